This design comes from an exercise in tuning for a short achievable clock period and few clock cycles on the open sky130 flow, not from production work.
Function was checked by simulation only, so behaviour that the tests miss may differ from the original.
Order is by start time. A run may have started before the one above it ended, and the first run may already hold edits.
Not every run is shown, and edits may drop behaviour that the tests do not exercise.
Power and IR drop assume default switching activity.

File: design/flow/run.sh
#!/bin/bash
# synth_recipe.tcl (not shown) runs the flow's synth.tcl, then flattens the netlist and writes it again
# the make line also repeats each setting of config.mk as NAME=value (left out here)
make -C /OpenROAD-flow-scripts/flow DESIGN_CONFIG=/design/flow/config.mk WORK_HOME=/design/flow/orfs CLKGATE_MAP_FILE= SYNTH_SCRIPT=/design/flow/synth_recipe.tcl finish
File: design/flow/config.mk
export PLATFORM = sky130hd
export DESIGN_NAME = SNAIL
export DESIGN_NICKNAME = SNAIL
export VERILOG_FILES = /design/flow/design.v
export SDC_FILE = /design/flow/constraint.sdc
export NUM_CORES = 4
export LEC_CHECK = 0
export CAP_MARGIN = 20
export CORE_MARGIN = 2
export CORE_UTILIZATION = 40
export SLEW_MARGIN = 20
File: design/flow/constraint.sdc
create_clock -name core_clock -period 10.0 [get_ports {clk}]
set_input_delay 2.0000 -clock core_clock [delete_from_list [all_inputs] [get_ports {clk}]]
set_output_delay 2.0000 -clock core_clock [all_outputs]
set_load 0.01 [all_outputs]
File: design/flow/design.v
module ALU (
    input wire [7:0] A,
    input wire [7:0] B,
    input wire [1:0] op,
    output reg [7:0] E
);
    always @(*) begin
        case (op)
            2'd0: E = A + B;
            2'd1: E = A - B;
            2'd2: E = A & B;
            default: E = A ^ B;
        endcase
    end
endmodule
module REGFILE (
    input wire [2:0] srcA,
    input wire [2:0] srcB,
    output wire [7:0] A,
    output wire [7:0] B,
    output wire [7:0] R7,
    input wire weE,
    input wire [2:0] dstE,
    input wire [7:0] E,
    input wire weP,
    input wire [2:0] dstP,
    input wire [7:0] P,
    input wire weM,
    input wire [2:0] dstM,
    input wire [7:0] M,
    input wire clk
);
    wire [7:0] rv [0:7];
    assign rv[0] = 8'h00;
    assign A = rv[srcA];
    assign B = rv[srcB];
    assign R7 = rv[7];
    genvar i;
    generate
        for (i = 1; i < 8; i = i + 1) begin : g_r
            reg [7:0] q;
            assign rv[i] = q;
            always @(posedge clk) begin
                if (weE && dstE == i)
                    q <= E;
                else if (weP && dstP == i)
                    q <= P;
                else if (weM && dstM == i)
                    q <= M;
            end
        end
    endgenerate
endmodule
module SNAIL (
    output wire [7:0] ram_addr,
    output wire [7:0] ram_wdat,
    input wire [7:0] ram_rdat,
    output wire ram_rd_, ram_wr_,
    output wire [7:0] rom_addr,
    input wire [23:0] rom_data,
    input wire clk, rst_
);
    reg [7:0] pc;            
    reg [7:0] ra_pred;       
    reg dv;                  
    reg [23:0] ir;           
    reg [7:0] dpc;           
    reg [7:0] m_addr, m_wdat;
    reg m_wr_n, m_rd_n;
    reg m_rdop;              
    reg m_ldw;               
    reg [2:0] m_dst;
    assign rom_addr = pc;
    assign ram_addr = m_addr;
    assign ram_wdat = m_wdat;
    assign ram_wr_ = m_wr_n;
    assign ram_rd_ = m_rd_n;
    wire [3:0] ins = ir[23:20];
    wire [3:0] fn = ir[19:16];
    wire [7:0] b1 = ir[15:8];
    wire [7:0] b2 = ir[7:0];
    wire is_ld = ins == 4'h1;
    wire is_st = ins == 4'h2;
    wire is_opr = ins == 4'h3;
    wire is_opi = ins == 4'h4;
    wire is_jxx = ins == 4'h5;
    wire is_push = ins == 4'h6;
    wire is_pop = ins == 4'h7;
    wire is_call = ins == 4'h8;
    wire is_ret = ins == 4'h9;
    wire is_cbr = is_jxx && (fn == 4'h1 || fn == 4'h2 || fn == 4'h3 || fn == 4'h4);
    wire stk = is_ret || is_call || is_push || is_pop;
    wire [2:0] srcA = is_ret ? 3'h7 : b1[6:4];
    wire [2:0] srcB = stk ? 3'h7 : b1[2:0];
    wire useA = is_ld || is_st || is_opr || is_opi || is_push || is_ret || is_cbr;
    wire useB = is_st || is_opr || stk || is_cbr;
    wire [7:0] valA, valB, r7;
    wire [7:0] aluA = (is_call || is_push) ? 8'hff : (is_ret || is_pop) ? 8'h01 : valA;
    wire [7:0] aluB = (is_ld || is_st || is_opi) ? b2 : valB;
    wire [7:0] valE;
    ALU alu(.A(aluA), .B(aluB), .op(fn[1:0]), .E(valE));
    wire eq = valA == valB;
    wire gt = valA > valB;
    wire taken = fn == 4'h1 && eq || fn == 4'h2 && !eq ||
                 fn == 4'h3 && !eq && !gt || fn == 4'h4 && gt;
    wire m_st = !m_wr_n;
    wire fwd = m_st && m_addr == r7;         
    wire ld_use = m_ldw && (useA && srcA == m_dst || useB && srcB == m_dst);
    wire stk_wait = (is_pop || is_ret) && (m_rdop || m_st && !fwd);
    wire stall = dv && (ld_use || stk_wait);
    wire commit = dv && !stall;
    wire [7:0] memval = m_st ? m_wdat : ram_rdat;    
    wire [2:0] dstE = stk ? 3'h7 : is_opr ? b2[6:4] : is_opi ? b1[2:0] : 3'h0;
    wire pop7 = is_pop && b1[6:4] == 3'h7;
    wire weE = commit && dstE != 3'h0 && !pop7;
    wire weP = commit && is_pop;
    REGFILE regfile(
        .srcA(srcA), .srcB(srcB), .A(valA), .B(valB), .R7(r7),
        .weE(weE), .dstE(dstE), .E(valE),
        .weP(weP), .dstP(b1[6:4]), .P(memval),
        .weM(m_ldw), .dstM(m_dst), .M(ram_rdat),
        .clk(clk)
    );
    wire [7:0] r7_next = (weE && dstE == 3'h7) ? valE :
                         (weP && pop7) ? memval :
                         (m_ldw && m_dst == 3'h7) ? ram_rdat : r7;
    wire [7:0] dpc2 = dpc + 8'd2;
    wire [7:0] dpc3 = dpc + 8'd3;
    wire mem_op = commit && (is_ld || is_st || is_push || is_call);
    wire st_op = is_st || is_push || is_call;
    always @(posedge clk or negedge rst_) begin
        if (!rst_) begin
            m_wr_n <= 1'b1;
            m_rd_n <= 1'b1;
            m_rdop <= 1'b0;
            m_ldw <= 1'b0;
        end else begin
            m_wr_n <= !(mem_op && st_op);
            m_rd_n <= mem_op && st_op;
            m_rdop <= mem_op && is_ld;
            m_ldw <= mem_op && is_ld && b1[2:0] != 3'h0;
        end
    end
    always @(posedge clk) begin
        m_addr <= mem_op ? valE : r7_next;
        m_wdat <= is_st ? valB : is_push ? valA : dpc2;
        m_dst <= b1[2:0];
    end
    wire [3:0] fins = rom_data[23:20];
    wire [3:0] ffn = rom_data[19:16];
    wire f_jmp = fins == 4'h5 && ffn == 4'h0;
    wire f_cbr = fins == 4'h5 && (ffn == 4'h1 || ffn == 4'h2 || ffn == 4'h3 || ffn == 4'h4);
    wire f_call = fins == 4'h8;
    wire f_ret = fins == 4'h9;
    wire f_hlt = fins == 4'hF;
    wire f_len1 = fins == 4'h0 || f_ret;
    wire f_len2 = f_jmp || fins == 4'h6 || fins == 4'h7 || f_call;
    wire [7:0] pc1 = pc + 8'd1;
    wire [7:0] pc2 = pc + 8'd2;
    wire [7:0] pc3 = pc + 8'd3;
    wire [7:0] fpred = (f_jmp || f_call) ? rom_data[15:8] :
                       f_cbr ? rom_data[7:0] :
                       f_ret ? ra_pred :
                       f_hlt ? pc :
                       f_len1 ? pc1 :
                       f_len2 ? pc2 : pc3;
    wire redir_br = commit && is_cbr && !taken;
    wire redir_ret = commit && is_ret && memval != pc;
    wire redir = redir_br || redir_ret;
    always @(posedge clk or negedge rst_) begin
        if (!rst_) begin
            pc <= 8'h00;
            dv <= 1'b0;
            ra_pred <= 8'h00;
        end else begin
            pc <= redir_ret ? memval : redir_br ? dpc3 : stall ? pc : fpred;
            dv <= redir ? 1'b0 : stall ? dv : 1'b1;
            if (f_call && !stall && !redir)
                ra_pred <= pc2;
        end
    end
    always @(posedge clk) begin
        if (!stall) begin
            ir <= rom_data;
            dpc <= pc;
        end
    end
endmodule
==> metrics.md, run 1 <==
| Metric | Value |
|---|---|
| Status | `finished clean` |
| Final hold vios | `0` |
| Power per Cell Area | `235 nW/um^2` |
| Post-synth design cell area | `9390 um^2` |
| Synth cell types | `78` |
| Setup CP Type | `reg -> reg` |
| Die H | `157 um` |
| Post-synthesis mux area share | `20.9%` |
| Slowest cell delay on critical path | `760 ps` |
| Setup Buffers After CTS | `0` |
| Setup TNS | `0 ps` |
| Largest net degree at the start of global routing | `34` |
| Fmax | `0.179 GHz` |
| Total wire length | `31.1 mm` |
| Commonest non-fill, non-tap cell in the layout | `mux2i_1` |
| Crit path cell chain | `nand4bb_1, nand2_1, nor3_1, a221oi_1, nand2_1, ha_1, o21a_1, o211ai_1, a31oi_1, a211oi_1, mux2_2, o2111a_1, and4b_1, mux2_1` |
| Compound-Gate Fraction of Synth Area | `14.8%` |
| Post-synth EDFFs | `78` |
| Synth top area share | `24.9%` |
| CTS tree | `built` |
| CTS root buf | `clkbuf_16` |
| Initial antenna violation count | `0` |
| Placed cell count | `1281` |
| CP Buf/Inv Count | `0` |
| CTS max path bufs | `2` |
| Avg Cell Area, Syn | `9.70 um^2` |
| Largest family of logic cells by synthesized area | `multiplexers` |
| Routed Antenna Nets | `0` |
| Nets | `1048` |
| Syn nets | `1034` |
| Final period util | `55.9%` |
| Adder-Cell Fraction of Synth Area | `4.34%` |
| Clock skew | `12.5 ps` |
| DRC Markers | `0` |
| Die Wd | `157 um` |
| CP Launch Type | `flop` |
| Clock-pin slew on the worst setup and hold paths | `70 ps` |
| Max-slew headroom | `23.6%` |
| Share of cells above drive strength 1 | `7.94%` |
| RePlAce Congestion | `0.944` |
| Starting Density | `40.4%` |
| Flops & latches, synth | `126` |
| Std-Cell Rows | `56` |
| Register area | `3410 um^2` |
| DR vias | `7884` |
| Most frequent cells in the layout | `mux2i_1 (162), nand2_1 (79), edfxtp_1 (78)` |
| Die Area | `24700 um^2` |
| Ant diodes | `0` |
| Post-DP HPWL | `23.4 mm` |
| # fillers | `2284` |
| 1st-pass router iterations | `5` |
| Post-synth top area cell | `edfxtp_1` |
| Via density | `6.00` |
| Min Tclk post-route | `5590 ps` |
| TritonCTS Sinks | `126` |
| Hold Crit Class | `reg -> reg` |
| Pwr Total | `2.53 mW` |
| Static Leak | `4.72 nW` |
| H-tree depth | `4` |
| Clock Latency Late Sink | `430 ps` |
| Max Slew Vio Count | `0` |
| Synth area leaders | `edfxtp_1 (25%), mux2i_1 (17%), dfxtp_1 (5.8%)` |
| First-pass GRT wire length | `47.0 mm` |
| I/O Buffers | `59` |
| Drt initial violations | `1019` |
| Area Overhead vs Synth | `14.4%` |
| RSZ-0062 raised after global routing | `no` |
| Ys flop type | `edfxtp_1` |
| Req. time, crit path | `10320 ps` |
| Area of the multi-input gates | `5570 um^2` |
| Vias in the first global route | `7547` |
| Post_cts resized | `0` |
| CTS Buf Count | `17` |
| Total GRT Usage | `25.6%` |
| Gate Count Post-Synth | `968` |
| Critical Path Most Common Cell | `nand2_1` |
| Tightest Pin Transition | `1140 ps` |
| Top Ports | `60` |
| Critical path peak fanout | `21` |
| Routed wire per std cell | `23.7 um` |
| Core ar. | `23300 um^2` |
| Worst path arrival time | `5900 ps` |
| Sequential area share after synthesis | `36.3%` |
| Post-Synth XOR/XNOR Area | `4.72%` |
| Synth warn | `3` |
| Worst path top cell family by delay | `simple AND/OR/NAND/NOR gates` |
| GRT overflow | `0` |
| Cts hold-fix bufs | `0` |
| Final std cells w/o fill | `1314` |
| Max stage delay cell, worst path | `edfxtp_1` |
| Final number of setup-violating endpoints | `0` |
| Area share of and/or/nand/nor cells after synthesis | `14.3%` |
| Worst ir drop on vdd | `0.154 mV` |
| CP endpoint kind | `flop` |
| Asr flop ratio synth | `16.7%` |
| MaxCap Viol Count | `0` |
## path summary, 6_finish.rpt
kind | slack, ps | from | cells past startpoint | endpoint
min in group asynchronous | 1550 | rst_ | 1 | ra_pred[6]$_DFFE_PN0P_
hold reg to reg | 500 | ra_pred[6]$_DFFE_PN0P_ | 1 | ra_pred[6]$_DFFE_PN0P_
setup reg to reg | 4410 | ir[22]$_DFFE_PN_ | 14 | ra_pred[0]$_DFFE_PN0P_
setup / recovery | 4410 | ir[22]$_DFFE_PN_ | 14 | ra_pred[0]$_DFFE_PN0P_
max in group asynchronous | 8060 | rst_ | 1 | pc[3]$_DFFE_PN0P_
hold / removal | 500 | ra_pred[6]$_DFFE_PN0P_ | 1 | ra_pred[6]$_DFFE_PN0P_
## metrics by stage
stage | setup WS [ps] | util, % | area [um^2] | hold slack (ps)
6_report | 4410 | 46.2 | 10700 | 502
5_1_grt | 4000 | 46.2 | 10700 | 523
4_1_cts | 4520 | 46.1 | 10700 | 499
3_5_place_dp | 4540 | 43.6 | 10100 | 483
3_3_place_gp | 4550 | 43.6 | 10100 | 471
2_1_floorplan | 5780 | - | 9390 | 343
## layer usage
layer	part of all wire (%)	vias to the layer above	GRT usage (%)
li1	-	3659	-
met1	47	3864	38.2
met2	44	331	37.8
met3	7.7	30	5.07
met4	1.6	0	6.54
met5	0	-	0
## where the power goes
group	leakage [nW]	internal, mW	total, mW	switching [mW]
sequential	1.23	0.684	0.889	0.204
combinational	3.19	0.452	1.01	0.558
clock	0.299	0.381	0.626	0.246
## sequential cells by signal, indices dropped and copies added, names as in the netlist, 3 cells and up
register and cells:
dpc 8, m_wdat 8, regfile.g_r.q 56, m_dst 3, m_addr 8, ir 22, pc 8, ra_pred 8
## cells by family (layout without fill, tap and decap cells)
logic type / Yosys count / in the layout
flip-flops: 126 / 126
adder cells (fa/ha/maj): 32 / 32
XOR/XNOR: 49 / 49
multiplexers: 192 / 192
AO/OA/AOI/OAI: 201 / 201
AND/OR/NAND/NOR: 264 / 264
buffers and inverters: 104 / 131
## Yosys cell counts (13+ instances only)
cell type / n
dfxtp_1: 27
dfrtp_1: 19
edfxtp_1: 78
xnor2_1: 26
nor2_1: 55
buf_2: 20
nor3_1: 17
nor2b_1: 13
mux2_2: 24
a21oi_1: 44
ha_1: 31
inv_1: 30
nand3_1: 23
mux2i_1: 162
nand2_1: 79
nand4_1: 15
o21ai_0: 41
xor2_1: 22
clkbuf_1: 44
## final cells by class
type | instances | area share, %
clock buffers | 19 | 4.22
well taps | 319 | 3.72
multi-input cells | 738 | 51.8
clock inverters | 13 | 1.23
repair buffers | 69 | 6.22
flip-flops and latches | 126 | 31.8
inverters | 30 | 1.05
Testbench counts, summed over its fixed seeds: cycles 12,124.
==> inputs of run 2 (changes only) <==
==> design/flow/design.v (replaced) <==
module ALU (
    input wire [7:0] A,
    input wire [7:0] B,
    input wire [3:0] op,     
    output wire [7:0] E
);
    wire [7:0] sum = A + (B ^ {8{op[1]}}) + {7'd0, op[1]};
    assign E = ({8{op[0] | op[1]}} & sum) |
               ({8{op[2]}} & (A & B)) |
               ({8{op[3]}} & (A ^ B));
endmodule
module REGFILE (
    input wire [7:1] selA,
    input wire [7:1] selB,
    input wire [7:1] selS,
    output wire [7:0] A,
    output wire [7:0] B,
    output wire [7:0] S,
    output wire [7:0] R7,
    input wire [7:1] weE,
    input wire [7:0] E,
    input wire [7:1] weP,
    input wire [7:0] P,
    input wire [7:1] weM,
    input wire [7:0] M,
    input wire clk
);
    wire [7:0] q [1:7];
    wire [7:0] ra [0:7];
    wire [7:0] rb [0:7];
    wire [7:0] rs [0:7];
    assign ra[0] = 8'h00;
    assign rb[0] = 8'h00;
    assign rs[0] = 8'h00;
    genvar i;
    generate
        for (i = 1; i < 8; i = i + 1) begin : g_r
            reg [7:0] r;
            assign q[i] = r;
            always @(posedge clk) begin
                if (weE[i])
                    r <= E;
                else if (weP[i])
                    r <= P;
                else if (weM[i])
                    r <= M;
            end
            assign ra[i] = ra[i-1] | ({8{selA[i]}} & r);
            assign rb[i] = rb[i-1] | ({8{selB[i]}} & r);
            assign rs[i] = rs[i-1] | ({8{selS[i]}} & r);
        end
    endgenerate
    assign A = ra[7];
    assign B = rb[7];
    assign S = rs[7];
    assign R7 = q[7];
endmodule
module SNAIL (
    output wire [7:0] ram_addr,
    output wire [7:0] ram_wdat,
    input wire [7:0] ram_rdat,
    output wire ram_rd_, ram_wr_,
    output wire [7:0] rom_addr,
    input wire [23:0] rom_data,
    input wire clk, rst_
);
    function [7:1] onehot(input [2:0] r);
        integer k;
        for (k = 1; k < 8; k = k + 1)
            onehot[k] = r == k;
    endfunction
    reg [7:0] pc;            
    reg [7:0] ra_pred;       
    reg dv;                  
    reg [7:0] e_b2;          
    reg [7:0] e_pc2, e_pc3;  
    reg [7:1] e_selA;        
    reg [7:1] e_selB;        
    reg [7:1] e_selS;        
    reg [7:1] e_read;        
    reg [7:1] e_weE;         
    reg [7:1] e_weP;         
    reg [2:0] e_ldd;         
    reg e_kFF, e_k01, e_kB2, e_kcall;
    reg [3:0] e_op;          
    reg [3:0] e_cc;          
    reg e_ld, e_st, e_popret, e_ret;
    reg [7:0] m_addr, m_wdat;
    reg m_wr_n, m_rd_n;
    reg m_rdop;              
    reg [7:1] m_ldh;         
    assign rom_addr = pc;
    assign ram_addr = m_addr;
    assign ram_wdat = m_wdat;
    assign ram_wr_ = m_wr_n;
    assign ram_rd_ = m_rd_n;
    wire [7:0] valA, valB, valS, r7;
    wire [7:0] aluA = valA | {8{e_kFF}} | {7'd0, e_k01};
    wire [7:0] aluB = valB | ({8{e_kB2}} & e_b2);
    wire [7:0] valE;
    ALU alu(.A(aluA), .B(aluB), .op(e_op), .E(valE));
    wire eq = aluA == aluB;
    wire gt = aluA > aluB;
    wire taken = e_cc[0] & eq | e_cc[1] & !eq | e_cc[2] & !eq & !gt | e_cc[3] & gt;
    wire m_st = !m_wr_n;
    wire fwd = m_st && m_addr == r7;         
    wire ld_use = |(e_read & m_ldh);
    wire stk_wait = e_popret && (m_rdop || m_st && !fwd);
    wire stall = dv && (ld_use || stk_wait);
    wire commit = dv && !stall;
    wire [7:0] memval = m_st ? m_wdat : ram_rdat;    
    wire [7:1] weE = {7{commit}} & e_weE;
    wire [7:1] weP = {7{commit}} & e_weP;
    REGFILE regfile(
        .selA(e_selA), .selB(e_selB), .selS(e_selS),
        .A(valA), .B(valB), .S(valS), .R7(r7),
        .weE(weE), .E(valE),
        .weP(weP), .P(memval),
        .weM(m_ldh), .M(ram_rdat),
        .clk(clk)
    );
    wire mem_op = commit && (e_ld || e_st);
    wire addr_e = mem_op || weE[7];
    always @(posedge clk or negedge rst_) begin
        if (!rst_) begin
            m_wr_n <= 1'b1;
            m_rd_n <= 1'b1;
            m_rdop <= 1'b0;
            m_ldh <= 7'd0;
        end else begin
            m_wr_n <= !(commit && e_st);
            m_rd_n <= commit && e_st;
            m_rdop <= commit && e_ld;
            m_ldh <= (commit && e_ld) ? onehot(e_ldd) : 7'd0;
        end
    end
    always @(posedge clk) begin
        m_addr <= addr_e ? valE : weP[7] ? memval : m_ldh[7] ? ram_rdat : r7;
        m_wdat <= e_kcall ? e_pc2 : valS;
    end
    wire [3:0] fins = rom_data[23:20];
    wire [3:0] ffn = rom_data[19:16];
    wire [2:0] fa = rom_data[14:12];
    wire [2:0] fb = rom_data[10:8];
    wire [2:0] fc = rom_data[6:4];
    wire f_ld = fins == 4'h1;
    wire f_st = fins == 4'h2;
    wire f_opr = fins == 4'h3;
    wire f_opi = fins == 4'h4;
    wire f_jxx = fins == 4'h5;
    wire f_push = fins == 4'h6;
    wire f_pop = fins == 4'h7;
    wire f_call = fins == 4'h8;
    wire f_ret = fins == 4'h9;
    wire f_hlt = fins == 4'hF;
    wire f_jmp = f_jxx && ffn == 4'h0;
    wire f_cbr = f_jxx && (ffn == 4'h1 || ffn == 4'h2 || ffn == 4'h3 || ffn == 4'h4);
    wire f_stk = f_push || f_pop || f_call || f_ret;
    wire f_len1 = fins == 4'h0 || f_ret;
    wire f_len2 = f_jmp || f_push || f_pop || f_call;
    wire [7:0] pc1 = pc + 8'd1;
    wire [7:0] pc2 = pc + 8'd2;
    wire [7:0] pc3 = pc + 8'd3;
    wire [7:0] fpred = (f_jmp || f_call) ? rom_data[15:8] :
                       f_cbr ? rom_data[7:0] :
                       f_ret ? ra_pred :
                       f_hlt ? pc :
                       f_len1 ? pc1 :
                       f_len2 ? pc2 : pc3;
    wire redir_br = commit && e_cc != 4'd0 && !taken;
    wire redir_ret = commit && e_ret && memval != pc;
    wire redir = redir_br || redir_ret;
    always @(posedge clk or negedge rst_) begin
        if (!rst_) begin
            pc <= 8'h00;
            dv <= 1'b0;
            ra_pred <= 8'h00;
        end else begin
            pc <= redir_ret ? memval : redir_br ? e_pc3 : stall ? pc : fpred;
            dv <= !redir;
            if (f_call)
                ra_pred <= pc2;
        end
    end
    wire f_usea = f_ld || f_st || f_opr || f_opi || f_cbr;
    always @(posedge clk) begin
        if (!stall) begin
            e_b2 <= rom_data[7:0];
            e_pc2 <= pc2;
            e_pc3 <= pc3;
            e_selA <= f_usea ? onehot(fa) : 7'd0;
            e_selB <= (f_opr || f_cbr) ? onehot(fb) : f_stk ? 7'b1000000 : 7'd0;
            e_selS <= f_st ? onehot(fb) : f_push ? onehot(fa) : 7'd0;
            e_read <= (f_usea ? onehot(fa) : 7'd0) |
                      ((f_opr || f_cbr || f_st) ? onehot(fb) : 7'd0) |
                      (f_push ? onehot(fa) : 7'd0) |
                      (f_stk ? 7'b1000000 : 7'd0);
            e_weE <= f_opr ? onehot(fc) : f_opi ? onehot(fb) :
                     (f_push || f_call || f_ret || f_pop && fa != 3'h7) ? 7'b1000000 : 7'd0;
            e_weP <= f_pop ? onehot(fa) : 7'd0;
            e_ldd <= fb;
            e_kFF <= f_push || f_call;
            e_k01 <= f_pop || f_ret;
            e_kB2 <= f_ld || f_st || f_opi;
            e_kcall <= f_call;
            e_op <= {ffn[1:0] == 2'd3, ffn[1:0] == 2'd2, ffn[1:0] == 2'd1, ffn[1:0] == 2'd0};
            e_cc <= f_jxx ? {ffn == 4'h4, ffn == 4'h3, ffn == 4'h2, ffn == 4'h1} : 4'd0;
            e_ld <= f_ld;
            e_st <= f_st || f_push || f_call;
            e_popret <= f_pop || f_ret;
            e_ret <= f_ret;
        end
    end
endmodule
==> run 2 against run 1 <==
Final cell count grew 6.6%. Non-clock buffer count is the same. Worst setup slack gained 740 ps. Total power grew 41%. Clock skew grew 4.3 ps. Cell area grew 12%. First-iteration DRC count grew 25%. Worst hold slack lost 61 ps. Critical endpoint is now e_read[7]$_DFFE_PN_. Largest power group unchanged. Highest routed layer unchanged.
==> metrics.md, run 2 <==
| Metric | Value |
|---|---|
| Cell with the most instances after synthesis | `edfxtp_1` |
| Area share of and/or/nand/nor cells after synthesis | `13.5%` |
| Power per Cell Area | `297 nW/um^2` |
| Max stage delay cell, worst path | `clkdlybuf4s50_1` |
| Total wire length | `37.0 mm` |
| Cts hold-fix bufs | `0` |
| Most frequent cells in the layout | `edfxtp_1 (132), a22oi_1 (98), nor2_1 (89)` |
| Min Tclk post-route | `4850 ps` |
| Largest family of logic cells by synthesized area | `compound AO/OA/AOI/OAI gates` |
| Post-synth top area cell | `edfxtp_1` |
| Gate power share | `43.5%` |
| CP Launch Type | `input pin` |
| Final period util | `48.5%` |
| Post_cts resized | `0` |
| Std-Cell Rows | `59` |
| Avg Cell Area, Syn | `10.2 um^2` |
| RSZ-0062 raised after global routing | `no` |
| Synth area leaders | `edfxtp_1 (37%), a22oi_1 (6.9%), dfrtp_1 (5.9%)` |
| Max reg flops | `56` |
| Nets | `1113` |
| 1st-pass router iterations | `6` |
| CTS root buf | `clkbuf_16` |
| Core ar. | `26100 um^2` |
| GRT overflow | `0` |
| Final setup margin | `5150 ps` |
| First-pass GRT wire length | `55.4 mm` |
| Setup TNS | `0 ps` |
| Most frequent cells after synthesis | `edfxtp_1 (132), a22oi_1 (98), nor2_1 (90)` |
| Compound-Gate Fraction of Synth Area | `22.6%` |
| Top reg by flops | `regfile.g_r.r` |
| Vias in the first global route | `8408` |
| Starting Density | `40.8%` |
| Pre-CTS WS | `4740 ps` |
| Asr flop ratio synth | `14.8%` |
| Final number of setup-violating endpoints | `0` |
| M1 WL | `15.5 mm` |
| CTS max path bufs | `2` |
| Total GRT Usage | `26.6%` |
| Die Area | `27900 um^2` |
| Cell-internal power | `2.04 mW` |
| Post-synthesis mux area share | `4.29%` |
| Hold WS | `441 ps` |
| I/O Buffers | `59` |
| DR vias | `8951` |
| Slowest cell delay on critical path | `790 ps` |
| Clock Latency Late Sink | `440 ps` |
| Commonest non-fill, non-tap cell in the layout | `edfxtp_1` |
| Static Leak | `4.47 nW` |
| Max-slew headroom | `38.8%` |
| Area Overhead vs Synth | `13.0%` |
| Clock-pin slew on the worst setup and hold paths | `70 ps` |
| Sw Share | `42.5%` |
| Synth top area share | `37.3%` |
| DRC Markers | `0` |
| Setup Buffers After CTS | `0` |
| TritonCTS Sinks | `183` |
| Synth warn | `2` |
| CTS tree | `built` |
| Status | `finished clean` |
| Req. time, crit path | `10190 ps` |
| Post-Synth XOR/XNOR Area | `3.96%` |
| Ys flop type | `edfxtp_1` |
| Top Ports | `60` |
| Syn nets | `1099` |
| Routed wire per std cell | `26.4 um` |
| Wire length on met2 | `17.0 mm` |
| Max Slew Vio Count | `0` |
| Crit path cell chain | `clkdlybuf4s50_1, nand2b_1, nor3_1, and2_1, a31oi_1, nor2b_1, nor2_1, or3_1` |
| Drt initial violations | `1277` |
| H-tree depth | `4` |
| Die H | `167 um` |
| Via density | `6.39` |
| Post-synth design cell area | `10600 um^2` |
| Adder-Cell Fraction of Synth Area | `3.25%` |
| Share of total power in sequential cells | `37.8%` |
| Share of cells above drive strength 1 | `8.73%` |
| Top routing layer used | `met4` |
| Critical path peak fanout | `18` |
| Flops & latches, synth | `183` |
| CP endpoint kind | `flop` |
| Fmax | `0.206 GHz` |
| Setup CP Type | `in -> reg` |
| Hold Crit Class | `reg -> reg` |
| Largest net degree at the start of global routing | `54` |
| Psw | `1.51 mW` |
| RePlAce Congestion | `0.923` |
| Synth cell types | `79` |
| Sequential area share after synthesis | `48.2%` |
| Met3 routed WL | `3.10 mm` |
| Tightest Pin Transition | `910 ps` |
| Gate Count Post-Synth | `1038` |
| CTS Buf Count | `17` |
| Worst ir drop on vdd | `0.152 mV` |
| Final hold vios | `0` |
| Clock power share | `18.7%` |
| Post-DP HPWL | `28.9 mm` |
| Post-synth EDFFs | `132` |
| Die Wd | `167 um` |
| MaxCap Viol Count | `0` |
| Worst path arrival time | `5040 ps` |
| Clock skew | `16.8 ps` |
| Routed Antenna Nets | `0` |
| # fillers | `2468` |
| Initial antenna violation count | `1` |
[run 2: per-stage QoR]
step / cell area, um^2 / utilization (%) / cells / power (mW)
2_1_floorplan: 10600 / - / 1038 / 2.27
3_5_place_dp: 11400 / 43.8 / 1368 / 2.87
5_1_grt: 12000 / 46.0 / 1400 / 3.76
3_3_place_gp: 11400 / 43.8 / 1367 / 2.86
4_1_cts: 12000 / 46.0 / 1400 / 3.54
6_report: 12000 / 46.0 / 1401 / 3.56
[run 2: cell families after synthesis]
kind of cell               after synthesis
AOI/OAI and AO/OA                      334
xor gates and xnor gates                48
adders and majority gates               27
buffers and inverters                  110
DFF                                    183
muxes                                   42
and+or+nand+nor                        294
[run 2: area by class of cell]
cell class | count | area, um^2 | share of cell area [%]
Sequential cell | 183 | 5120 | 42.7
Multi-Input combinational cell | 745 | 5080 | 42.3
Timing Repair Buffer | 69 | 663 | 5.53
Clock buffer | 19 | 443 | 3.69
Tap cell | 335 | 419 | 3.49
Inverter | 36 | 136 | 1.14
Clock inverter | 13 | 135 | 1.13
Antenna cell | 1 | 2.50 | 0.0209
[run 2: worst paths after layout]
check                                     from                  end  cells past startpoint  slack [ps]
max in group asynchronous                 rst_     m_rd_n$_DFF_PN1_                      2        7730
setup / recovery                  rom_data[21]  e_read[7]$_DFFE_PN_                      8        5150
hold reg to reg                 e_st$_DFFE_PN_     m_wr_n$_DFF_PN1_                      1         440
setup reg to reg           e_selA[1]$_DFFE_PN_    pc[7]$_DFFE_PN0P_                     11        5550
min in group asynchronous                 rst_   m_ldh[2]$_DFF_PN0_                      2        1950
hold / removal                  e_st$_DFFE_PN_     m_wr_n$_DFF_PN1_                      1         440
[run 2: worst max-delay path: cells and delay by family]
kind | cells | cell delay (ps)
AND/OR/NAND/NOR | 6 | 1680
buffers and inverters | 1 | 790
AO/OA/AOI/OAI | 1 | 560
[run 2: metal layers]
layer | GRT usage [%] | vias up
li1 | - | 3999
met1 | 36.3 | 4273
met2 | 42.5 | 572
met3 | 4.40 | 107
met4 | 9.90 | 0
met5 | 0 | -
[run 2: power groups by stage]
stage               Clock, mW  Sequential [mW]  Combinational [mW]
global route            0.707             1.36                1.69
global placement            0             1.35                1.51
CTS                     0.675             1.33                1.53
floorplan                   0             1.20                1.07
finish                  0.666             1.34                1.55
detailed placement          0             1.35                1.52
Testbench counts for the RTL of run 2, summed over its fixed seeds: cycles 12,124.
==> inputs of run 3 (changes only) <==
==> design/flow/flow/run.sh (new file) <==
#!/bin/bash
set -euo pipefail
bash standard.sh SETUP_SLACK_MARGIN=7 TNS_END_PERCENT=100 ABC_CLOCK_PERIOD_IN_PS=2500 synth > log_synth.txt 2>&1
bash standard.sh SETUP_SLACK_MARGIN=7 TNS_END_PERCENT=100 ABC_CLOCK_PERIOD_IN_PS=2500 floorplan > log_floorplan.txt 2>&1
bash standard.sh SETUP_SLACK_MARGIN=7 TNS_END_PERCENT=100 ABC_CLOCK_PERIOD_IN_PS=2500 place > log_place.txt 2>&1
bash standard.sh SETUP_SLACK_MARGIN=7 TNS_END_PERCENT=100 ABC_CLOCK_PERIOD_IN_PS=2500 cts > log_cts.txt 2>&1
bash standard.sh SETUP_SLACK_MARGIN=7 TNS_END_PERCENT=100 ABC_CLOCK_PERIOD_IN_PS=2500 route > log_route.txt 2>&1
bash standard.sh SETUP_SLACK_MARGIN=7 TNS_END_PERCENT=100 ABC_CLOCK_PERIOD_IN_PS=2500 finish > log_finish.txt 2>&1
==> design/flow/standard.sh (new file) <==
#!/bin/bash
# synth_recipe.tcl (not shown) runs the flow's synth.tcl, then flattens the netlist and writes it again
# the make line also repeats each setting of config.mk as NAME=value (left out here)
make -C /OpenROAD-flow-scripts/flow DESIGN_CONFIG=/design/flow/config.mk WORK_HOME=/design/flow/orfs CLKGATE_MAP_FILE= SYNTH_SCRIPT=/design/flow/synth_recipe.tcl "${@:-finish}"
removed: design/flow/run.sh
==> run 3 against run 2 <==
Critical endpoint is now pc[3]$_DFFE_PN0P_. Final cell count up 7.9%. Global-route usage is 1.7 points higher. Via count is 6.7% higher. Clock power up 3%. Total power is 23% higher. Critical path type unchanged. Sequential share of layout area shrank 6.2 points.
==> metrics.md, run 3 <==
| Metric | Value |
|---|---|
| First-pass GRT wire length | `58.7 mm` |
| Gate power share | `54.8%` |
| Largest net degree at the start of global routing | `51` |
| CP Launch Type | `input pin` |
| Clock-pin slew on the worst setup and hold paths | `70 ps` |
| Met1 usage | `37.8%` |
| Cell-internal power | `2.52 mW` |
| RePlAce Congestion | `0.969` |
| Hold Crit Class | `reg -> reg` |
| Tightest Pin Transition | `939 ps` |
| Met3 Use GR | `5.73%` |
| Syn nets | `1099` |
| CTS tree | `built` |
| DRC Markers | `0` |
| Psw | `1.85 mW` |
| Die Area | `27900 um^2` |
| Synth top area share | `37.3%` |
| Post-DP HPWL | `28.9 mm` |
| Synth area leaders | `edfxtp_1 (37%), a22oi_1 (6.9%), dfrtp_1 (5.9%)` |
| Clock power share | `15.7%` |
| Cell with the most instances after synthesis | `edfxtp_1` |
| Asr flop ratio synth | `14.8%` |
| Top reg by flops | `regfile.g_r.r` |
| Vias in the first global route | `9008` |
| # fillers | `2234` |
| Final hold vios | `0` |
| Drt initial violations | `1245` |
| Flops & latches, synth | `183` |
| Max Slew Vio Count | `0` |
| Worst path top cell family by delay | `simple AND/OR/NAND/NOR gates` |
| MaxCap Viol Count | `0` |
| Min Tclk post-route | `3580 ps` |
| 1st-pass router iterations | `6` |
| Avg Cell Area, Syn | `10.2 um^2` |
| CTS max path bufs | `2` |
| TritonCTS Sinks | `183` |
| Post-synth design cell area | `10600 um^2` |
| Die Wd | `167 um` |
| Routed wire per std cell | `26.4 um` |
| Std-Cell Rows | `59` |
| Status | `finished clean` |
| Clock Latency Late Sink | `430 ps` |
| Slowest cell delay on critical path | `580 ps` |
| Fmax | `0.279 GHz` |
| Routed Antenna Nets | `0` |
| Gate Count Post-Synth | `1038` |
| Critical path peak fanout | `11` |
| Commonest non-fill, non-tap cell in the layout | `edfxtp_1` |
| H-tree depth | `4` |
| Initial antenna violation count | `2` |
| Final number of setup-violating endpoints | `0` |
| Total GRT Usage | `28.3%` |
| Setup TNS | `0 ps` |
| Crit path cell chain | `buf_12, inv_6, or4_4, buf_6, and2_4, o22a_1, o21ai_0, a211oi_2, a2bb2oi_2, mux2_4` |
| Die H | `167 um` |
| CTS Buf Count | `17` |
| Req. time, crit path | `10300 ps` |
| RSZ-0062 raised after global routing | `yes` |
| Top Ports | `60` |
| CP Buf/Inv Count | `3` |
| Util after Layout | `54.2%` |
| Ys flop type | `edfxtp_1` |
| Max reg flops | `56` |
| Setup CP Type | `in -> reg` |
| Worst ir drop on vdd | `0.504 mV` |
| CP endpoint kind | `flop` |
| Clock skew | `15.4 ps` |
| Starting Density | `40.8%` |
| Final period util | `35.8%` |
| Global route hottest layer | `met2` |
| M2 GR Usage | `45.6%` |
| I/O Buffers | `59` |
| Static Leak | `5.41 nW` |
| Most frequent cells after synthesis | `edfxtp_1 (132), a22oi_1 (98), nor2_1 (90)` |
| Final std cells w/o fill | `1512` |
| Power per Cell Area | `310 nW/um^2` |
| Share of cells above drive strength 1 | `36.1%` |
| Area Overhead vs Synth | `32.9%` |
| DR vias | `9552` |
| Sw Share | `42.4%` |
| Synth warn | `2` |
| Synth cell types | `79` |
| Post-synth EDFFs | `132` |
| Worst path arrival time | `3880 ps` |
| Share of total power in sequential cells | `29.5%` |
| Nets | `1223` |
| Sequential area share after synthesis | `48.2%` |
| Core ar. | `26100 um^2` |
| Max-slew headroom | `37.2%` |
| Max stage delay cell, worst path | `or4_4` |
| Via density | `6.32` |
| Pwr Total | `4.37 mW` |
| Post-synth top area cell | `edfxtp_1` |
| Hold WS | `471 ps` |
| Total wire length | `39.9 mm` |
| Most frequent cells in the layout | `edfxtp_1 (132), nand2_1 (76), buf_4 (73)` |
| GRT overflow | `0` |
| CTS root buf | `clkbuf_16` |
| Placed cell count | `1367` |
[run 3: path summary, 6_finish.rpt]
check / startpoint / endpoint / slack, ps / cells past startpoint
min: e_pc2[1]$_DFFE_PN_ / m_wdat[1]$_DFF_P_ / 470 / 1
min in group asynchronous: rst_ / ra_pred[1]$_DFFE_PN0P_ / 1960 / 2
max in group asynchronous: rst_ / pc[1]$_DFFE_PN0P_ / 7680 / 2
max: rom_data[23] / pc[3]$_DFFE_PN0P_ / 6420 / 10
min reg2reg: e_pc2[1]$_DFFE_PN_ / m_wdat[1]$_DFF_P_ / 470 / 1
max reg2reg: e_selA[1]$_DFFE_PN_ / pc[3]$_DFFE_PN0P_ / 6450 / 13
[run 3: kinds of logic (layout without fill, tap and decap cells)]
logic type / after synthesis / after routing / synth area share [%]
buffers and inverters: 110 / 246 / 4.26
xor gates and xnor gates: 48 / 48 / 3.96
adders and majority gates: 27 / 27 / 3.25
and+or+nand+nor: 294 / 295 / 13.5
muxes: 42 / 42 / 4.29
DFF: 183 / 183 / 48.2
AOI/OAI and AO/OA: 334 / 334 / 22.6
other: 0 / 2 / 0
[run 3: final cells by class]
class	count	area [um^2]	share of cell area (%)
Antenna cell	2	5.00	0.0354
Clock buffer	17	425	3.01
Clock inverter	15	171	1.21
Inverter	36	155	1.10
Multi-Input combinational cell	746	6100	43.2
Sequential cell	183	5160	36.5
Tap cell	335	419	2.97
Timing Repair Buffer	178	1690	12.0
[run 3: repair_timing]
action | 4_1_cts | 5_1_grt
endpoints found under the setup margin | 256 | 148
hold buffers | 0 | 0
gates cloned | 1 | 0
resized for setup | 373 | 105
buffers inserted | 97 | 13
pin swaps | 80 | 71
[run 3: worst reg2reg max path, cell delays in order (launching register included)]
cell and delay, ps:
edfxtp_1 380, buf_6 160, a22o_1 240, a221oi_2 170, nand4_1 210, ha_1 390, nor2_2 50, o21ai_2 180
a21boi_4 120, o41a_1 420, a2111o_1 450, and3_4 230, buf_6 120, mux2_4 290
[run 3: stage by stage]
step	setup slack, ps	cell area [um^2]
floorplan	6260	10900
global placement	4930	11600
detailed placement	4880	11600
CTS	6490	13700
global route	6310	14100
finish	6420	14100
[run 3: per-layer routing]
metal  part of all wire, %  routed length (um)
met1                    41               16300
met2                    46               18500
met3                   9.0                3590
met4                   4.0                1580
met5                     0                   0
[run 3: power groups by stage]
stage | registers, mW | clock network, mW | logic (mW)
4_1_cts | 1.28 | 0.691 | 2.10
3_5_place_dp | 1.36 | 0 | 1.56
6_report | 1.29 | 0.685 | 2.40
5_1_grt | 1.30 | 0.724 | 2.54
2_1_floorplan | 1.20 | 0 | 1.12
3_3_place_gp | 1.36 | 0 | 1.56
==> inputs of run 4 (changes only) <==
--- a/design/flow/design.v
+++ b/design/flow/design.v
@@ -13,9 +13,11 @@
     input wire [7:1] selA,
     input wire [7:1] selB,
     input wire [7:1] selS,
+    input wire [2:0] srcF,
     output wire [7:0] A,
     output wire [7:0] B,
     output wire [7:0] S,
+    output wire [7:0] F,
     output wire [7:0] R7,
     input wire [7:1] weE,
     input wire [7:0] E,
@@ -25,7 +27,7 @@
     input wire [7:0] M,
     input wire clk
 );
-    wire [7:0] q [1:7];
+    wire [7:0] q [0:7];
     wire [7:0] ra [0:7];
     wire [7:0] rb [0:7];
     wire [7:0] rs [0:7];
@@ -50,6 +52,8 @@
             assign rs[i] = rs[i-1] | ({8{selS[i]}} & r);
         end
     endgenerate
+    assign q[0] = 8'h00;
+    assign F = q[srcF];
     assign A = ra[7];
     assign B = rb[7];
     assign S = rs[7];
@@ -64,16 +68,31 @@
     input wire [23:0] rom_data,
     input wire clk, rst_
 );
+    integer k;
     function [7:1] onehot(input [2:0] r);
         integer k;
         for (k = 1; k < 8; k = k + 1)
             onehot[k] = r == k;
     endfunction
     reg [7:0] pc;            
+    reg [7:0] pc_out;        
     reg [7:0] ra_pred;       
     reg dv;                  
+    reg bad;                 
+    reg [7:0] bad_tgt;       
+    reg [7:1] z;             
+    reg [3:0] jt_v;
+    reg [23:0] jt_tag;       
+    reg [27:0] jt_oh;        
+    reg [3:0] jt_tz, jt_tnz; 
     reg [7:0] e_b2;          
     reg [7:0] e_pc2, e_pc3;  
+    reg [7:0] e_pc;          
+    reg e_pt;                
+    reg e_zv;                
+    reg [7:1] e_zoh;         
+    reg e_tz, e_tnz;         
+    reg e_zk, e_zf;          
     reg [7:1] e_selA;        
     reg [7:1] e_selB;        
     reg [7:1] e_selS;        
@@ -89,12 +108,13 @@
     reg m_wr_n, m_rd_n;
     reg m_rdop;              
     reg [7:1] m_ldh;         
-    assign rom_addr = pc;
+    assign rom_addr = pc_out;
     assign ram_addr = m_addr;
     assign ram_wdat = m_wdat;
     assign ram_wr_ = m_wr_n;
     assign ram_rd_ = m_rd_n;
-    wire [7:0] valA, valB, valS, r7;
+    wire [7:0] valA, valB, valS, valF, r7;
+    wire [2:0] fa = rom_data[14:12];
     wire [7:0] aluA = valA | {8{e_kFF}} | {7'd0, e_k01};
     wire [7:0] aluB = valB | ({8{e_kB2}} & e_b2);
     wire [7:0] valE;
@@ -102,18 +122,21 @@
     wire eq = aluA == aluB;
     wire gt = aluA > aluB;
     wire taken = e_cc[0] & eq | e_cc[1] & !eq | e_cc[2] & !eq & !gt | e_cc[3] & gt;
+    wire zadd = (aluA ^ aluB) == {aluA[6:0] | aluB[6:0], 1'b0};
+    wire zE = e_op[0] ? zadd : e_op[2] ? (aluA & aluB) == 8'd0 : eq;
     wire m_st = !m_wr_n;
     wire fwd = m_st && m_addr == r7;         
     wire ld_use = |(e_read & m_ldh);
     wire stk_wait = e_popret && (m_rdop || m_st && !fwd);
-    wire stall = dv && (ld_use || stk_wait);
-    wire commit = dv && !stall;
+    wire ev = dv && !bad;
+    wire stall = ev && (ld_use || stk_wait);
+    wire commit = ev && !stall;
     wire [7:0] memval = m_st ? m_wdat : ram_rdat;    
     wire [7:1] weE = {7{commit}} & e_weE;
     wire [7:1] weP = {7{commit}} & e_weP;
     REGFILE regfile(
-        .selA(e_selA), .selB(e_selB), .selS(e_selS),
-        .A(valA), .B(valB), .S(valS), .R7(r7),
+        .selA(e_selA), .selB(e_selB), .selS(e_selS), .srcF(fa),
+        .A(valA), .B(valB), .S(valS), .F(valF), .R7(r7),
         .weE(weE), .E(valE),
         .weP(weP), .P(memval),
         .weM(m_ldh), .M(ram_rdat),
@@ -123,24 +146,21 @@
     wire addr_e = mem_op || weE[7];
     always @(posedge clk or negedge rst_) begin
         if (!rst_) begin
-            m_wr_n <= 1'b1;
-            m_rd_n <= 1'b1;
             m_rdop <= 1'b0;
             m_ldh <= 7'd0;
         end else begin
-            m_wr_n <= !(commit && e_st);
-            m_rd_n <= commit && e_st;
             m_rdop <= commit && e_ld;
             m_ldh <= (commit && e_ld) ? onehot(e_ldd) : 7'd0;
         end
     end
     always @(posedge clk) begin
+        m_wr_n <= !(commit && e_st);
+        m_rd_n <= commit && e_st;
         m_addr <= addr_e ? valE : weP[7] ? memval : m_ldh[7] ? ram_rdat : r7;
         m_wdat <= e_kcall ? e_pc2 : valS;
     end
     wire [3:0] fins = rom_data[23:20];
     wire [3:0] ffn = rom_data[19:16];
-    wire [2:0] fa = rom_data[14:12];
     wire [2:0] fb = rom_data[10:8];
     wire [2:0] fc = rom_data[6:4];
     wire f_ld = fins == 4'h1;
@@ -161,33 +181,81 @@
     wire [7:0] pc1 = pc + 8'd1;
     wire [7:0] pc2 = pc + 8'd2;
     wire [7:0] pc3 = pc + 8'd3;
+    wire [7:1] eweE = {7{ev}} & e_weE;
+    wire [7:1] zunk = eweE & {7{!e_zk}} | {7{ev}} & e_weP | m_ldh;
+    wire [7:1] zval = eweE & {7{e_zf}} | ~eweE & z;
+    reg [3:0] jpt;
+    always @(*) begin
+        for (k = 0; k < 4; k = k + 1)
+            jpt[k] = !jt_v[k] || jt_tag[k*6 +: 6] != pc[7:2] || |(jt_oh[k*7 +: 7] & zunk) ||
+                     (jt_oh[k*7 +: 7] == 7'd0 || |(jt_oh[k*7 +: 7] & zval) ? jt_tz[k] : jt_tnz[k]);
+    end
+    wire pt = jpt[pc[1:0]];
     wire [7:0] fpred = (f_jmp || f_call) ? rom_data[15:8] :
-                       f_cbr ? rom_data[7:0] :
+                       (f_cbr && pt) ? rom_data[7:0] :
                        f_ret ? ra_pred :
                        f_hlt ? pc :
                        f_len1 ? pc1 :
                        f_len2 ? pc2 : pc3;
-    wire redir_br = commit && e_cc != 4'd0 && !taken;
-    wire redir_ret = commit && e_ret && memval != pc;
-    wire redir = redir_br || redir_ret;
+    wire mis_br = e_cc != 4'd0 && taken != e_pt;
+    wire mis_ret = e_ret && memval != pc;
     always @(posedge clk or negedge rst_) begin
         if (!rst_) begin
             pc <= 8'h00;
             dv <= 1'b0;
             ra_pred <= 8'h00;
+            bad <= 1'b0;
+            z <= 7'd0;
+            jt_v <= 4'd0;
+            jt_tz <= 4'd0;
+            jt_tnz <= 4'd0;
+            jt_tag <= 24'd0;
+            jt_oh <= 28'd0;
         end else begin
-            pc <= redir_ret ? memval : redir_br ? e_pc3 : stall ? pc : fpred;
-            dv <= !redir;
+            pc <= bad ? bad_tgt : stall ? pc : fpred;
+            dv <= !bad;
             if (f_call)
                 ra_pred <= pc2;
-        end
-    end
+            bad <= commit && (mis_br || mis_ret);
+            for (k = 1; k < 8; k = k + 1)
+                if (weE[k])
+                    z[k] <= zE;
+                else if (weP[k])
+                    z[k] <= memval == 8'd0;
+                else if (m_ldh[k])
+                    z[k] <= ram_rdat == 8'd0;
+            if (commit && e_zv) begin
+                jt_v[e_pc[1:0]] <= 1'b1;
+                jt_tag[e_pc[1:0]*6 +: 6] <= e_pc[7:2];
+                jt_oh[e_pc[1:0]*7 +: 7] <= e_zoh;
+                jt_tz[e_pc[1:0]] <= e_tz;
+                jt_tnz[e_pc[1:0]] <= e_tnz;
+            end
+        end
+    end
+    always @(posedge clk) begin
+        pc_out <= !rst_ ? 8'h00 : bad ? bad_tgt : stall ? pc : fpred;
+        bad_tgt <= e_ret ? memval : taken ? e_b2 : e_pc3;
+    end
+    wire [7:0] fb2 = rom_data[7:0];
+    wire f_zk = f_opi && ffn[0] && !(|(onehot(fa) & (weE | weP | m_ldh)));
+    wire f_zf = valF == fb2;
+    wire f_zv = f_cbr && (fa == 3'h0 || fb == 3'h0);
+    wire f_zside = fb == 3'h0;    
     wire f_usea = f_ld || f_st || f_opr || f_opi || f_cbr;
     always @(posedge clk) begin
         if (!stall) begin
             e_b2 <= rom_data[7:0];
             e_pc2 <= pc2;
             e_pc3 <= pc3;
+            e_pc <= pc;
+            e_pt <= pt;
+            e_zv <= f_zv;
+            e_zoh <= onehot(f_zside ? fa : fb);
+            e_tz <= ffn == 4'h1;
+            e_tnz <= ffn == 4'h2 || (f_zside ? ffn == 4'h4 : ffn == 4'h3);
+            e_zk <= f_zk;
+            e_zf <= f_zf;
             e_selA <= f_usea ? onehot(fa) : 7'd0;
             e_selB <= (f_opr || f_cbr) ? onehot(fb) : f_stk ? 7'b1000000 : 7'd0;
             e_selS <= f_st ? onehot(fb) : f_push ? onehot(fa) : 7'd0;
==> run 4 against run 3 <==
Register-to-register slack barely moved. Largest power group unchanged. Worst hold slack better by 1.4 ps. Final cell count increased by 63%. Worst setup slack worse by 27 ps. Via count up 70%. Global-route usage increased by 3.7 points. First-iteration DRC count rose by 82%. Die area rose by 59%. Clock skew is 10 ps higher. Non-clock buffer count increased by 52. Total power up 53%. Cell area is 57% higher. Critical path type unchanged.
==> metrics.md, run 4 <==
| Metric | Value |
|---|---|
| Status | `finished clean` |
| Tightest Pin Transition | `1070 ps` |
| Worst ir drop on vdd | `0.180 mV` |
| TritonCTS Sinks | `291` |
| Largest registers | `regfile.g_r.r x56, jt_oh x28, jt_tag x24` |
| Area of the multi-input gates | `9990 um^2` |
| Post-synth EDFFs | `152` |
| Total GRT Usage | `32.0%` |
| Max Slew Vio Count | `0` |
| Syn nets | `1833` |
| Asr flop ratio synth | `33.3%` |
| Commonest non-fill, non-tap cell in the layout | `nand2_1` |
| Wire length on met2 | `32.1 mm` |
| Clock-pin slew on the worst setup and hold paths | `60 ps` |
| First-pass GRT wire length | `104 mm` |
| Total wire length | `71.8 mm` |
| Register area | `7890 um^2` |
| Top Ports | `60` |
| Die Wd | `211 um` |
| Final number of setup-violating endpoints | `0` |
| RePlAce Congestion | `0.954` |
| Setup TNS | `0 ps` |
| Ys flop type | `edfxtp_1` |
| Core ar. | `42000 um^2` |
| Synth top area share | `26.7%` |
| Post-DP HPWL | `49.0 mm` |
| Vias in the first global route | `15400` |
| 1st-pass router iterations | `6` |
| DRC Markers | `0` |
| RSZ-0062 raised after global routing | `yes` |
| Largest net degree at the start of global routing | `75` |
| Most frequent cells after synthesis | `nand2_1 (191), edfxtp_1 (152), o21ai_0 (122)` |
| Synth warn | `2` |
| Clock skew | `25.6 ps` |
| Final period util | `36.1%` |
| Area Overhead vs Synth | `29.6%` |
| MaxCap Viol Count | `0` |
| Top reg by flops | `regfile.g_r.r` |
| Gate Count Post-Synth | `1760` |
| CTS root buf | `clkbuf_16` |
| Setup CP Type | `in -> reg` |
| Max-slew headroom | `28.6%` |
| Routed wire per std cell | `29.1 um` |
| Hold Crit Class | `reg -> reg` |
| Avg Cell Area, Syn | `9.72 um^2` |
| Critical path peak fanout | `4` |
| Synth area leaders | `edfxtp_1 (27%), dfrtp_1 (14%), dfxtp_1 (4.9%)` |
| Pre-CTS WS | `4830 ps` |
| Initial antenna violation count | `2` |
| M1 WL | `28.0 mm` |
| CTS tree | `built` |
| Power per Cell Area | `301 nW/um^2` |
| I/O Buffers | `59` |
| Met3 routed WL | `7.24 mm` |
| Cell with the most instances after synthesis | `nand2_1` |
| Die Area | `44400 um^2` |
| Final hold vios | `0` |
| Max reg flops | `56` |
| Via density | `6.58` |
| Fmax | `0.277 GHz` |
| Max stage delay cell, worst path | `or4_4` |
| Crit path cell chain | `buf_8, or2_4, or4_4, o21ai_4, nand2_2, a221oi_4, or2_4, mux2_4, a21oi_2` |
| Worst path arrival time | `4080 ps` |
| CP endpoint kind | `flop` |
| Routed Antenna Nets | `0` |
| Req. time, crit path | `10480 ps` |
| GRT overflow | `0` |
| Nets | `1980` |
| Final setup margin | `6390 ps` |
| Post-synth design cell area | `17100 um^2` |
| H-tree depth | `2` |
| Starting Density | `40.7%` |
| Cts hold-fix bufs | `0` |
| Die H | `211 um` |
| Most frequent cells in the layout | `nand2_1 (181), edfxtp_1 (152), buf_4 (125)` |
| CTS Buf Count | `34` |
| Min Tclk post-route | `3610 ps` |
| Post-synth top area cell | `edfxtp_1` |
| Drt initial violations | `2269` |
| Flops & latches, synth | `291` |
| Static Leak | `8.72 nW` |
| Sequential area share after synthesis | `45.8%` |
| Synth cell types | `83` |
| DR vias | `16300` |
| Top routing layer used | `met5` |
| CP Launch Type | `input pin` |
| Share of cells above drive strength 1 | `28.8%` |
| Std-Cell Rows | `75` |
| CTS max path bufs | `3` |
| Slowest cell delay on critical path | `560 ps` |
| Critical Path Most Common Cell | `or2_4` |
| Clock Latency Late Sink | `560 ps` |
| # fillers | `3808` |
[run 4: changes by cell type after synthesis, sizes merged, moves of 19 or more]
cell    before  now
clkbuf      43  101
a22o        16   60
dfrtp       25   97
o21ai       62  132
a21oi       41   72
edfxtp     132  152
mux2i       23   61
inv         35   57
nand2       83  191
a221oi      11   30
nand2b      13   33
[run 4: metal layers]
metal | vias to the layer above | global-route usage, %
met5 | - | 0
met4 | 2 | 16.9
met3 | 244 | 6.45
met2 | 1040 | 49.7
met1 | 8033 | 42.1
li1 | 6958 | -
[run 4: report_power, final]
group | total, mW | switching, mW | internal, mW
Clock | 1.27 | 0.542 | 0.727
Sequential | 2.13 | 0.474 | 1.65
Combinational | 3.29 | 1.83 | 1.46
Total | 6.68 | 2.84 | 3.84
[run 4: final cells by class]
type | instances | area share [%]
multi-input combinational | 1293 | 45.1
sequential | 291 | 35.6
timing repair buffer | 230 | 10.3
clock buffer | 48 | 4.31
tap | 539 | 3.04
inverter | 57 | 0.999
clock inverter | 13 | 0.666
antenna | 1 | 0.0113
[run 4: critical path, delay by kind of cell]
family / cells / cell delay (ps)
AO/OA/AOI/OAI: 3 / 540
buffers and inverters: 1 / 90
multiplexers: 1 / 310
AND/OR/NAND/NOR: 4 / 1140
[run 4: path summary, 6_finish.rpt]
kind	start	end	slack [ps]	cells past startpoint
max reg2reg	regfile.g_r[1].r[1]$_DFFE_PP_	bad_tgt[3]$_DFF_P_	6450	11
min	jt_v[3]$_DFFE_PN0P_	jt_v[3]$_DFFE_PN0P_	470	1
max in group asynchronous	rst_	bad$_DFF_PN0_	7320	2
max	rom_data[17]	pc_out[1]$_SDFF_PN0_	6390	9
min reg2reg	jt_v[3]$_DFFE_PN0P_	jt_v[3]$_DFFE_PN0P_	470	1
min in group asynchronous	rst_	jt_v[3]$_DFFE_PN0P_	1490	1
[run 4: cell families after synthesis]
group | after synthesis | synth area share, %
and+or+nand+nor | 527 | 14.9
adders and majority gates | 39 | 2.90
AOI/OAI and AO/OA | 550 | 22.3
xor gates and xnor gates | 83 | 4.33
muxes | 93 | 5.77
DFF | 291 | 45.8
buffers and inverters | 177 | 3.98
[run 4: through the flow]
stage / util (%) / cell area [um^2] / hold slack [ps] / instances / power [mW]
after detailed placement: 43.5 / 18300 / 449 / 2256 / 4.45
after floorplan: - / 17600 / 423 / 1760 / 3.52
after global routing: 52.7 / 22200 / 496 / 2471 / 6.94
after global placement: 43.5 / 18300 / 442 / 2256 / 4.43
final: 52.7 / 22200 / 473 / 2472 / 6.68
after CTS: 51.1 / 21500 / 469 / 2434 / 6.27
[run 4: what timing repair did]
item | CTS | global route
pin swaps | 94 | 44
cloned | 5 | 0
setup buffers | 112 | 37
setup endpoints to repair | 375 | 272
gates resized for setup | 488 | 93
Testbench counts for the RTL of run 4, summed over its fixed seeds: cycles 12,044.
==> inputs of run 5 (changes only) <==
--- a/design/flow/design.v
+++ b/design/flow/design.v
@@ -1,64 +1,3 @@
-module ALU (
-    input wire [7:0] A,
-    input wire [7:0] B,
-    input wire [3:0] op,     
-    output wire [7:0] E
-);
-    wire [7:0] sum = A + (B ^ {8{op[1]}}) + {7'd0, op[1]};
-    assign E = ({8{op[0] | op[1]}} & sum) |
-               ({8{op[2]}} & (A & B)) |
-               ({8{op[3]}} & (A ^ B));
-endmodule
-module REGFILE (
-    input wire [7:1] selA,
-    input wire [7:1] selB,
-    input wire [7:1] selS,
-    input wire [2:0] srcF,
-    output wire [7:0] A,
-    output wire [7:0] B,
-    output wire [7:0] S,
-    output wire [7:0] F,
-    output wire [7:0] R7,
-    input wire [7:1] weE,
-    input wire [7:0] E,
-    input wire [7:1] weP,
-    input wire [7:0] P,
-    input wire [7:1] weM,
-    input wire [7:0] M,
-    input wire clk
-);
-    wire [7:0] q [0:7];
-    wire [7:0] ra [0:7];
-    wire [7:0] rb [0:7];
-    wire [7:0] rs [0:7];
-    assign ra[0] = 8'h00;
-    assign rb[0] = 8'h00;
-    assign rs[0] = 8'h00;
-    genvar i;
-    generate
-        for (i = 1; i < 8; i = i + 1) begin : g_r
-            reg [7:0] r;
-            assign q[i] = r;
-            always @(posedge clk) begin
-                if (weE[i])
-                    r <= E;
-                else if (weP[i])
-                    r <= P;
-                else if (weM[i])
-                    r <= M;
-            end
-            assign ra[i] = ra[i-1] | ({8{selA[i]}} & r);
-            assign rb[i] = rb[i-1] | ({8{selB[i]}} & r);
-            assign rs[i] = rs[i-1] | ({8{selS[i]}} & r);
-        end
-    endgenerate
-    assign q[0] = 8'h00;
-    assign F = q[srcF];
-    assign A = ra[7];
-    assign B = rb[7];
-    assign S = rs[7];
-    assign R7 = q[7];
-endmodule
 module SNAIL (
     output wire [7:0] ram_addr,
     output wire [7:0] ram_wdat,
@@ -80,7 +19,6 @@
     reg dv;                  
     reg bad;                 
     reg [7:0] bad_tgt;       
-    reg [7:1] z;             
     reg [3:0] jt_v;
     reg [23:0] jt_tag;       
     reg [27:0] jt_oh;        
@@ -114,16 +52,18 @@
     assign ram_wr_ = m_wr_n;
     assign ram_rd_ = m_rd_n;
     wire [7:0] valA, valB, valS, valF, r7;
+    wire [7:1] z;            
     wire [2:0] fa = rom_data[14:12];
     wire [7:0] aluA = valA | {8{e_kFF}} | {7'd0, e_k01};
     wire [7:0] aluB = valB | ({8{e_kB2}} & e_b2);
     wire [7:0] valE;
-    ALU alu(.A(aluA), .B(aluB), .op(e_op), .E(valE));
+    wire [7:0] sum = aluA + (aluB ^ {8{e_op[1]}}) + {7'd0, e_op[1]};
+    assign valE = ({8{e_op[0] | e_op[1]}} & sum) |
+                  ({8{e_op[2]}} & (aluA & aluB)) |
+                  ({8{e_op[3]}} & (aluA ^ aluB));
     wire eq = aluA == aluB;
     wire gt = aluA > aluB;
     wire taken = e_cc[0] & eq | e_cc[1] & !eq | e_cc[2] & !eq & !gt | e_cc[3] & gt;
-    wire zadd = (aluA ^ aluB) == {aluA[6:0] | aluB[6:0], 1'b0};
-    wire zE = e_op[0] ? zadd : e_op[2] ? (aluA & aluB) == 8'd0 : eq;
     wire m_st = !m_wr_n;
     wire fwd = m_st && m_addr == r7;         
     wire ld_use = |(e_read & m_ldh);
@@ -134,14 +74,38 @@
     wire [7:0] memval = m_st ? m_wdat : ram_rdat;    
     wire [7:1] weE = {7{commit}} & e_weE;
     wire [7:1] weP = {7{commit}} & e_weP;
-    REGFILE regfile(
-        .selA(e_selA), .selB(e_selB), .selS(e_selS), .srcF(fa),
-        .A(valA), .B(valB), .S(valS), .F(valF), .R7(r7),
-        .weE(weE), .E(valE),
-        .weP(weP), .P(memval),
-        .weM(m_ldh), .M(ram_rdat),
-        .clk(clk)
-    );
+    wire [7:0] q [0:7];
+    wire [7:0] ra [0:7];
+    wire [7:0] rb [0:7];
+    wire [7:0] rs [0:7];
+    assign q[0] = 8'h00;
+    assign ra[0] = 8'h00;
+    assign rb[0] = 8'h00;
+    assign rs[0] = 8'h00;
+    genvar i;
+    generate
+        for (i = 1; i < 8; i = i + 1) begin : g_r
+            reg [7:0] r;
+            assign q[i] = r;
+            assign z[i] = r == 8'h00;
+            always @(posedge clk) begin
+                if (weE[i])
+                    r <= valE;
+                else if (weP[i])
+                    r <= memval;
+                else if (m_ldh[i])
+                    r <= ram_rdat;
+            end
+            assign ra[i] = ra[i-1] | ({8{e_selA[i]}} & r);
+            assign rb[i] = rb[i-1] | ({8{e_selB[i]}} & r);
+            assign rs[i] = rs[i-1] | ({8{e_selS[i]}} & r);
+        end
+    endgenerate
+    assign valA = ra[7];
+    assign valB = rb[7];
+    assign valS = rs[7];
+    assign valF = q[fa];
+    assign r7 = q[7];
     wire mem_op = commit && (e_ld || e_st);
     wire addr_e = mem_op || weE[7];
     always @(posedge clk or negedge rst_) begin
@@ -176,8 +140,6 @@
     wire f_jmp = f_jxx && ffn == 4'h0;
     wire f_cbr = f_jxx && (ffn == 4'h1 || ffn == 4'h2 || ffn == 4'h3 || ffn == 4'h4);
     wire f_stk = f_push || f_pop || f_call || f_ret;
-    wire f_len1 = fins == 4'h0 || f_ret;
-    wire f_len2 = f_jmp || f_push || f_pop || f_call;
     wire [7:0] pc1 = pc + 8'd1;
     wire [7:0] pc2 = pc + 8'd2;
     wire [7:0] pc3 = pc + 8'd3;
@@ -191,12 +153,14 @@
                      (jt_oh[k*7 +: 7] == 7'd0 || |(jt_oh[k*7 +: 7] & zval) ? jt_tz[k] : jt_tnz[k]);
     end
     wire pt = jpt[pc[1:0]];
-    wire [7:0] fpred = (f_jmp || f_call) ? rom_data[15:8] :
-                       (f_cbr && pt) ? rom_data[7:0] :
-                       f_ret ? ra_pred :
-                       f_hlt ? pc :
-                       f_len1 ? pc1 :
-                       f_len2 ? pc2 : pc3;
+    wire f_b1 = f_jmp || f_call;
+    wire f_b2 = f_cbr && pt;
+    wire f_p1 = fins == 4'h0;
+    wire f_p2 = f_push || f_pop;
+    wire f_p3 = !(f_b1 || f_b2 || f_ret || f_hlt || f_p1 || f_p2);
+    wire [7:0] fpred = ({8{f_b1}} & rom_data[15:8]) | ({8{f_b2}} & rom_data[7:0]) |
+                       ({8{f_ret}} & ra_pred) | ({8{f_hlt}} & pc) | ({8{f_p1}} & pc1) |
+                       ({8{f_p2}} & pc2) | ({8{f_p3}} & pc3);
     wire mis_br = e_cc != 4'd0 && taken != e_pt;
     wire mis_ret = e_ret && memval != pc;
     always @(posedge clk or negedge rst_) begin
@@ -205,7 +169,6 @@
             dv <= 1'b0;
             ra_pred <= 8'h00;
             bad <= 1'b0;
-            z <= 7'd0;
             jt_v <= 4'd0;
             jt_tz <= 4'd0;
             jt_tnz <= 4'd0;
@@ -217,13 +180,6 @@
             if (f_call)
                 ra_pred <= pc2;
             bad <= commit && (mis_br || mis_ret);
-            for (k = 1; k < 8; k = k + 1)
-                if (weE[k])
-                    z[k] <= zE;
-                else if (weP[k])
-                    z[k] <= memval == 8'd0;
-                else if (m_ldh[k])
-                    z[k] <= ram_rdat == 8'd0;
             if (commit && e_zv) begin
                 jt_v[e_pc[1:0]] <= 1'b1;
                 jt_tag[e_pc[1:0]*6 +: 6] <= e_pc[7:2];
@@ -235,7 +191,7 @@
     end
     always @(posedge clk) begin
         pc_out <= !rst_ ? 8'h00 : bad ? bad_tgt : stall ? pc : fpred;
-        bad_tgt <= e_ret ? memval : taken ? e_b2 : e_pc3;
+        bad_tgt <= e_ret ? memval : e_pt ? e_pc3 : e_b2;
     end
     wire [7:0] fb2 = rom_data[7:0];
     wire f_zk = f_opi && ffn[0] && !(|(onehot(fa) & (weE | weP | m_ldh)));
==> run 5 against run 4 <==
Still clean on timing, DRC and antenna. First-iteration DRC count decreased by 10%. Register-to-register slack about the same. Fmax increased by 1.6%. Clock skew increased by 4.5 ps. Worst hold slack got worse by 16 ps. Critical path depth increased by 5. Utilization decreased by 0.71 points. Clock power about the same. Sequential power about the same. Die area decreased by 2.2%. Sequential cell count decreased by 7. Highest routed layer is now met4.
==> metrics.md, run 5 <==
| Metric | Value |
|---|---|
| 1st-pass router iterations | `9` |
| Placed cell count | `2214` |
| Reg2reg end | `g_r[1].r[4]$_DFFE_PP_` |
| Max-slew headroom | `27.9%` |
| Synth top area share | `27.3%` |
| Sequential area share after synthesis | `45.8%` |
| Slowest cell delay on critical path | `490 ps` |
| RSZ-0062 raised after global routing | `yes` |
| Ys flop type | `edfxtp_1` |
| I/O Buffers | `59` |
| Drt initial violations | `2033` |
| TritonCTS Sinks | `284` |
| Final setup margin | `6450 ps` |
| Vias in the first global route | `15200` |
| Core ar. | `41000 um^2` |
| Cell area after layout | `21300 um^2` |
| Top Ports | `60` |
| Final std cells w/o fill | `2406` |
| Cts hold-fix bufs | `0` |
| Reg2reg setup slack | `6450 ps` |
| Routed Antenna Nets | `0` |
| Largest registers | `g_r.r x56, jt_oh x28, jt_tag x24` |
| Worst path arrival time | `3830 ps` |
| Register area | `7710 um^2` |
| Pwr Total | `6.51 mW` |
| Util after Layout | `52.0%` |
| Min Tclk post-route | `3550 ps` |
| Largest net degree at the start of global routing | `74` |
| Avg Cell Area, Syn | `9.75 um^2` |
| Area of the multi-input gates | `9500 um^2` |
| CP endpoint | `g_r[1].r[4]$_DFFE_PP_` |
| Nets | `1914` |
| CTS max path bufs | `3` |
| Synth area leaders | `edfxtp_1 (27%), dfrtp_1 (13%), dfxtp_1 (5.0%)` |
| Commonest non-fill, non-tap cell in the layout | `edfxtp_1` |
| Worst Setup SP | `g_r[5].r[0]$_DFFE_PP_` |
| RePlAce Congestion | `1.02` |
| First-pass GRT wire length | `103 mm` |
| CP endpoint kind | `flop` |
| Req. time, crit path | `10280 ps` |
| Area after DPL | `17900 um^2` |
| Top reg by flops | `g_r.r` |
| Synth warn | `1` |
| R2r worst-path depth | `14` |
| Max reg flops | `56` |
| Pre-CTS WS | `5270 ps` |
| Max stage delay cell, worst path | `edfxtp_1` |
| Clock Latency Late Sink | `570 ps` |
| Routed wire per std cell | `29.7 um` |
| Clock-pin slew on the worst setup and hold paths | `70 ps` |
| CTS tree | `built` |
| MaxCap Viol Count | `0` |
| Initial antenna violation count | `1` |
| Post-synth EDFFs | `152` |
| CTS root buf | `clkbuf_16` |
| DRC Markers | `0` |
| Most frequent cells after synthesis | `nor2_1 (170), edfxtp_1 (152), nand2_1 (143)` |
| Share of cells above drive strength 1 | `28.1%` |
| Die Wd | `208 um` |
| Power per Cell Area | `305 nW/um^2` |
| Asr flop ratio synth | `31.7%` |
| Syn nets | `1781` |
| # fillers | `3666` |
| Starting Density | `40.8%` |
| Tightest Pin Transition | `1080 ps` |
| Post-synth design cell area | `16700 um^2` |
| Hold WS | `456 ps` |
| Area Overhead vs Synth | `27.6%` |
| Crit path cell chain | `buf_4, a22oi_2, nand4_4, mux2_4, fa_2, a21o_1, a21oi_2, buf_4, buf_6, xnor2_2, a222oi_1, buf_4, and2_4, a211oi_1` |
| Post-synth top area cell | `edfxtp_1` |
| Die Area | `43400 um^2` |
| Final number of setup-violating endpoints | `0` |
| Critical Path Most Common Cell | `buf_4` |
| CTS Buf Count | `34` |
| CP Buf/Inv Count | `4` |
| Total GRT Usage | `32.3%` |
| Post-DP HPWL | `49.2 mm` |
| Most frequent cells in the layout | `edfxtp_1 (152), nor2_1 (139), nand2_1 (137)` |
| RR Startpoint | `g_r[5].r[0]$_DFFE_PP_` |
| Gate Count Post-Synth | `1715` |
| Final period util | `35.5%` |
| Status | `finished clean` |
| Worst ir drop on vdd | `0.210 mV` |
| Setup CP Type | `reg -> reg` |
| Total wire length | `71.4 mm` |
| Critical path peak fanout | `5` |
| Fmax | `0.282 GHz` |
| H-tree depth | `2` |
| Std-Cell Rows | `74` |
| Die H | `208 um` |
| DR vias | `15900` |
| Via density | `6.62` |
| Cell with the most instances after synthesis | `nor2_1` |
| Hold Crit Class | `reg -> reg` |
| Flops & latches, synth | `284` |
| Worst path top cell family by delay | `compound AO/OA/AOI/OAI gates` |
| Clock skew | `30.1 ps` |
| Static Leak | `8.49 nW` |
| Max Slew Vio Count | `0` |
| Setup TNS | `0 ps` |
| GRT overflow | `0` |
| CP Launch Type | `flop` |
| Final hold vios | `0` |
| WP depth | `14` |
| Synth cell types | `90` |
## run 5: cell families (layout without fill, tap and decap cells)
| logic type | count (synthesis) | after routing | synth area share (%) |
|---|---|---|---|
| flip-flops | 284 | 284 | 45.8 |
| other | 0 | 1 | 0 |
| XOR/XNOR | 77 | 77 | 4.12 |
| multiplexers | 65 | 65 | 4.27 |
| buffers and inverters | 168 | 326 | 4.40 |
| AND/OR/NAND/NOR | 580 | 580 | 17.0 |
| adder cells (fa/ha/maj) | 32 | 32 | 2.44 |
| AO/OA/AOI/OAI | 509 | 509 | 22.0 |
## run 5: metal layers
layer	vias up	GRT usage, %	part of all wire (%)
met2	1168	46.4	42
met5	-	0	0
met3	265	8.51	13
li1	6793	-	-
met4	0	18.6	6.6
met1	7693	43.8	39
## run 5: what timing repair did
action,CTS,global route
gates resized for setup,378,96
pin swaps,60,56
buffers inserted,100,25
gates cloned,5,0
endpoints found under the setup margin,386,187
## run 5: how the worst min path moves through the flow
stage / slack [ps] / cells past startpoint / startpoint / endpoint
floorplan: 420 / 1 / e_st$_DFFE_PN_ / m_wr_n$_DFF_P_
global placement: 450 / 1 / jt_v[2]$_DFFE_PN0P_ / jt_v[2]$_DFFE_PN0P_
detailed placement: 440 / 1 / jt_v[2]$_DFFE_PN0P_ / jt_v[2]$_DFFE_PN0P_
CTS: 460 / 1 / jt_v[2]$_DFFE_PN0P_ / jt_v[2]$_DFFE_PN0P_
global route: 480 / 1 / jt_v[0]$_DFFE_PN0P_ / jt_v[0]$_DFFE_PN0P_
finish: 460 / 1 / jt_v[2]$_DFFE_PN0P_ / jt_v[2]$_DFFE_PN0P_
## run 5: area by class of cell
class                   count  share of cell area (%)
diodes                      1                  0.0117
flip-flops and latches    284                    36.1
well taps                 532                    3.12
multi-input cells        1263                    44.5
inverters                  41                   0.721
clock buffers              47                    4.66
repair buffers            224                    10.2
clock inverters            14                   0.592
## run 5: report_power, final
| part | total [mW] | leakage [nW] | switching (mW) | internal, mW |
|---|---|---|---|---|
| Clock | 1.27 | 0.554 | 0.535 | 0.730 |
| Combinational | 3.14 | 4.72 | 1.82 | 1.32 |
| Sequential | 2.11 | 3.21 | 0.484 | 1.62 |
| Total | 6.51 | 8.49 | 2.84 | 3.67 |
Testbench counts for the RTL of run 5, summed over its fixed seeds: cycles 12,044.
==> inputs of run 6 (changes only) <==
==> design/flow/flow/run.sh (replaced) <==
#!/bin/bash
set -euo pipefail
bash standard.sh SETUP_SLACK_MARGIN=8 TNS_END_PERCENT=100 ABC_CLOCK_PERIOD_IN_PS=2500 synth > log_synth.txt 2>&1
bash standard.sh SETUP_SLACK_MARGIN=8 TNS_END_PERCENT=100 ABC_CLOCK_PERIOD_IN_PS=2500 floorplan > log_floorplan.txt 2>&1
bash standard.sh SETUP_SLACK_MARGIN=8 TNS_END_PERCENT=100 ABC_CLOCK_PERIOD_IN_PS=2500 place > log_place.txt 2>&1
bash standard.sh SETUP_SLACK_MARGIN=8 TNS_END_PERCENT=100 ABC_CLOCK_PERIOD_IN_PS=2500 cts > log_cts.txt 2>&1
bash standard.sh SETUP_SLACK_MARGIN=8 TNS_END_PERCENT=100 ABC_CLOCK_PERIOD_IN_PS=2500 route > log_route.txt 2>&1
bash standard.sh SETUP_SLACK_MARGIN=8 TNS_END_PERCENT=100 ABC_CLOCK_PERIOD_IN_PS=2500 finish > log_finish.txt 2>&1
==> run 6 against run 5 <==
Still clean on timing, DRC and antenna. Cell area rose by 20%. Clock power barely moved. Sequential share of layout area fell by 5.9 points. First-iteration DRC count rose by 28%. Non-clock buffer count rose by 191. Largest power group unchanged.
==> metrics.md, run 6 <==
| Metric | Value |
|---|---|
| Worst path arrival time | `3820 ps` |
| Pwr Total | `7.55 mW` |
| TritonCTS Sinks | `284` |
| Synth cell types | `90` |
| Max reg flops | `56` |
| Std-Cell Rows | `74` |
| Flops & latches, synth | `284` |
| Die Area | `43400 um^2` |
| CTS Buf Count | `35` |
| Routed wire per std cell | `30.9 um` |
| Ys flop type | `edfxtp_1` |
| Final hold vios | `0` |
| CP Launch Type | `flop` |
| CTS max path bufs | `3` |
| Most frequent cells after synthesis | `nor2_1 (170), edfxtp_1 (152), nand2_1 (143)` |
| Min Tclk post-route | `3520 ps` |
| Synth warn | `1` |
| Reg2reg setup slack | `6480 ps` |
| Critical path peak fanout | `5` |
| CTS tree | `built` |
| Avg Cell Area, Syn | `9.75 um^2` |
| Top Ports | `60` |
| Asr flop ratio synth | `31.7%` |
| Clock skew | `35.3 ps` |
| Ant diodes | `0` |
| Via density | `6.72` |
| Total GRT Usage | `35.3%` |
| Share of cells above drive strength 1 | `45.3%` |
| Post-synth top area cell | `edfxtp_1` |
| Synth top area share | `27.3%` |
| Post-DP HPWL | `49.8 mm` |
| Fmax | `0.284 GHz` |
| MaxCap Viol Count | `0` |
| I/O Buffers | `59` |
| RePlAce Congestion | `0.974` |
| Syn nets | `1781` |
| Clock-pin slew on the worst setup and hold paths | `60 ps` |
| Core ar. | `41000 um^2` |
| Post-synth design cell area | `16700 um^2` |
| First-pass GRT wire length | `112 mm` |
| Routed Antenna Nets | `0` |
| RSZ-0062 raised after global routing | `yes` |
| Drt initial violations | `2609` |
| Setup TNS | `0 ps` |
| Clock Latency Late Sink | `570 ps` |
| Largest net degree at the start of global routing | `38` |
| Nets | `2115` |
| Vias in the first global route | `16000` |
| DR vias | `17500` |
| GRT overflow | `0` |
| Final period util | `35.2%` |
| CP endpoint kind | `flop` |
| Gate Count Post-Synth | `1715` |
| Worst ir drop on vdd | `0.139 mV` |
| Top reg by flops | `g_r.r` |
| Initial antenna violation count | `1` |
| Static Leak | `10.3 nW` |
| Most frequent cells in the layout | `buf_4 (191), edfxtp_1 (152), nor2_1 (116), buf_6 (116), nand2_1 (97)` |
| Status | `finished clean` |
| CTS root buf | `clkbuf_16` |
| Cell with the most instances after synthesis | `nor2_1` |
| Setup CP Type | `reg -> reg` |
| H-tree depth | `2` |
| Hold Crit Class | `reg -> reg` |
| DRC Markers | `0` |
| 1st-pass router iterations | `8` |
| Commonest non-fill, non-tap cell in the layout | `buf_4` |
| Die Wd | `208 um` |
| Synth area leaders | `edfxtp_1 (27%), dfrtp_1 (13%), dfxtp_1 (5.0%)` |
| Post-synth EDFFs | `152` |
| Area Overhead vs Synth | `53.5%` |
| Tightest Pin Transition | `1090 ps` |
| Max Slew Vio Count | `0` |
| Final number of setup-violating endpoints | `0` |
| Max-slew headroom | `27.0%` |
| Largest registers | `g_r.r x56, jt_oh x28, jt_tag x24` |
| Die H | `208 um` |
| Sequential area share after synthesis | `45.8%` |
| Req. time, crit path | `10300 ps` |
| Total wire length | `80.5 mm` |
| Starting Density | `40.8%` |
| Power per Cell Area | `294 nW/um^2` |
[run 6: path summary, 6_finish.rpt]
| path | end | start | cells after the start |
|---|---|---|---|
| hold reg to reg | jt_v[2]$_DFFE_PN0P_ | jt_v[2]$_DFFE_PN0P_ | 1 |
| max in group asynchronous | jt_oh[17]$_DFFE_PN0P_ | rst_ | 2 |
| setup reg to reg | g_r[3].r[6]$_DFFE_PP_ | e_selB[7]$_DFFE_PN_ | 14 |
| setup / recovery | g_r[3].r[6]$_DFFE_PP_ | e_selB[7]$_DFFE_PN_ | 14 |
| min in group asynchronous | pc[6]$_DFF_PN0_ | rst_ | 1 |
| hold / removal | jt_v[2]$_DFFE_PN0P_ | jt_v[2]$_DFFE_PN0P_ | 1 |
[run 6: through the flow]
step	instance area [um^2]	worst slack, ps	util [%]	instances	hold slack [ps]
2_1_floorplan	17900	6350	-	1715	415
3_3_place_gp	18300	5300	44.7	2200	455
3_5_place_dp	18300	5270	44.7	2202	461
4_1_cts	23200	6510	56.5	2476	474
5_1_grt	25700	6340	62.5	2608	489
6_report	25700	6480	62.5	2608	478
[run 6: cells by family after synthesis]
logic type | after synthesis | synth area share, %
adders and majority gates | 32 | 2.44
AOI/OAI and AO/OA | 509 | 22.0
buffers and inverters | 168 | 4.40
muxes | 65 | 4.27
DFF | 284 | 45.8
and+or+nand+nor | 580 | 17.0
xor gates and xnor gates | 77 | 4.12
[run 6: what timing repair did]
action,CTS,global route
gates cloned,33,2
setup buffers,177,130
endpoints found under the setup margin,511,458
pin swaps,96,160
hold buffers,0,0
resized for setup,605,334
[run 6: layout make-up]
type / instances / area, um^2
Fill cell: 3077 / 15400
Multi-Input combinational cell: 1272 / 11000
Sequential cell: 284 / 7740
Timing Repair Buffer: 415 / 4920
Clock buffer: 50 / 1000
Tap cell: 532 / 666
Inverter: 41 / 181
Clock inverter: 14 / 110
[run 6: routing by layer]
layer | wire length [um] | track usage [%]
met1 | 31100 | 49.0
met4 | 4960 | 15.7
met5 | 0 | 0
met2 | 33500 | 50.7
met3 | 10900 | 10.5
[run 6: worst max-delay path, cell delays in order (launching register included)]
cell	delay, ps
edfxtp_1	540
a22oi_2	280
nand4_4	150
mux2_4	340
fa_2	400
a21o_1	180
a21oi_2	130
o21bai_1	100
a21oi_1	160
xnor2_1	110
a222oi_1	360
buf_4	240
nand2_4	80
a21oi_2	130
nor2_1	50
[run 6: report_power, final]
| group | total [mW] | leakage, nW | switching [mW] | internal, mW |
|---|---|---|---|---|
| clock | 1.26 | 0.556 | 0.533 | 0.730 |
| sequential | 2.15 | 3.21 | 0.513 | 1.64 |
| combinational | 4.14 | 6.50 | 2.21 | 1.92 |
| total | 7.55 | 10.3 | 3.26 | 4.29 |
==> inputs of run 7 (changes only) <==
--- a/design/flow/design.v
+++ b/design/flow/design.v
@@ -57,8 +57,9 @@
     wire [7:0] aluA = valA | {8{e_kFF}} | {7'd0, e_k01};
     wire [7:0] aluB = valB | ({8{e_kB2}} & e_b2);
     wire [7:0] valE;
-    wire [7:0] sum = aluA + (aluB ^ {8{e_op[1]}}) + {7'd0, e_op[1]};
-    assign valE = ({8{e_op[0] | e_op[1]}} & sum) |
+    wire [7:0] sum = aluA + aluB;
+    wire [7:0] dif = aluA - aluB;
+    assign valE = ({8{e_op[0]}} & sum) | ({8{e_op[1]}} & dif) |
                   ({8{e_op[2]}} & (aluA & aluB)) |
                   ({8{e_op[3]}} & (aluA ^ aluB));
     wire eq = aluA == aluB;
==> design/flow/flow/run.sh (replaced) <==
#!/bin/bash
set -euo pipefail
bash standard.sh SETUP_SLACK_MARGIN=7 TNS_END_PERCENT=100 ABC_CLOCK_PERIOD_IN_PS=2500 synth > log_synth.txt 2>&1
bash standard.sh SETUP_SLACK_MARGIN=7 TNS_END_PERCENT=100 ABC_CLOCK_PERIOD_IN_PS=2500 floorplan > log_floorplan.txt 2>&1
bash standard.sh SETUP_SLACK_MARGIN=7 TNS_END_PERCENT=100 ABC_CLOCK_PERIOD_IN_PS=2500 place > log_place.txt 2>&1
bash standard.sh SETUP_SLACK_MARGIN=7 TNS_END_PERCENT=100 ABC_CLOCK_PERIOD_IN_PS=2500 cts > log_cts.txt 2>&1
bash standard.sh SETUP_SLACK_MARGIN=7 TNS_END_PERCENT=100 ABC_CLOCK_PERIOD_IN_PS=2500 route > log_route.txt 2>&1
bash standard.sh SETUP_SLACK_MARGIN=7 TNS_END_PERCENT=100 ABC_CLOCK_PERIOD_IN_PS=2500 finish > log_finish.txt 2>&1
==> run 7 against run 6 <==
Non-clock buffer count down 229. Fmax down 4.3%. Synthesized cell count down 1.9%. Synthesized area down 0.18%. Final cell count down 10%. Critical endpoint is now g_r[1].r[6]$_DFFE_PP_. Sequential share of layout area up 6.4 points. Register-to-register slack worse by 160 ps. Clock power up 4%. Die area down 0.18%. Largest power group unchanged. Cell area down 18%. Critical path type unchanged.
==> metrics.md, run 7 <==
| Metric | Value |
|---|---|
| Status | `finished clean` |
| Most frequent cells after synthesis | `edfxtp_1 (152), nor2_1 (138), nand2_1 (137)` |
| Die H | `208 um` |
| Critical path peak fanout | `7` |
| Synth cell types | `85` |
| Max Slew Vio Count | `0` |
| Starting Density | `40.7%` |
| Sequential area share after synthesis | `45.9%` |
| Post-DP HPWL | `47.7 mm` |
| Final hold vios | `0` |
| Via density | `6.67` |
| Commonest non-fill, non-tap cell in the layout | `edfxtp_1` |
| Max reg flops | `56` |
| Die Wd | `208 um` |
| Gate Count Post-Synth | `1682` |
| Final period util | `36.8%` |
| Ant diodes | `0` |
| Syn nets | `1743` |
| Area Overhead vs Synth | `26.4%` |
| Std-Cell Rows | `74` |
| Routed wire per std cell | `29.6 um` |
| DRC Markers | `0` |
| Cts hold-fix bufs | `0` |
| Setup CP Type | `reg -> reg` |
| Cell with the most instances after synthesis | `edfxtp_1` |
| Vias in the first global route | `14500` |
| Share of total power in sequential cells | `32.8%` |
| Avg Cell Area, Syn | `9.92 um^2` |
| CP Launch Type | `flop` |
| Area share of and/or/nand/nor cells after synthesis | `16.0%` |
| Nets | `1841` |
| Most frequent cells in the layout | `edfxtp_1 (152), nand2_1 (126), nor2_1 (110)` |
| Tightest Pin Transition | `976 ps` |
| Area after DPL | `17800 um^2` |
| Hold Crit Class | `reg -> reg` |
| Util after Layout | `51.4%` |
| Initial antenna violation count | `0` |
| Asr flop ratio synth | `31.7%` |
| Req. time, crit path | `10410 ps` |
| Post-synthesis mux area share | `4.51%` |
| Total GRT Usage | `31.0%` |
| Adder-Cell Fraction of Synth Area | `2.11%` |
| CTS max path bufs | `3` |
| Post-Synth XOR/XNOR Area | `3.67%` |
| Routed Antenna Nets | `0` |
| Final std cells w/o fill | `2339` |
| Core ar. | `41000 um^2` |
| Largest registers | `g_r.r x56, jt_oh x28, jt_tag x24` |
| Fmax | `0.272 GHz` |
| First-pass GRT wire length | `99.2 mm` |
| Worst path arrival time | `4090 ps` |
| Clock skew | `20.2 ps` |
| Placed cell count | `2162` |
| Static Leak | `8.25 nW` |
| Cell area after layout | `21100 um^2` |
| Max-slew headroom | `34.0%` |
| Clock-pin slew on the worst setup and hold paths | `60 ps` |
| I/O Buffers | `59` |
| Setup TNS | `0 ps` |
| Drt initial violations | `1986` |
| DR vias | `15600` |
| CTS Buf Count | `35` |
| Hold path depth | `1` |
| Die Area | `43400 um^2` |
| Post-synth design cell area | `16700 um^2` |
| CTS root buf | `clkbuf_16` |
| # fillers | `3671` |
| CTS tree | `built` |
| GRT overflow | `0` |
| CP endpoint kind | `flop` |
| Post-synth EDFFs | `152` |
| Largest family of logic cells by synthesized area | `compound AO/OA/AOI/OAI gates` |
| Post-synth top area cell | `edfxtp_1` |
| Min Tclk post-route | `3680 ps` |
| Psw | `2.77 mW` |
| Ys flop type | `edfxtp_1` |
| Synth area leaders | `edfxtp_1 (27%), dfrtp_1 (13%), a22oi_1 (5.1%)` |
| Cell-internal power | `3.69 mW` |
| MaxCap Viol Count | `0` |
| RSZ-0062 raised after global routing | `yes` |
| Sw Share | `42.9%` |
| 1st-pass router iterations | `8` |
| Clock power share | `20.2%` |
| Flops & latches, synth | `284` |
| Largest net degree at the start of global routing | `59` |
| Synth warn | `1` |
| R2r worst-path depth | `16` |
| H-tree depth | `2` |
| Share of cells above drive strength 1 | `28.3%` |
| Worst ir drop on vdd | `0.205 mV` |
| Top reg by flops | `g_r.r` |
| Gate power share | `46.9%` |
| Total wire length | `69.2 mm` |
| Clock Latency Late Sink | `560 ps` |
| Compound-Gate Fraction of Synth Area | `23.2%` |
| TritonCTS Sinks | `284` |
| Final number of setup-violating endpoints | `0` |
| Power per Cell Area | `307 nW/um^2` |
| Top Ports | `60` |
| RePlAce Congestion | `0.968` |
| Synth top area share | `27.4%` |
run 7: cell families (layout without fill, tap and decap cells):
group | Yosys count | after routing
simple gates | 527 | 528
mux | 64 | 64
flops | 284 | 284
compound gates | 528 | 529
xor+xnor | 70 | 70
fa+ha+maj | 27 | 27
buf+inv | 182 | 305
run 7: path summary, 6_finish.rpt:
path	slack, ps	from	to
worst max-delay path	6320	g_r[5].r[0]$_DFFE_PP_	g_r[1].r[6]$_DFFE_PP_
worst min-delay path	460	jt_v[2]$_DFFE_PN0P_	jt_v[2]$_DFFE_PN0P_
worst max register to register	6320	g_r[5].r[0]$_DFFE_PP_	g_r[1].r[6]$_DFFE_PP_
worst min register to register	460	jt_v[2]$_DFFE_PN0P_	jt_v[2]$_DFFE_PN0P_
max in group asynchronous	7440	rst_	jt_tag[4]$_DFFE_PN0P_
min in group asynchronous	1390	rst_	jt_oh[22]$_DFFE_PN0P_
run 7: worst max-delay path: stages, from the launching register on:
cell and delay, ps:
edfxtp_1 500, a22o_1 280, a2111oi_4 210, and4_4 300, ha_4 150, inv_2 40
fa_2 380, nor2b_4 130, o21a_1 190, o21ai_2 140, a21oi_2 80, o31a_1 330
a31oi_4 260, nor2_4 130, buf_4 160, a21oi_2 150, a2bb2oi_2 130
run 7: final cells by class:
type / count / area (um^2) / area share, %
Inverter: 55 / 214 / 1.01
Timing Repair Buffer: 186 / 1880 / 8.94
Clock inverter: 17 / 179 / 0.848
Clock buffer: 47 / 993 / 4.71
Tap cell: 532 / 666 / 3.16
Sequential cell: 284 / 7720 / 36.6
Multi-Input combinational cell: 1218 / 9430 / 44.7
run 7: per-stage QoR:
step	power [mW]	hold WS, ps	worst slack, ps
after global placement	4.40	448	5030
after floorplan	3.52	417	6140
after CTS	6.07	465	6430
after global routing	6.71	487	6240
after detailed placement	4.41	451	4920
final	6.47	464	6320
run 7: power by group through the flow:
| stage | sequential [mW] | clock, mW | combinational, mW |
|---|---|---|---|
| 2_1_floorplan | 1.81 | 0 | 1.72 |
| 3_3_place_gp | 2.10 | 0 | 2.29 |
| 4_1_cts | 2.09 | 1.32 | 2.65 |
| 6_report | 2.12 | 1.31 | 3.03 |
| 5_1_grt | 2.13 | 1.37 | 3.21 |
| 3_5_place_dp | 2.09 | 0 | 2.32 |
run 7: timing repair:
item | CTS | global route
pin swaps | 49 | 53
setup buffers | 72 | 36
gates cloned | 2 | 3
endpoints found under the setup margin | 380 | 212
resized for setup | 378 | 110
run 7: layer usage:
metal	track usage, %	part of all wire [%]	up-vias
met5	0	0	-
met1	42.0	40	7564
met4	15.1	5.6	0
li1	-	-	6630
met2	46.7	43	1169
met3	7.22	11	235
Testbench counts for the RTL of run 7, summed over its fixed seeds: cycles 12,044.

static timing again, ports no longer ideal:
The flow's constraints put no driver on any port. The routed layouts listed below were extracted and timed again, unchanged, in two steps. Step 1 assumes that a clkbuf_16 drives the clock port and a buf_2 every other input. Step 2, shift: input delay + t, output delay - t, t = (earliest + latest rising clock arrival at the registers) / 2. This alone moves slack from input paths to output paths. Slacks: ideal / step 1 / step 2; pairs: ideal / step 1.
run	t (ns)	slack for setup (ns)	worst setup path after step 2	clock arrival spread, ns
run 1	0.474	4.413 / 4.413 / 4.413	register to register	0.012 / 0.013
run 2	0.479	5.152 / 5.176 / 4.697	input to register	0.017 / 0.018
run 3	0.475	6.420 / 6.405 / 5.930	input to register	0.016 / 0.017
run 4	0.597	6.393 / 6.408 / 5.811	input to register	0.026 / 0.026
run 5	0.609	6.450 / 6.450 / 6.036	input to register	0.030 / 0.030
run 6	0.604	6.478 / 6.478 / 6.025	input to register	0.036 / 0.036
run 7	0.601	6.320 / 6.320 / 5.987	input to register	0.020 / 0.021
After both steps setup and hold are still met in every run listed. The setup slack of run 4, which loses most, moves by +0.015 ns with the drivers and by -0.582 ns with both steps.
